Context: an optimization exercise on an open-source flow, tuned for small area and a short achievable clock period. The choices shown serve that exercise and are no tape-out recipe.
In this exercise RTL edits were held to simulation tests only and were not proved equivalent to the original.
The runs stand in the order in which they began. Some may have run side by side, so a run need not build on the results above it, and the first need not be the original design.
The series may have gaps, and a smaller design here may also do less where the tests do not look.
The clock port is modelled as an ideal driver; clocking choices that lean on that would not hold on a real chip.
No activity file was given, so power comes from the tool's default toggle rates.

### design.v
module PC(clk,reset,AddrIn,AddrOut);
  input clk;
  input reset;  
  input[15:0] AddrIn;
  output[15:0] AddrOut;
  reg[15:0] R;
  assign AddrOut=R;
  always @(posedge clk)
    if (reset) R<=0;
    else R<=AddrIn;
endmodule
module IF_ID(Clk,Reset,Flush,InsIn,PCIn,InsOut,PCOut);
input Clk;
input Reset;
input Flush;
input[15:0]InsIn;
input[15:0]PCIn;
output[15:0]InsOut;
output[15:0]PCOut;
reg[31:0]R;
assign InsOut=R[31:16];
assign PCOut=R[15:0];
always@(posedge Clk)
if(Reset)R<=0;
else if(Flush)R<=0;
else begin R[31:16]<=InsIn;R[15:0]<=PCIn;end
endmodule
module DECODER(opcode,controls);
input[4:0] opcode;
output reg[7:0]controls;
parameter NOP=5'b00000,ADD=5'b00001,SUB=5'b00010,MOVI=5'b00011;
parameter LODR=5'b00100,STOR=5'b00101,JMP=5'b00110,JEQ=5'b00111;
always@(opcode)
case(opcode)
NOP:controls=8'b00000010;
ADD:controls=8'b00100011;
SUB:controls=8'b00100111;
MOVI:controls=8'b00100001;
LODR:controls=8'b10000011;
STOR:controls=8'b01000010;
JMP:controls=8'b00101010;
JEQ:controls=8'b00110110;
default:controls=8'b00000010;
endcase
endmodule
module RG(Clk, R1, R2, R3, D1, D2, D3, RegWrite);
input [2:0] R1,R2,R3;
input [15:0]D3;
input Clk;
input RegWrite;
output [15:0]D1,D2;
reg[15:0]RAM[7:0];
assign D1=RAM[R1];
assign D2=RAM[R2];
always@(posedge Clk)
if(RegWrite==1)RAM[R3]<=D3;
endmodule
module ADD5_16(in5,in16,out);
input[4:0]in5;
input[15:0]in16;
output[15:0]out;
wire[15:0]temp;
assign temp={{(11){in5[4]}},in5};
assign out=temp+in16;
endmodule
module ADD11_16(in11,in16,out);
input[10:0]in11;
input[15:0]in16;
output[15:0]out;
wire[15:0]temp;
assign temp={{(5){in11[10]}},in11};
assign out=temp+in16;
endmodule
module ID_EX(Clk,Reset,Flush,ControlsIn,Data1In,Data2In,JEQAddrIn,JMPAddrIn,Imm8In,Reg1In,Reg2In,ControlsOut,Data1Out,Data2Out,JEQAddrOut,JMPAddrOut,Imm8Out,Reg1Out,Reg2Out);
input Clk,Reset,Flush;
input[7:0]ControlsIn;
input[15:0]Data1In;
input[15:0]Data2In;
input[15:0]JEQAddrIn;
input[15:0]JMPAddrIn;
input[7:0]Imm8In;
input[2:0]Reg1In;
input[2:0]Reg2In;
output[7:0]ControlsOut;
output[15:0]Data1Out;
output[15:0]Data2Out;
output[15:0]JEQAddrOut;
output[15:0]JMPAddrOut;
output[7:0]Imm8Out;
output[2:0]Reg1Out;
output[2:0]Reg2Out;
reg[85:0]R;
assign ControlsOut=R[85:78];
assign Data1Out=R[77:62];
assign Data2Out=R[61:46];
assign JEQAddrOut=R[45:30];
assign JMPAddrOut=R[29:14];
assign Imm8Out=R[13:6];
assign Reg1Out=R[5:3];
assign Reg2Out=R[2:0];
always@(posedge Clk)
begin
if(Reset)R<=0;
else if(Flush)R<=0;
else 
begin 
R[85:78]<=ControlsIn;
R[77:62]<=Data1In;
R[61:46]<=Data2In;
R[45:30]<=JEQAddrIn;
R[29:14]<=JMPAddrIn;
R[13:6]<=Imm8In;
R[5:3]<=Reg1In;
R[2:0]<=Reg2In;
end
end
endmodule
module MUX2_1(a0,a1,s,y);
input [15:0] a0,a1;
input s;
output [15:0]y;
assign y=s? a1:a0;
endmodule
module ALU(
input[15:0] dataA,
input[15:0] dataB,
input op,
output reg[15:0] result,
output zero
);
assign zero=~|result;
always @(dataA,dataB,op)
case (op)
1'b0:result=dataA+dataB;
1'b1:result=dataA-dataB;
endcase
endmodule
module EXT8_16(
  input[7:0] in,
  output[15:0] out
);
  assign out={{(8){in[7]}},in};
endmodule
module EX_MEM(
input Clk,
input Reset,
input Flush,
input[4:0]ControlsIn,
input[15:0]ResultIn,
input ZeroIn,
input[15:0]DataIn,
input[15:0]MemAddrIn,
input[15:0]JEQAddrIn,
input[2:0]Reg1In,
output[4:0]ControlsOut,
output[15:0]ResultOut,
output ZeroOut,
output[15:0]DataOut,
output[15:0]MemAddrOut,
output[15:0]JEQAddrOut,
output[2:0]Reg1Out
);
reg[72:0]R;
assign ControlsOut=R[72:68];
assign ResultOut=R[67:52];
assign ZeroOut=R[51];
assign DataOut=R[50:35];
assign MemAddrOut=R[34:19];
assign JEQAddrOut=R[18:3];
assign Reg1Out=R[2:0];
always@(posedge Clk)
if(Reset)R<=0;
else if(Flush)R<=0;
else begin
R[72:68]<=ControlsIn;
R[67:52]<=ResultIn;
R[51]<=ZeroIn;
R[50:35]<=DataIn;
R[34:19]<=MemAddrIn;
R[18:3]<=JEQAddrIn;
R[2:0]<=Reg1In;
end
endmodule
module AND(
  input in1,
  input in2,
  output out
);
  assign out=in1&in2;
endmodule
module CONTROL_HAZARD(JEQControl,JMPControl,IF_IDFLUSH,ID_EXFLUSH,EX_MAFLUSH);
input JEQControl,JMPControl;
output IF_IDFLUSH,ID_EXFLUSH,EX_MAFLUSH;
assign IF_IDFLUSH=JMPControl|JEQControl;
assign ID_EXFLUSH=JMPControl|JEQControl;
assign EX_MAFLUSH=JEQControl;
endmodule
module DATA_HARZARD(
input EX_MEM_RW,
input[2:0]EX_MEM_Reg1,
input[2:0]ID_EX_Reg1,
input[2:0]ID_EX_Reg2,
output reg S_D1_Result,
output reg S_D2_Result
);
always@(EX_MEM_RW,EX_MEM_Reg1,ID_EX_Reg1,ID_EX_Reg2)
begin
if(EX_MEM_RW)
begin
if(EX_MEM_Reg1==ID_EX_Reg1)
S_D1_Result=1;
else S_D1_Result=0;
if(EX_MEM_Reg1==ID_EX_Reg2)
S_D2_Result=1;
else S_D2_Result=0;
end
else
begin
S_D1_Result=0;
S_D2_Result=0;
end
end
endmodule
module MEM_WB(
input clk,
input reset,
input controlsIn,
input[15:0] result2In,
input[2:0] Reg1In,
output controlsOut,
output[15:0] result2Out,
output[2:0] Reg1Out
);
reg[19:0] R;
assign controlsOut=R[19];
assign result2Out=R[18:3];
assign Reg1Out=R[2:0];
always@(posedge clk)
if (reset) R<=0;
else begin
R[19]<=controlsIn;
R[18:3]<=result2In;
R[2:0]<=Reg1In; 
end
endmodule
module PCPLUS(
  input[15:0] in,
  output[15:0] out
); 
  assign out=in+1;
endmodule
module CPU(
input clk,
input reset,
output[15:0]imem_addr,
input[15:0]imem_data,
output dmem_re,
output dmem_we,
output[15:0]dmem_addr,
output[15:0]dmem_wdata,
input[15:0]dmem_rdata,
output wb_en,
output[2:0]wb_reg,
output[15:0]wb_data
);
wire[15:0]AddrFromAddrMUX2;
wire[15:0]AddrToPC;
assign AddrToPC=AddrFromAddrMUX2;
wire[15:0]AddrFromPC;
PC pc(clk,reset,AddrToPC,AddrFromPC);
wire[15:0]AddrToIMEM;
assign AddrToIMEM=AddrFromPC;
wire[15:0]InsFromIMEM;
assign imem_addr=AddrToIMEM;
assign InsFromIMEM=imem_data;
wire[15:0]InsToIFID;
assign InsToIFID=InsFromIMEM;
wire[15:0]AddrToIFID;
assign AddrToIFID=AddrFromPC;
wire[15:0]InsFromIFID;
wire[15:0]AddrFromIFID;
wire FlushIFID;
IF_ID ifid(clk,reset,FlushIFID,InsToIFID,AddrToIFID,InsFromIFID,AddrFromIFID);
wire[4:0] OpcodeToDecoder;
assign OpcodeToDecoder=InsFromIFID[15:11];
wire[7:0]ControlsFromDecoder;
DECODER decoder(OpcodeToDecoder,ControlsFromDecoder);
wire RegWriteFromMEMWB;
wire RegWriteToRG;
assign RegWriteToRG=RegWriteFromMEMWB;
wire[2:0]Reg1ToRG;
assign Reg1ToRG=InsFromIFID[10:8];
wire[2:0]Reg2ToRG;
assign Reg2ToRG=InsFromIFID[7:5];
wire[2:0]Reg1FromMEMWB;
wire[2:0]Reg3ToRG;
assign Reg3ToRG=Reg1FromMEMWB;
wire[15:0]ResultFromMEMWB;
wire[15:0]Data3ToRG;
assign Data3ToRG=ResultFromMEMWB;
wire[15:0]Data1FromRG;
wire[15:0]Data2FromRG;
RG rg(clk,Reg1ToRG,Reg2ToRG,Reg3ToRG,Data1FromRG,Data2FromRG,Data3ToRG,RegWriteToRG);
wire[4:0]Offset5TOADDER5;
assign Offset5TOADDER5=InsFromIFID[4:0];
wire[15:0]AddrToADDER5;
assign AddrToADDER5=AddrFromIFID;
wire[15:0]JEQAddrFromADDER5;
ADD5_16 JEQADDR(Offset5TOADDER5,AddrToADDER5,JEQAddrFromADDER5);
wire[10:0]Offset11TOADDER11;
assign Offset11TOADDER11=InsFromIFID[10:0];
wire[15:0]AddrToADDER11;
assign AddrToADDER11=AddrFromIFID;
wire[15:0]JMPAddrFromADDER11;
ADD11_16 JMPaddr(Offset11TOADDER11,AddrToADDER11,JMPAddrFromADDER11);
wire[7:0]ControlsToIDEX;
assign ControlsToIDEX=ControlsFromDecoder;
wire[15:0]Data1ToIDEX;
assign Data1ToIDEX=Data1FromRG;
wire[15:0]Data2ToIDEX;
assign Data2ToIDEX=Data2FromRG;
wire[15:0]JEQAddrToIDEX;
assign JEQAddrToIDEX=JEQAddrFromADDER5;
wire[15:0]JMPAddrToIDEX;
assign JMPAddrToIDEX=JMPAddrFromADDER11;
wire[7:0]Imm8ToIDEX;
assign Imm8ToIDEX=InsFromIFID[7:0];
wire[2:0]Reg1ToIDEX;
wire[2:0]Reg2ToIDEX;
assign Reg1ToIDEX=InsFromIFID[10:8];
assign Reg2ToIDEX=InsFromIFID[7:5];
wire FlushIDEX; 
wire[7:0]ControlsFromIDEX;
wire[15:0]Data1FromIDEX;
wire[15:0]Data2FromIDEX;
wire[15:0]JEQAddrFromIDEX;
wire[15:0]JMPAddrFromIDEX;
wire[7:0]Imm8FromIDEX;
wire[2:0]Reg1FromIDEX;
wire[2:0]Reg2FromIDEX;
ID_EX idex(clk,reset,FlushIDEX,ControlsToIDEX,Data1ToIDEX,Data2ToIDEX,JEQAddrToIDEX,JMPAddrToIDEX,Imm8ToIDEX,Reg1ToIDEX,Reg2ToIDEX,ControlsFromIDEX,Data1FromIDEX,Data2FromIDEX,JEQAddrFromIDEX,JMPAddrFromIDEX,Imm8FromIDEX,Reg1FromIDEX,Reg2FromIDEX);
wire[15:0]Data1ToMux1;
wire[15:0]Data2ToMux2;
assign Data1ToMux1=Data1FromIDEX;
assign Data2ToMux2=Data2FromIDEX;
wire[15:0]ResultToMux1;   
wire[15:0]ResultToMux2;
wire SelectMux1;
wire SelectMux2;
wire[15:0]Mux1Data1ToALu;
wire[15:0]Mux2Data2ToALu;
MUX2_1 AluData1Mux(Data1ToMux1,ResultToMux1,SelectMux1,Mux1Data1ToALu);
MUX2_1 AluData2Mux(Data2ToMux2,ResultToMux2,SelectMux2,Mux2Data2ToALu);
wire AluopToAlu;
assign AluopToAlu=ControlsFromIDEX[2];
wire[15:0]ResultFromAlu;
wire ZeroFromAlu;
ALU alu(Mux1Data1ToALu,Mux2Data2ToALu,AluopToAlu,ResultFromAlu,ZeroFromAlu);
wire[7:0]Imm8ToSEXT8;
assign Imm8ToSEXT8=Imm8FromIDEX;
wire[15:0]Imm16FromSEXT8;
EXT8_16 imm8_16(Imm8ToSEXT8,Imm16FromSEXT8);
wire JMPFlag;
assign JMPFlag=ControlsFromIDEX[3];
wire opToMUXResultorImm;
assign opToMUXResultorImm=ControlsFromIDEX[1]; 
wire[15:0]Data1ToMUXResultorImm;
wire[15:0]Data0ToMUXResultorImm;
assign Data0ToMUXResultorImm=Imm16FromSEXT8;
assign Data1ToMUXResultorImm=ResultFromAlu;
wire[15:0]DataFromMUXResultorImm;
MUX2_1 MUXResultorImm(Data0ToMUXResultorImm,Data1ToMUXResultorImm,opToMUXResultorImm,DataFromMUXResultorImm);
wire[4:0]ControlsToEXMEM;
assign ControlsToEXMEM={ControlsFromIDEX[7],ControlsFromIDEX[6],ControlsFromIDEX[4],ControlsFromIDEX[5],ControlsFromIDEX[0]};
wire[15:0]ResultToEXMEM;
assign ResultToEXMEM=DataFromMUXResultorImm;
wire ZeroToEXMEM;
assign ZeroToEXMEM=ZeroFromAlu;
wire[15:0] MemAddrToEXMEM;
assign MemAddrToEXMEM=Data2FromIDEX;
wire[15:0]DataToEXMEM;
assign DataToEXMEM=Data1FromIDEX;
wire[15:0]JEQAddrToEXMEM;
assign JEQAddrToEXMEM=JEQAddrFromIDEX;
wire[2:0]Reg1ToEXMEM;
assign Reg1ToEXMEM=Reg1FromIDEX;
wire FlushEXMEM;
wire[4:0]ControlsFromEXMEM;
wire[15:0]ResultFromEXMEM;
wire ZeroFromEXMEM;
wire[15:0]MemAddrFromEXMEM;
wire[15:0]DataFromEXMEM;
wire[15:0]JEQAddrFromEXMEM;
wire[2:0]Reg1FromEXMEM;
EX_MEM exmem(clk,reset,FlushEXMEM,ControlsToEXMEM,ResultToEXMEM,ZeroToEXMEM,DataToEXMEM,MemAddrToEXMEM,JEQAddrToEXMEM,Reg1ToEXMEM,ControlsFromEXMEM,ResultFromEXMEM,ZeroFromEXMEM,DataFromEXMEM,MemAddrFromEXMEM,JEQAddrFromEXMEM,Reg1FromEXMEM);
assign ResultToMux1=ResultFromEXMEM;
assign ResultToMux2=ResultFromEXMEM;
wire ReadToDMEM;
assign ReadToDMEM=ControlsFromEXMEM[4];
wire WriteToDMEM;
assign WriteToDMEM=ControlsFromEXMEM[3];
wire[15:0]AddrToDMEM;
assign AddrToDMEM=MemAddrFromEXMEM;
wire[15:0]DataToDMEM;
assign DataToDMEM=DataFromEXMEM;
wire[15:0]DataFromDMEM;
assign dmem_re=ReadToDMEM;
assign dmem_we=WriteToDMEM;
assign dmem_addr=AddrToDMEM;
assign dmem_wdata=DataToDMEM;
assign DataFromDMEM=dmem_rdata;
wire JEQFlag;
wire JEQSignal;
assign JEQSignal=ControlsFromEXMEM[2];
AND JEQFLAG(ZeroFromEXMEM,JEQSignal,JEQFlag);
CONTROL_HAZARD controlhazard(JEQFlag,JMPFlag,FlushIFID,FlushIDEX,FlushEXMEM);
wire EXMEM_WB;
assign EXMEM_WB=ControlsFromEXMEM[0];
DATA_HARZARD datahazard(EXMEM_WB,Reg1FromEXMEM,Reg1FromIDEX,Reg2FromIDEX,SelectMux1,SelectMux2);
wire opToMUXResultorMem;
assign opToMUXResultorMem=ControlsFromEXMEM[1]; 
wire[15:0]Data0ToMUXResultorMem;
assign Data0ToMUXResultorMem=DataFromDMEM;
wire[15:0]Data1ToMUXResultorMem;
assign Data1ToMUXResultorMem=ResultFromEXMEM;
wire[15:0]DataFromMUXResultorMem;
MUX2_1 MUXResultorMem(Data0ToMUXResultorMem,Data1ToMUXResultorMem,opToMUXResultorMem,DataFromMUXResultorMem);
wire RegWriteToMEMWB;
assign RegWriteToMEMWB=ControlsFromEXMEM[0];
wire[15:0]ResultToMEMWB;
assign ResultToMEMWB=DataFromMUXResultorMem;
wire[2:0]Reg1ToMEMWB;
assign Reg1ToMEMWB=Reg1FromEXMEM;
MEM_WB memwb(clk,reset,RegWriteToMEMWB,ResultToMEMWB,Reg1ToMEMWB,RegWriteFromMEMWB,ResultFromMEMWB,Reg1FromMEMWB);
wire[15:0]AddrToPCPLUS;
assign AddrToPCPLUS=AddrFromPC;
wire[15:0]AddrFromPCPLUS;
PCPLUS pcplus(AddrToPCPLUS,AddrFromPCPLUS);
wire opToAddrMUX1;
assign opToAddrMUX1=JMPFlag; 
wire[15:0]Addr0ToAddrMUX1;
assign Addr0ToAddrMUX1=AddrFromPCPLUS;
wire[15:0]Addr1ToAddrMUX1;
assign Addr1ToAddrMUX1=JMPAddrFromIDEX;
wire[15:0]AddrFromAddrMUX1;
MUX2_1 AddrMUX1(Addr0ToAddrMUX1,Addr1ToAddrMUX1,opToAddrMUX1,AddrFromAddrMUX1);
wire opToAddrMUX2;
assign opToAddrMUX2=JEQFlag;
wire[15:0]Addr0ToAddrMUX2;
assign Addr0ToAddrMUX2=AddrFromAddrMUX1;
wire[15:0]Addr1ToAddrMUX2;
assign Addr1ToAddrMUX2=JEQAddrFromEXMEM;
MUX2_1 AddrMUX2(Addr0ToAddrMUX2,Addr1ToAddrMUX2,opToAddrMUX2,AddrFromAddrMUX2);
assign wb_en=RegWriteFromMEMWB;
assign wb_reg=Reg1FromMEMWB;
assign wb_data=ResultFromMEMWB;
endmodule
### run.sh
#!/bin/bash
# synth_recipe.tcl (not shown) runs the flow's synth.tcl, then flattens the netlist and writes it again
# the make line also repeats each setting of config.mk as NAME=value (left out here)
make -C /OpenROAD-flow-scripts/flow DESIGN_CONFIG=/design/flow/config.mk WORK_HOME=/design/flow/orfs CLKGATE_MAP_FILE= SYNTH_SCRIPT=/design/flow/synth_recipe.tcl finish
### config.mk
export PLATFORM = sky130hd
export DESIGN_NAME = CPU
export DESIGN_NICKNAME = CPU
export VERILOG_FILES = /design/flow/design.v
export SDC_FILE = /design/flow/constraint.sdc
export NUM_CORES = 4
export LEC_CHECK = 0
export CAP_MARGIN = 20
export CORE_MARGIN = 2
export CORE_UTILIZATION = 40
export SLEW_MARGIN = 20
### constraint.sdc
create_clock -name core_clock -period 5.0 [get_ports {clk}]
set_input_delay 1.0000 -clock core_clock [delete_from_list [all_inputs] [get_ports {clk}]]
set_output_delay 1.0000 -clock core_clock [all_outputs]
set_load 0.01 [all_outputs]
==> results.sh, run 1 <==
export IMPL_outcome="no timing/DRC/antenna violations"
export IMPL_setup_tns_ns=0
export IMPL_initial_core_util_pct=40.25
export IMPL_drc=0
export IMPL_layout_min_cycle_time_ns=4.595
export IMPL_netlist_instances=1248
export IMPL_synthTopCellsByCount="224 x dfxtp_1, 128 x edfxtp_1, 118 x nor2_1, 105 x and2_1, 76 x nand2_1"
export IMPL_wl_per_cell_um=19.54
export IMPL_area_growth_pct=18.08
export IMPL_grt_pass1_wl_um=56510
export IMPL_synth_xor_area_share_pct=3.757
export IMPL_ys_ff_latch=352
export IMPL_synth_fa_ha_area_share_pct=3.674
export IMPL_cpMaxStageDelayCell="or4_1"
export IMPL_fmax_mhz=217.6
export IMPL_grt_util_all_layers_pct=19.02
export IMPL_synth_edff_count=128
export IMPL_regToRegEndpoint="exmem.R[51]$_SDFF_PP0_"
export IMPL_criticalPathCategory="reg2reg"
export IMPL_yosysTopAreaCell="dfxtp_1"
export IMPL_first_iter_violations=799
export IMPL_whs_endpoint="exmem.R[71]$_SDFF_PP0_"
export IMPL_synth_flop_cell="dfxtp_1"
export IMPL_fin_skew_ns=0.01084
export IMPL_relSlewSlack_pct=28.60
export IMPL_crit_fanout=7
export IMPL_numCtsBuffers=37
export IMPL_final_period_utilization_pct=91.89
export IMPL_holdBufCountCts=0
export IMPL_end_kind="flip-flop"
export IMPL_fin_ws_ns=0.4053
export IMPL_synth_top_family_by_area="multiplexers"
export IMPL_powerDensity_mw_per_mm2=357.7
export IMPL_drt_total_wl_um=36730
export IMPL_diodes=0
export IMPL_num_rows=71
export IMPL_hpwlAfterDp_um=24450
export IMPL_syn_area_mm2=0.01505
export IMPL_htreeDepth=2
export IMPL_start_kind="flip-flop"
export IMPL_avgViaCountPerCell=5.187
export IMPL_first_pass_iters=5
export IMPL_root_buffer="clkbuf_16"
export IMPL_synthArstFlopShare_pct=0
export IMPL_r2r_start="exmem.R[2]$_SDFF_PP0_"
export IMPL_maxCapViolations=0
export IMPL_cp_required_ns=5.45
export IMPL_drive_above_1_share_pct=11.69
export IMPL_ys_types=58
export IMPL_dp_slack_ns=0.4632
export IMPL_synth_top_area_share_pct=29.79
export IMPL_muxShareOfSynthArea_pct=15.08
export IMPL_power_mw=6.359
export IMPL_r2r_setup_slack_ns=0.41
export IMPL_die_area_mm2=0.03920
export IMPL_syn_area_per_cell_um2=12.06
export IMPL_clkSlewWorstSetupHoldPaths_ns=0.06
export IMPL_setup_viol=0
export IMPL_hold_violations=0
export IMPL_io_pin_count=104
export IMPL_path_cells="xnor2_1, nand4_1, mux2_2, nand2b_1, xnor2_1, fa_1, a21oi_2, o21bai_1, xor2_1, or4_1, or4_1, or4_1, or4b_1, nor4b_2"
export IMPL_cp_slowest_stage_delay_ns=0.52
export IMPL_via_count=9751
export IMPL_critPathArrivalTime_ns=5.05
export IMPL_antenna_found_initial=1
export IMPL_finalWeightedCongestion=0.8451
export IMPL_fp_dieW_um=198
export IMPL_clock_sinks=352
export IMPL_maxSlewViolCount=0
export IMPL_ys_seq_area_share_pct=55.32
export IMPL_synthTopCellsByArea="dfxtp_1 30%, edfxtp_1 26%, mux4_2 9.6%"
export IMPL_drtAntennaViolNets=0
export IMPL_p_leak_nw=6.475
export IMPL_cts_resized=0
export IMPL_rr_worst_depth=14
export IMPL_grt_max_degree=57
export IMPL_hold_slack_ns=0.4217
export IMPL_portBuffers=103
export IMPL_synth_nets=1325
export IMPL_path_common_cell="or4_1"
export IMPL_min_from="idex.R[84]$_SDFF_PP0_"
export IMPL_yosys_warnings=9
export IMPL_grt_pass1_vias=9783
export IMPL_final_nets=1421
export IMPL_clockBufferDepth=3
export IMPL_synth_compound_area_share_pct=6.034
export IMPL_die_h_um=198
export IMPL_grt_remaining_overflow=0
export IMPL_insertion_delay_ns=0.54
export IMPL_tightest_slew_ns=1.070
export IMPL_post_cts_buffers=0
export IMPL_coreArea_mm2=0.03740
export IMPL_yosysMostFrequentCell="dfxtp_1"
export IMPL_hold_path_depth=1
export IMPL_ir_drop_uv=188.8
export IMPL_synth_simple_area_share_pct=14.33
export IMPL_grt_setup_unrepaired="false"
export IMPL_hp_class="reg2reg"
export IMPL_cts_tree="built"
## registers in the layout (all words and copies together), names as in the netlist, named ones only
| signal | flops |
|---|---|
| ifid.R | 29 |
| memwb.R | 20 |
| idex.R | 78 |
| pc.R | 16 |
| rg.RAM | 128 |
| exmem.R | 73 |
## kinds of logic (layout without fill, tap and decap cells)
family	Yosys count	after routing
AOI/OAI and AO/OA	149	149
xor gates and xnor gates	63	63
adders and majority gates	43	43
buffers and inverters	72	193
DFF	352	352
muxes	145	145
and+or+nand+nor	424	424
## metrics by stage
stage | utilization [%] | std cells | cell area, um^2
4_1_cts | 47.48 | 1880 | 17760
5_1_grt | 47.53 | 1880 | 17780
2_1_floorplan | - | 1248 | 15050
6_report | 47.53 | 1880 | 17780
3_3_place_gp | 44.55 | 1816 | 16660
3_5_place_dp | 44.55 | 1816 | 16660
## worst max-delay path by stage
stage	from	slack, ns	endpoint	depth (start not counted)
2_1_floorplan	exmem.R[1]$_SDFF_PP0_	0.44	exmem.R[51]$_SDFF_PP0_	15
3_3_place_gp	exmem.R[2]$_SDFF_PP0_	0.59	exmem.R[51]$_SDFF_PP0_	14
3_5_place_dp	exmem.R[2]$_SDFF_PP0_	0.46	exmem.R[51]$_SDFF_PP0_	14
4_1_cts	exmem.R[2]$_SDFF_PP0_	0.43	exmem.R[51]$_SDFF_PP0_	14
5_1_grt	exmem.R[1]$_SDFF_PP0_	0.19	exmem.R[51]$_SDFF_PP0_	15
6_report	exmem.R[2]$_SDFF_PP0_	0.41	exmem.R[51]$_SDFF_PP0_	14
## power breakdown
part / internal, mW / switching (mW)
clock: 1.42 / 1.11
combinational: 0.321 / 0.352
sequential: 3.06 / 0.103
total: 4.80 / 1.56
## cells in the final DEF (no fill, tap or decap), types with 5 or more instances in the layout
cell type	Yosys	final
ha_1	41	41
nand4_1	5	5
mux2_2	15	15
nor3_1	29	27
o21a_1	6	6
xnor2_1	39	39
inv_1	12	12
or3_1	9	8
clkbuf_16	0	37
mux4_2	64	64
o211ai_1	9	9
nor2_1	118	110
and3_1	9	9
nor2b_1	12	12
clkinv_1	0	5
or4_1	6	6
a21oi_1	54	54
and2_1	105	105
a211oi_1	13	13
dfxtp_1	224	221
nand2_1	76	76
clkdlybuf4s50_1	0	103
nand3_1	12	12
o21ai_0	36	36
nor4_1	5	5
edfxtp_1	128	128
nor2_4	0	6
xor2_1	23	23
buf_4	0	14
clkbuf_1	44	11
mux2i_1	66	66
nand2b_1	22	22
a31oi_1	5	5
## layout make-up
cell class,count,area (um^2)
clock inverters,13,87.58
fillers,3342,19620
flip-flops and latches,352,8332
inverters,12,45.04
multi-input cells,824,6529
well taps,511,639.4
repair buffers,117,1136
clock buffers,51,1008
## routing by layer
metal / share of wire (%) / GRT usage, %
met5: 0.035 / 0
met4: 1.7 / 4.762
met3: 5.6 / 3.355
met2: 45 / 29.51
met1: 48 / 27.62
## worst max-delay path: cells and delay by family (launching register included)
family,cells,cell delay (ns)
adder cells (fa/ha/maj),1,0.45
XOR/XNOR,3,0.41
multiplexers,1,0.43
flip-flops,1,0.38
AND/OR/NAND/NOR,7,2.54
AO/OA/AOI/OAI,2,0.31
==> run 2: changes to the inputs <==
==> design.v (replaced) <==
module CPU(
input clk,
input reset,
output[15:0]imem_addr,
input[15:0]imem_data,
output dmem_re,
output dmem_we,
output[15:0]dmem_addr,
output[15:0]dmem_wdata,
input[15:0]dmem_rdata,
output wb_en,
output[2:0]wb_reg,
output[15:0]wb_data
);
reg [15:0] pc;
assign imem_addr = pc;
reg [4:0]  if_op;      
reg [10:0] if_f;       
reg [15:0] rf [7:0];
reg        wb_en_r;
reg [2:0]  wb_reg_r;
reg [15:0] wb_data_r;
always @(posedge clk)
  if (wb_en_r) rf[wb_reg_r] <= wb_data_r;
wire [2:0] id_ra = if_f[10:8];
wire [2:0] id_rb = if_f[7:5];
wire id_add  = (if_op == 5'd1);
wire id_sub  = (if_op == 5'd2);
wire id_movi = (if_op == 5'd3);
wire id_lodr = (if_op == 5'd4);
wire id_stor = (if_op == 5'd5);
wire id_jmp  = (if_op == 5'd6);
wire id_jeq  = (if_op == 5'd7);
wire id_rw   = id_add | id_sub | id_movi | id_lodr;
wire [11:0] id_djmp = {if_f[10], if_f} - 12'd2;
wire [15:0] id_d1 = id_jmp  ? {4'b0, id_djmp} : rf[id_ra];
wire [15:0] id_d2 = id_movi ? {{8{if_f[7]}}, if_f[7:0]} : rf[id_rb];
reg ex_rw, ex_mr, ex_mw, ex_jeq, ex_jmp, ex_sub;
reg ex_s1, ex_e1, ex_s2, ex_e2;
reg [15:0] ex_d1, ex_d2;
reg [2:0]  ex_rd;
reg [4:0]  ex_off;
reg mem_rw, mem_mr, mem_mw, mem_tk;
reg [15:0] mem_x, mem_addr;
reg [2:0]  mem_rd;
wire fwd1 = ex_rw & (ex_rd == id_ra);
wire fwd2 = ex_rw & (ex_rd == id_rb);
wire id_use1 = id_add | id_sub | id_lodr | id_jeq;
wire id_s1 = fwd1 & id_use1;
wire id_s2 = fwd2 & id_use1;
wire id_e1 = ~id_s1 & ~id_movi;
wire id_e2 = ~id_s2 & ~id_stor;
wire flush = ex_jmp | mem_tk;
wire kill  = reset | flush;
wire [15:0] opa = ({16{ex_s1}} & mem_x) | ({16{ex_e1}} & ex_d1);
wire [15:0] opb = ({16{ex_s2}} & mem_x) | ({16{ex_e2}} & ex_d2);
wire [15:0] alu = ex_sub ? (opa - opb) : (opa + opb);
wire        eq  = (opa == opb);
wire [5:0]  djeq = {ex_off[4], ex_off} - 6'd3;
assign dmem_re    = mem_mr;
assign dmem_we    = mem_mw;
assign dmem_addr  = mem_addr;
assign dmem_wdata = mem_x;
wire [15:0] mem_res = mem_mr ? dmem_rdata : mem_x;
wire [15:0] delta = mem_tk ? {{10{mem_addr[5]}}, mem_addr[5:0]} :
                    ex_jmp ? {{4{ex_d1[11]}}, ex_d1[11:0]} : 16'd1;
always @(posedge clk) begin
  if (reset) pc <= 16'd0;
  else       pc <= pc + delta;
  if (kill) if_op <= 5'd0;
  else      if_op <= imem_data[15:11];
  if_f <= imem_data[10:0];
  if (kill) begin
    ex_rw <= 1'b0; ex_mr <= 1'b0; ex_mw <= 1'b0;
    ex_jeq <= 1'b0; ex_jmp <= 1'b0;
  end else begin
    ex_rw <= id_rw; ex_mr <= id_lodr; ex_mw <= id_stor;
    ex_jeq <= id_jeq; ex_jmp <= id_jmp;
  end
  ex_sub <= id_sub;
  ex_s1 <= id_s1; ex_e1 <= id_e1;
  ex_s2 <= id_s2; ex_e2 <= id_e2;
  ex_d1 <= id_d1;
  ex_d2 <= id_d2;
  ex_rd <= id_ra;
  ex_off <= if_f[4:0];
  if (reset | mem_tk) begin
    mem_rw <= 1'b0; mem_mr <= 1'b0; mem_mw <= 1'b0; mem_tk <= 1'b0;
  end else begin
    mem_rw <= ex_rw; mem_mr <= ex_mr; mem_mw <= ex_mw; mem_tk <= ex_jeq & eq;
  end
  mem_x <= alu;
  mem_addr <= ex_jeq ? {10'b0, djeq} : ex_d2;
  mem_rd <= ex_rd;
  if (reset) wb_en_r <= 1'b0;
  else       wb_en_r <= mem_rw;
  wb_reg_r  <= mem_rd;
  wb_data_r <= mem_res;
end
assign wb_en   = wb_en_r;
assign wb_reg  = wb_reg_r;
assign wb_data = wb_data_r;
endmodule
==> run 2 against run 1 <==
- highest routed layer is now met4
- cell count decreased by 21%
- final area decreased by 17%
- global-route usage decreased by 0.17 points
- combinational power increased by 44%
- clock power decreased by 17%
- hold slack got worse by 0.091 ns
- synthesized cell count decreased by 21%
==> results.sh, run 2 <==
export IMPL_yosysMostFrequentCell="dfxtp_1"
export IMPL_maxSlewViolCount=0
export IMPL_ys_seq_area_share_pct=53.40
export IMPL_holdBufCountCts=0
export IMPL_layout_common_cells="139 x dfxtp_1, 128 x edfxtp_1, 103 x clkdlybuf4s50_1, 64 x mux4_2, 55 x nand2_1"
export IMPL_path_depth=10
export IMPL_hpwlAfterDp_um=21720
export IMPL_criticalPathCategory="reg2reg"
export IMPL_hold_violations=0
export IMPL_drt_total_wl_um=30930
export IMPL_clockBufferDepth=3
export IMPL_yosys_warnings=1
export IMPL_final_area_mm2=0.01482
export IMPL_largest_reg_flops=128
export IMPL_post_cts_buffers=0
export IMPL_synthTopCellsByCount="141 x dfxtp_1, 128 x edfxtp_1, 64 x mux4_2, 55 x nand2_1, 55 x nor2_1"
export IMPL_grt_setup_unrepaired="false"
export IMPL_fp_dieW_um=180.7
export IMPL_finalWeightedCongestion=0.8545
export IMPL_portBuffers=103
export IMPL_syn_area_per_cell_um2=12.66
export IMPL_initial_core_util_pct=40.70
export IMPL_rr_worst_depth=10
export IMPL_htreeDepth=1
export IMPL_avgViaCountPerCell=5.428
export IMPL_synth_edff_count=128
export IMPL_grt_pass1_wl_um=47830
export IMPL_cts_resized=0
export IMPL_numCtsBuffers=28
export IMPL_r2r_setup_slack_ns=1.70
export IMPL_netlist_instances=986
export IMPL_r2r_start="mem_tk$_SDFF_PP0_"
export IMPL_drc=0
export IMPL_cts_tree="built"
export IMPL_die_area_mm2=0.03264
export IMPL_clock_sinks=269
export IMPL_grt_util_all_layers_pct=18.85
export IMPL_syn_area_mm2=0.01248
export IMPL_crit_start="mem_tk$_SDFF_PP0_"
export IMPL_place_area_mm2=0.01387
export IMPL_cp_required_ns=5.42
export IMPL_io_pin_count=104
export IMPL_first_iter_violations=829
export IMPL_antenna_found_initial=1
export IMPL_synthTopCellsByArea="edfxtp_1 31%, dfxtp_1 23%, mux4_2 12%"
export IMPL_grt_pass1_vias=8158
export IMPL_fmax_mhz=302.9
export IMPL_clkSlewWorstSetupHoldPaths_ns=0.06
export IMPL_insertion_delay_ns=0.54
export IMPL_cp_slowest_stage_delay_ns=0.57
export IMPL_grt_remaining_overflow=0
export IMPL_critPathArrivalTime_ns=3.72
export IMPL_cpMaxStageDelayCell="nor2b_1"
export IMPL_powerDensity_mw_per_mm2=402.3
export IMPL_critPathBufInv=0
export IMPL_num_rows=64
export IMPL_tightest_slew_ns=1.061
export IMPL_setup_tns_ns=0
export IMPL_p_leak_nw=5.565
export IMPL_layout_min_cycle_time_ns=3.302
export IMPL_synthArstFlopShare_pct=0
export IMPL_critPathCapture="pc[10]$_SDFF_PP0_"
export IMPL_drive_above_1_share_pct=15.08
export IMPL_synth_nets=1070
export IMPL_root_buffer="clkbuf_16"
export IMPL_relSlewSlack_pct=29.06
export IMPL_via_count=8087
export IMPL_final_nets=1156
export IMPL_diodes=0
export IMPL_area_growth_pct=18.71
export IMPL_regMostFlops="rf"
export IMPL_outcome="no timing/DRC/antenna violations"
export IMPL_ys_ff_latch=269
export IMPL_fin_skew_ns=0.01925
export IMPL_die_h_um=180.7
export IMPL_regToRegEndpoint="pc[10]$_SDFF_PP0_"
export IMPL_ys_types=67
export IMPL_final_period_utilization_pct=66.03
export IMPL_wl_per_cell_um=20.76
export IMPL_synth_flop_cell="dfxtp_1"
export IMPL_crit_fanout=12
export IMPL_setup_viol=0
export IMPL_drtAntennaViolNets=0
export IMPL_end_kind="flip-flop"
export IMPL_cp_top_family="compound AO/OA/AOI/OAI gates"
export IMPL_path_cells="nor2b_1, a21oi_1, ha_1, fa_1, a21oi_1, nor2b_1, a311oi_1, o2bb2ai_2, o21a_1, mux2_2"
export IMPL_yosysTopAreaCell="edfxtp_1"
export IMPL_coreArea_mm2=0.03067
export IMPL_ir_drop_uv=298.4
export IMPL_maxCapViolations=0
export IMPL_grt_max_degree=38
export IMPL_mostFrequentLayoutCell="dfxtp_1"
export IMPL_synth_top_area_share_pct=30.79
export IMPL_first_pass_iters=5
export IMPL_start_kind="flip-flop"
export IMPL_hp_class="reg2reg"
run 2: cell types whose count changed after synthesis, sizes merged, moves of 16 or more:
cell / delta
o21ai: +19
nand2: -21
a21oi: -19
and2: -96
mux2i: -48
a22o: +34
nor2: -63
buf: +16
inv: +27
dfxtp: -83
run 2: worst min path at each step:
| stage | from | endpoint | cells past startpoint |
|---|---|---|---|
| after floorplan | mem_rd[0]$_DFF_P_ | wb_reg_r[0]$_DFF_P_ | 0 |
| after global placement | mem_rd[1]$_DFF_P_ | wb_reg_r[1]$_DFF_P_ | 0 |
| after detailed placement | mem_rd[0]$_DFF_P_ | wb_reg_r[0]$_DFF_P_ | 0 |
| after CTS | mem_rd[0]$_DFF_P_ | wb_reg_r[0]$_DFF_P_ | 0 |
| after global routing | mem_rd[0]$_DFF_P_ | wb_reg_r[0]$_DFF_P_ | 0 |
| final | mem_rd[0]$_DFF_P_ | wb_reg_r[0]$_DFF_P_ | 0 |
run 2: power by group:
| group | internal, mW | switching (mW) | leakage (nW) | total [mW] |
|---|---|---|---|---|
| Combinational | 0.507 | 0.465 | 2.78 | 0.971 |
| Clock | 1.25 | 0.852 | 0.459 | 2.10 |
| Sequential | 2.60 | 0.290 | 2.33 | 2.89 |
run 2: layout make-up:
cell class                 count  area, um^2
fill                        2711       15850
sequential                   269        6669
multi-input combinational    615        5406
timing repair buffer         119        1151
clock buffer                  37       817.0
tap                          396       495.5
inverter                      39       146.4
clock inverter                15       133.9
run 2: layer usage:
| metal | up-vias | track usage, % | wire length [um] | share of wire, % |
|---|---|---|---|---|
| met3 | 41 | 3.314 | 1692 | 5.5 |
| met1 | 3978 | 25.52 | 13890 | 45 |
| met2 | 198 | 31.48 | 14710 | 48 |
| li1 | 3870 | - | - | - |
| met5 | - | 0 | 0 | 0 |
| met4 | 0 | 4.710 | 640 | 2.1 |
run 2: per-stage QoR:
step / power (mW) / util, % / worst slack [ns] / hold WS, ns / std cells
6_report: 5.962 / 48.32 / 1.698 / 0.3310 / 1490
5_1_grt: 6.223 / 48.32 / 1.402 / 0.3484 / 1490
4_1_cts: 6.021 / 48.32 / 1.713 / 0.3327 / 1490
3_5_place_dp: 3.897 / 45.22 / 1.726 / 0.3171 / 1438
3_3_place_gp: 3.902 / 45.22 / 1.828 / 0.3134 / 1438
2_1_floorplan: 3.350 / - / 2.040 / 0.3096 / 986
run 2: kinds of logic (layout without fill, tap and decap cells):
family | count (synthesis) | count (layout) | synth area share, %
compound gates | 211 | 211 | 12.02
xor+xnor | 41 | 41 | 2.877
fa+ha+maj | 50 | 50 | 5.192
buf+inv | 102 | 210 | 3.528
flops | 269 | 269 | 53.40
mux | 103 | 103 | 14.88
simple gates | 210 | 210 | 8.099
run 2: worst register-to-register path: cells and delay by family, from the launching register on:
kind / cells / cell delay, ns
AOI/OAI and AO/OA: 5 / 1.13
adders and majority gates: 2 / 0.72
DFF: 1 / 0.38
and+or+nand+nor: 2 / 0.66
muxes: 1 / 0.32
==> run 3: changes to the inputs <==
==> design.v (replaced) <==
module EQZ16(
  input  [15:0] p,
  output        eq
);
  assign eq = ~|p;
endmodule
module g_inv(input a, output y); assign y = ~a; endmodule
module g_nand2(input a, b, output y); assign y = ~(a & b); endmodule
module g_nor2(input a, b, output y); assign y = ~(a | b); endmodule
module g_and2(input a, b, output y); assign y = a & b; endmodule
module g_xor2(input a, b, output y); assign y = a ^ b; endmodule
module g_xnor2(input a, b, output y); assign y = ~(a ^ b); endmodule
module g_aoi21(input a, b, c, output y); assign y = ~((a & b) | c); endmodule
module g_oai21(input a, b, c, output y); assign y = ~((a | b) & c); endmodule
module g_aoi22(input a, b, c, d, output y); assign y = ~((a & b) | (c & d)); endmodule
module g_aoi222(input a, b, c, d, e, f, output y); assign y = ~((a & b) | (c & d) | (e & f)); endmodule
module g_nand4(input a, b, c, d, output y); assign y = ~(a & b & c & d); endmodule
module g_mux2(input a, b, s, output y); assign y = s ? b : a; endmodule
module pfx16_inv(input [15:0] p, input [15:0] g, input inv, output [15:0] s);
  wire w1;
  g_aoi21 u1(.a(p[1]), .b(g[0]), .c(g[1]), .y(w1));
  wire w2;
  g_aoi21 u2(.a(p[3]), .b(g[2]), .c(g[3]), .y(w2));
  wire w3;
  g_nand2 u3(.a(p[3]), .b(p[2]), .y(w3));
  wire w4;
  g_aoi21 u4(.a(p[5]), .b(g[4]), .c(g[5]), .y(w4));
  wire w5;
  g_nand2 u5(.a(p[5]), .b(p[4]), .y(w5));
  wire w6;
  g_aoi21 u6(.a(p[7]), .b(g[6]), .c(g[7]), .y(w6));
  wire w7;
  g_nand2 u7(.a(p[7]), .b(p[6]), .y(w7));
  wire w8;
  g_aoi21 u8(.a(p[9]), .b(g[8]), .c(g[9]), .y(w8));
  wire w9;
  g_nand2 u9(.a(p[9]), .b(p[8]), .y(w9));
  wire w10;
  g_aoi21 u10(.a(p[11]), .b(g[10]), .c(g[11]), .y(w10));
  wire w11;
  g_nand2 u11(.a(p[11]), .b(p[10]), .y(w11));
  wire w12;
  g_aoi21 u12(.a(p[13]), .b(g[12]), .c(g[13]), .y(w12));
  wire w13;
  g_nand2 u13(.a(p[13]), .b(p[12]), .y(w13));
  wire w14;
  g_aoi21 u14(.a(p[15]), .b(g[14]), .c(g[15]), .y(w14));
  wire w15;
  g_nand2 u15(.a(p[15]), .b(p[14]), .y(w15));
  wire w16;
  g_inv u16(.a(g[2]), .y(w16));
  wire w17;
  g_inv u17(.a(p[2]), .y(w17));
  wire w18;
  g_oai21 u18(.a(w17), .b(w1), .c(w16), .y(w18));
  wire w19;
  g_oai21 u19(.a(w3), .b(w1), .c(w2), .y(w19));
  wire w20;
  g_inv u20(.a(g[6]), .y(w20));
  wire w21;
  g_inv u21(.a(p[6]), .y(w21));
  wire w22;
  g_oai21 u22(.a(w21), .b(w4), .c(w20), .y(w22));
  wire w23;
  g_nor2 u23(.a(w21), .b(w5), .y(w23));
  wire w24;
  g_oai21 u24(.a(w7), .b(w4), .c(w6), .y(w24));
  wire w25;
  g_nor2 u25(.a(w7), .b(w5), .y(w25));
  wire w26;
  g_inv u26(.a(g[10]), .y(w26));
  wire w27;
  g_inv u27(.a(p[10]), .y(w27));
  wire w28;
  g_oai21 u28(.a(w27), .b(w8), .c(w26), .y(w28));
  wire w29;
  g_nor2 u29(.a(w27), .b(w9), .y(w29));
  wire w30;
  g_oai21 u30(.a(w11), .b(w8), .c(w10), .y(w30));
  wire w31;
  g_nor2 u31(.a(w11), .b(w9), .y(w31));
  wire w32;
  g_inv u32(.a(g[14]), .y(w32));
  wire w33;
  g_inv u33(.a(p[14]), .y(w33));
  wire w34;
  g_oai21 u34(.a(w33), .b(w12), .c(w32), .y(w34));
  wire w35;
  g_nor2 u35(.a(w33), .b(w13), .y(w35));
  wire w36;
  g_oai21 u36(.a(w15), .b(w12), .c(w14), .y(w36));
  wire w37;
  g_nor2 u37(.a(w15), .b(w13), .y(w37));
  wire w38;
  g_aoi21 u38(.a(p[4]), .b(w19), .c(g[4]), .y(w38));
  wire w39;
  g_inv u39(.a(w4), .y(w39));
  wire w40;
  g_inv u40(.a(w5), .y(w40));
  wire w41;
  g_aoi21 u41(.a(w40), .b(w19), .c(w39), .y(w41));
  wire w42;
  g_aoi21 u42(.a(w23), .b(w19), .c(w22), .y(w42));
  wire w43;
  g_aoi21 u43(.a(w25), .b(w19), .c(w24), .y(w43));
  wire w44;
  g_aoi21 u44(.a(p[12]), .b(w30), .c(g[12]), .y(w44));
  wire w45;
  g_nand2 u45(.a(p[12]), .b(w31), .y(w45));
  wire w46;
  g_inv u46(.a(w12), .y(w46));
  wire w47;
  g_inv u47(.a(w13), .y(w47));
  wire w48;
  g_aoi21 u48(.a(w47), .b(w30), .c(w46), .y(w48));
  wire w49;
  g_nand2 u49(.a(w47), .b(w31), .y(w49));
  wire w50;
  g_aoi21 u50(.a(w35), .b(w30), .c(w34), .y(w50));
  wire w51;
  g_nand2 u51(.a(w35), .b(w31), .y(w51));
  wire w52;
  g_aoi21 u52(.a(w37), .b(w30), .c(w36), .y(w52));
  wire w53;
  g_nand2 u53(.a(w37), .b(w31), .y(w53));
  wire w54;
  g_inv u54(.a(g[8]), .y(w54));
  wire w55;
  g_inv u55(.a(p[8]), .y(w55));
  wire w56;
  g_oai21 u56(.a(w55), .b(w43), .c(w54), .y(w56));
  wire w57;
  g_oai21 u57(.a(w9), .b(w43), .c(w8), .y(w57));
  wire w58;
  g_inv u58(.a(w28), .y(w58));
  wire w59;
  g_inv u59(.a(w29), .y(w59));
  wire w60;
  g_oai21 u60(.a(w59), .b(w43), .c(w58), .y(w60));
  wire w61;
  g_inv u61(.a(w30), .y(w61));
  wire w62;
  g_inv u62(.a(w31), .y(w62));
  wire w63;
  g_oai21 u63(.a(w62), .b(w43), .c(w61), .y(w63));
  wire w64;
  g_oai21 u64(.a(w45), .b(w43), .c(w44), .y(w64));
  wire w65;
  g_oai21 u65(.a(w49), .b(w43), .c(w48), .y(w65));
  wire w66;
  g_oai21 u66(.a(w51), .b(w43), .c(w50), .y(w66));
  wire w67;
  g_oai21 u67(.a(w53), .b(w43), .c(w52), .y(w67));
  wire w68;
  g_xor2 u68(.a(p[0]), .b(inv), .y(w68));
  wire w69;
  g_xor2 u69(.a(p[1]), .b(inv), .y(w69));
  wire w70;
  g_xor2 u70(.a(p[2]), .b(inv), .y(w70));
  wire w71;
  g_xor2 u71(.a(p[3]), .b(inv), .y(w71));
  wire w72;
  g_xor2 u72(.a(p[4]), .b(inv), .y(w72));
  wire w73;
  g_xor2 u73(.a(p[5]), .b(inv), .y(w73));
  wire w74;
  g_xor2 u74(.a(p[6]), .b(inv), .y(w74));
  wire w75;
  g_xor2 u75(.a(p[7]), .b(inv), .y(w75));
  wire w76;
  g_xor2 u76(.a(p[8]), .b(inv), .y(w76));
  wire w77;
  g_xor2 u77(.a(p[9]), .b(inv), .y(w77));
  wire w78;
  g_xor2 u78(.a(p[10]), .b(inv), .y(w78));
  wire w79;
  g_xor2 u79(.a(p[11]), .b(inv), .y(w79));
  wire w80;
  g_xor2 u80(.a(p[12]), .b(inv), .y(w80));
  wire w81;
  g_xor2 u81(.a(p[13]), .b(inv), .y(w81));
  wire w82;
  g_xor2 u82(.a(p[14]), .b(inv), .y(w82));
  wire w83;
  g_xor2 u83(.a(p[15]), .b(inv), .y(w83));
  wire w84;
  g_xor2 u84(.a(w69), .b(g[0]), .y(w84));
  wire w85;
  g_xnor2 u85(.a(w70), .b(w1), .y(w85));
  wire w86;
  g_xor2 u86(.a(w71), .b(w18), .y(w86));
  wire w87;
  g_xor2 u87(.a(w72), .b(w19), .y(w87));
  wire w88;
  g_xnor2 u88(.a(w73), .b(w38), .y(w88));
  wire w89;
  g_xnor2 u89(.a(w74), .b(w41), .y(w89));
  wire w90;
  g_xnor2 u90(.a(w75), .b(w42), .y(w90));
  wire w91;
  g_xnor2 u91(.a(w76), .b(w43), .y(w91));
  wire w92;
  g_xor2 u92(.a(w77), .b(w56), .y(w92));
  wire w93;
  g_xor2 u93(.a(w78), .b(w57), .y(w93));
  wire w94;
  g_xor2 u94(.a(w79), .b(w60), .y(w94));
  wire w95;
  g_xor2 u95(.a(w80), .b(w63), .y(w95));
  wire w96;
  g_xor2 u96(.a(w81), .b(w64), .y(w96));
  wire w97;
  g_xor2 u97(.a(w82), .b(w65), .y(w97));
  wire w98;
  g_xor2 u98(.a(w83), .b(w66), .y(w98));
  assign s[0] = w68;
  assign s[1] = w84;
  assign s[2] = w85;
  assign s[3] = w86;
  assign s[4] = w87;
  assign s[5] = w88;
  assign s[6] = w89;
  assign s[7] = w90;
  assign s[8] = w91;
  assign s[9] = w92;
  assign s[10] = w93;
  assign s[11] = w94;
  assign s[12] = w95;
  assign s[13] = w96;
  assign s[14] = w97;
  assign s[15] = w98;
endmodule
module pfx16(input [15:0] p, input [15:0] g, output [15:0] s);
  wire w1;
  g_aoi21 u1(.a(p[1]), .b(g[0]), .c(g[1]), .y(w1));
  wire w2;
  g_aoi21 u2(.a(p[3]), .b(g[2]), .c(g[3]), .y(w2));
  wire w3;
  g_nand2 u3(.a(p[3]), .b(p[2]), .y(w3));
  wire w4;
  g_aoi21 u4(.a(p[5]), .b(g[4]), .c(g[5]), .y(w4));
  wire w5;
  g_nand2 u5(.a(p[5]), .b(p[4]), .y(w5));
  wire w6;
  g_aoi21 u6(.a(p[7]), .b(g[6]), .c(g[7]), .y(w6));
  wire w7;
  g_nand2 u7(.a(p[7]), .b(p[6]), .y(w7));
  wire w8;
  g_aoi21 u8(.a(p[9]), .b(g[8]), .c(g[9]), .y(w8));
  wire w9;
  g_nand2 u9(.a(p[9]), .b(p[8]), .y(w9));
  wire w10;
  g_aoi21 u10(.a(p[11]), .b(g[10]), .c(g[11]), .y(w10));
  wire w11;
  g_nand2 u11(.a(p[11]), .b(p[10]), .y(w11));
  wire w12;
  g_aoi21 u12(.a(p[13]), .b(g[12]), .c(g[13]), .y(w12));
  wire w13;
  g_nand2 u13(.a(p[13]), .b(p[12]), .y(w13));
  wire w14;
  g_aoi21 u14(.a(p[15]), .b(g[14]), .c(g[15]), .y(w14));
  wire w15;
  g_nand2 u15(.a(p[15]), .b(p[14]), .y(w15));
  wire w16;
  g_inv u16(.a(g[2]), .y(w16));
  wire w17;
  g_inv u17(.a(p[2]), .y(w17));
  wire w18;
  g_oai21 u18(.a(w17), .b(w1), .c(w16), .y(w18));
  wire w19;
  g_oai21 u19(.a(w3), .b(w1), .c(w2), .y(w19));
  wire w20;
  g_inv u20(.a(g[6]), .y(w20));
  wire w21;
  g_inv u21(.a(p[6]), .y(w21));
  wire w22;
  g_oai21 u22(.a(w21), .b(w4), .c(w20), .y(w22));
  wire w23;
  g_nor2 u23(.a(w21), .b(w5), .y(w23));
  wire w24;
  g_oai21 u24(.a(w7), .b(w4), .c(w6), .y(w24));
  wire w25;
  g_nor2 u25(.a(w7), .b(w5), .y(w25));
  wire w26;
  g_inv u26(.a(g[10]), .y(w26));
  wire w27;
  g_inv u27(.a(p[10]), .y(w27));
  wire w28;
  g_oai21 u28(.a(w27), .b(w8), .c(w26), .y(w28));
  wire w29;
  g_nor2 u29(.a(w27), .b(w9), .y(w29));
  wire w30;
  g_oai21 u30(.a(w11), .b(w8), .c(w10), .y(w30));
  wire w31;
  g_nor2 u31(.a(w11), .b(w9), .y(w31));
  wire w32;
  g_inv u32(.a(g[14]), .y(w32));
  wire w33;
  g_inv u33(.a(p[14]), .y(w33));
  wire w34;
  g_oai21 u34(.a(w33), .b(w12), .c(w32), .y(w34));
  wire w35;
  g_nor2 u35(.a(w33), .b(w13), .y(w35));
  wire w36;
  g_oai21 u36(.a(w15), .b(w12), .c(w14), .y(w36));
  wire w37;
  g_nor2 u37(.a(w15), .b(w13), .y(w37));
  wire w38;
  g_aoi21 u38(.a(p[4]), .b(w19), .c(g[4]), .y(w38));
  wire w39;
  g_inv u39(.a(w4), .y(w39));
  wire w40;
  g_inv u40(.a(w5), .y(w40));
  wire w41;
  g_aoi21 u41(.a(w40), .b(w19), .c(w39), .y(w41));
  wire w42;
  g_aoi21 u42(.a(w23), .b(w19), .c(w22), .y(w42));
  wire w43;
  g_aoi21 u43(.a(w25), .b(w19), .c(w24), .y(w43));
  wire w44;
  g_aoi21 u44(.a(p[12]), .b(w30), .c(g[12]), .y(w44));
  wire w45;
  g_nand2 u45(.a(p[12]), .b(w31), .y(w45));
  wire w46;
  g_inv u46(.a(w12), .y(w46));
  wire w47;
  g_inv u47(.a(w13), .y(w47));
  wire w48;
  g_aoi21 u48(.a(w47), .b(w30), .c(w46), .y(w48));
  wire w49;
  g_nand2 u49(.a(w47), .b(w31), .y(w49));
  wire w50;
  g_aoi21 u50(.a(w35), .b(w30), .c(w34), .y(w50));
  wire w51;
  g_nand2 u51(.a(w35), .b(w31), .y(w51));
  wire w52;
  g_aoi21 u52(.a(w37), .b(w30), .c(w36), .y(w52));
  wire w53;
  g_nand2 u53(.a(w37), .b(w31), .y(w53));
  wire w54;
  g_inv u54(.a(g[8]), .y(w54));
  wire w55;
  g_inv u55(.a(p[8]), .y(w55));
  wire w56;
  g_oai21 u56(.a(w55), .b(w43), .c(w54), .y(w56));
  wire w57;
  g_oai21 u57(.a(w9), .b(w43), .c(w8), .y(w57));
  wire w58;
  g_inv u58(.a(w28), .y(w58));
  wire w59;
  g_inv u59(.a(w29), .y(w59));
  wire w60;
  g_oai21 u60(.a(w59), .b(w43), .c(w58), .y(w60));
  wire w61;
  g_inv u61(.a(w30), .y(w61));
  wire w62;
  g_inv u62(.a(w31), .y(w62));
  wire w63;
  g_oai21 u63(.a(w62), .b(w43), .c(w61), .y(w63));
  wire w64;
  g_oai21 u64(.a(w45), .b(w43), .c(w44), .y(w64));
  wire w65;
  g_oai21 u65(.a(w49), .b(w43), .c(w48), .y(w65));
  wire w66;
  g_oai21 u66(.a(w51), .b(w43), .c(w50), .y(w66));
  wire w67;
  g_oai21 u67(.a(w53), .b(w43), .c(w52), .y(w67));
  wire w68;
  g_xor2 u68(.a(p[1]), .b(g[0]), .y(w68));
  wire w69;
  g_xnor2 u69(.a(p[2]), .b(w1), .y(w69));
  wire w70;
  g_xor2 u70(.a(p[3]), .b(w18), .y(w70));
  wire w71;
  g_xor2 u71(.a(p[4]), .b(w19), .y(w71));
  wire w72;
  g_xnor2 u72(.a(p[5]), .b(w38), .y(w72));
  wire w73;
  g_xnor2 u73(.a(p[6]), .b(w41), .y(w73));
  wire w74;
  g_xnor2 u74(.a(p[7]), .b(w42), .y(w74));
  wire w75;
  g_xnor2 u75(.a(p[8]), .b(w43), .y(w75));
  wire w76;
  g_xor2 u76(.a(p[9]), .b(w56), .y(w76));
  wire w77;
  g_xor2 u77(.a(p[10]), .b(w57), .y(w77));
  wire w78;
  g_xor2 u78(.a(p[11]), .b(w60), .y(w78));
  wire w79;
  g_xor2 u79(.a(p[12]), .b(w63), .y(w79));
  wire w80;
  g_xor2 u80(.a(p[13]), .b(w64), .y(w80));
  wire w81;
  g_xor2 u81(.a(p[14]), .b(w65), .y(w81));
  wire w82;
  g_xor2 u82(.a(p[15]), .b(w66), .y(w82));
  assign s[0] = p[0];
  assign s[1] = w68;
  assign s[2] = w69;
  assign s[3] = w70;
  assign s[4] = w71;
  assign s[5] = w72;
  assign s[6] = w73;
  assign s[7] = w74;
  assign s[8] = w75;
  assign s[9] = w76;
  assign s[10] = w77;
  assign s[11] = w78;
  assign s[12] = w79;
  assign s[13] = w80;
  assign s[14] = w81;
  assign s[15] = w82;
endmodule
module CPU(
input clk,
input reset,
output[15:0]imem_addr,
input[15:0]imem_data,
output dmem_re,
output dmem_we,
output[15:0]dmem_addr,
output[15:0]dmem_wdata,
input[15:0]dmem_rdata,
output wb_en,
output[2:0]wb_reg,
output[15:0]wb_data
);
reg [15:0] pc;
assign imem_addr = pc;
reg [4:0]  if_op;      
reg [10:0] if_f;       
reg [15:0] rf [7:0];
reg        wb_en_r;
reg [2:0]  wb_reg_r;
reg [15:0] wb_data_r;
always @(posedge clk)
  if (wb_en_r) rf[wb_reg_r] <= wb_data_r;
wire [2:0] id_ra = if_f[10:8];
wire [2:0] id_rb = if_f[7:5];
wire id_add  = (if_op == 5'd1);
wire id_sub  = (if_op == 5'd2);
wire id_movi = (if_op == 5'd3);
wire id_lodr = (if_op == 5'd4);
wire id_stor = (if_op == 5'd5);
wire id_jmp  = (if_op == 5'd6);
wire id_jeq  = (if_op == 5'd7);
wire id_rw   = id_add | id_sub | id_movi | id_lodr;
wire [11:0] id_djmp = {if_f[10], if_f} - 12'd2;
wire [15:0] id_rd1 = rf[id_ra];
wire [15:0] id_d2 = id_movi ? {{8{if_f[7]}}, if_f[7:0]} : rf[id_rb];
reg ex_rw, ex_mr, ex_mw, ex_jeq, ex_jmp, ex_sub;
reg ex_s1p, ex_s1n, ex_e1, ex_s2, ex_e2;
reg [15:0] ex_d1s;     
reg [15:0] ex_d2;
reg [2:0]  ex_rd;
reg [4:0]  ex_off;
reg mem_rw, mem_mr, mem_mw, mem_tk, mem_ld;
reg [15:0] mem_x, mem_addr;
reg [2:0]  mem_rd;
wire fwd1 = ex_rw & (ex_rd == id_ra);
wire fwd2 = ex_rw & (ex_rd == id_rb);
wire id_use1 = id_add | id_sub | id_lodr | id_jeq;
wire id_s1 = fwd1 & id_use1;
wire id_s2 = fwd2 & id_use1;
wire id_e1 = ~id_s1 & ~id_movi;
wire id_e2 = ~id_s2 & ~id_stor;
wire flush = ex_jmp | mem_tk;
wire kill  = reset | flush;
wire [15:0] mem_xi, na, nb, alu_p, alu_g, alu;
genvar gi;
generate
  for (gi = 0; gi < 16; gi = gi + 1) begin : exb
    g_inv   ux(.a(mem_x[gi]), .y(mem_xi[gi]));
    g_aoi222 ua(.a(ex_s1p), .b(mem_x[gi]), .c(ex_s1n), .d(mem_xi[gi]), .e(ex_e1), .f(ex_d1s[gi]), .y(na[gi]));
    g_aoi22 ub(.a(ex_s2), .b(mem_x[gi]), .c(ex_e2), .d(ex_d2[gi]), .y(nb[gi]));
    g_xor2  up(.a(na[gi]), .b(nb[gi]), .y(alu_p[gi]));
    g_nor2  ug(.a(na[gi]), .b(nb[gi]), .y(alu_g[gi]));
  end
endgenerate
pfx16_inv alu_add(.p(alu_p), .g(alu_g), .inv(ex_sub), .s(alu));
wire [7:0] eq_a;
wire [1:0] eq_b;
wire       eq;
generate
  for (gi = 0; gi < 8; gi = gi + 1) begin : eqa
    g_nor2 u(.a(alu_p[2*gi]), .b(alu_p[2*gi+1]), .y(eq_a[gi]));
  end
  for (gi = 0; gi < 2; gi = gi + 1) begin : eqb
    g_nand4 u(.a(eq_a[4*gi]), .b(eq_a[4*gi+1]), .c(eq_a[4*gi+2]), .d(eq_a[4*gi+3]), .y(eq_b[gi]));
  end
endgenerate
g_nor2 ueq(.a(eq_b[0]), .b(eq_b[1]), .y(eq));
wire [5:0]  djeq = {ex_off[4], ex_off} - 6'd3;
assign dmem_re    = mem_mr;
assign dmem_we    = mem_mw;
assign dmem_addr  = mem_addr;
assign dmem_wdata = mem_x;
wire [15:0] mem_res = mem_ld ? dmem_rdata : mem_x;
reg  [11:0] delta;
wire tk_ok    = ~(reset | mem_tk) & ex_jeq;     
wire tk_next  = tk_ok & eq;
wire jmp_next = ~kill & id_jmp;
wire [11:0] delta_nj = jmp_next ? id_djmp : 12'd1;
wire [11:0] delta_tk = tk_ok ? {{6{djeq[5]}}, djeq} : delta_nj;
wire [11:0] delta_next;
generate
  for (gi = 0; gi < 12; gi = gi + 1) begin : dsel
    g_mux2 u(.a(delta_nj[gi]), .b(delta_tk[gi]), .s(eq), .y(delta_next[gi]));
  end
endgenerate
wire [15:0] pc_sum, pc_p, pc_g;
wire [15:0] dext = {{4{delta[11]}}, delta};
generate
  for (gi = 0; gi < 16; gi = gi + 1) begin : pcb
    g_xor2 up(.a(pc[gi]), .b(dext[gi]), .y(pc_p[gi]));
    g_and2 ug(.a(pc[gi]), .b(dext[gi]), .y(pc_g[gi]));
  end
endgenerate
pfx16 pc_add(.p(pc_p), .g(pc_g), .s(pc_sum));
always @(posedge clk) begin
  if (reset) pc <= 16'd0;
  else       pc <= pc_sum;
  delta <= delta_next;
  if (kill) if_op <= 5'd0;
  else      if_op <= imem_data[15:11];
  if_f <= imem_data[10:0];
  if (kill) begin
    ex_rw <= 1'b0; ex_mr <= 1'b0; ex_mw <= 1'b0;
    ex_jeq <= 1'b0; ex_jmp <= 1'b0;
  end else begin
    ex_rw <= id_rw; ex_mr <= id_lodr; ex_mw <= id_stor;
    ex_jeq <= id_jeq; ex_jmp <= id_jmp;
  end
  ex_sub <= id_sub;
  ex_s1p <= id_s1 & ~id_sub; ex_s1n <= id_s1 & id_sub; ex_e1 <= id_e1;
  ex_s2 <= id_s2; ex_e2 <= id_e2;
  ex_d1s <= id_rd1 ^ {16{id_sub}};
  ex_d2 <= id_d2;
  ex_rd <= id_ra;
  ex_off <= if_f[4:0];
  if (reset | mem_tk) begin
    mem_rw <= 1'b0; mem_mr <= 1'b0; mem_mw <= 1'b0;
  end else begin
    mem_rw <= ex_rw; mem_mr <= ex_mr; mem_mw <= ex_mw;
  end
  mem_tk <= tk_next;
  mem_ld <= ex_mr;         
  mem_x <= alu;
  mem_addr <= ex_d2;
  mem_rd <= ex_rd;
  if (reset) wb_en_r <= 1'b0;
  else       wb_en_r <= mem_rw;
  wb_reg_r  <= mem_rd;
  wb_data_r <= mem_res;
end
assign wb_en   = wb_en_r;
assign wb_reg  = wb_reg_r;
assign wb_data = wb_data_r;
endmodule
==> flow/run.sh (new file) <==
#!/bin/bash
# Own layout flow: the standard ORFS flow (standard.sh, standard synthesis) with two changes:
#  - port buffers are sky130 buf_2 cells
#  - CTS with larger sink clusters and no dummy loads
# Each step's full output goes to its own log here; ORFS keeps its per-step logs under orfs/logs.
set -euo pipefail
export BUFFER_PORTS_ARGS="-buffer_cell sky130_fd_sc_hd__buf_2"
export CTS_ARGS="-sink_clustering_enable -repair_clock_nets -sink_clustering_size 30 -sink_clustering_max_diameter 80 -dont_use_dummy_load"
bash standard.sh synth > synth.log 2>&1
bash standard.sh finish > layout.log 2>&1
==> standard.sh (new file) <==
#!/bin/bash
# synth_recipe.tcl (not shown) runs the flow's synth.tcl, then flattens the netlist and writes it again
# the make line also repeats each setting of config.mk as NAME=value (left out here)
make -C /OpenROAD-flow-scripts/flow DESIGN_CONFIG=/design/flow/config.mk WORK_HOME=/design/flow/orfs CLKGATE_MAP_FILE= SYNTH_SCRIPT=/design/flow/synth_recipe.tcl "${@:-finish}"
--- a/config.mk
+++ b/config.mk
@@ -8,4 +8,7 @@
 export CAP_MARGIN = 20
 export CORE_MARGIN = 2
 export CORE_UTILIZATION = 40
+export SETUP_SLACK_MARGIN = 2.8
 export SLEW_MARGIN = 20
+export SYNTH_HIERARCHICAL = 1
+export SYNTH_MINIMUM_KEEP_SIZE = 0
removed: run.sh
==> run 3 against run 2 <==
- still clean on timing, DRC and antenna
- critical path depth decreased by 3
- sequential share of layout area increased by 5.1 points
- fmax increased by 47%
- register-to-register slack improved by 1.1 ns
- final area decreased by 5.7%
- critical endpoint is now delta[8]$_DFF_P_
- largest cell class unchanged
- highest routed layer unchanged
==> results.sh, run 3 <==
export IMPL_holdBufCountCts=0
export IMPL_critPathArrivalTime_ns=2.61
export IMPL_htreeDepth=1
export IMPL_via_count=7360
export IMPL_clock_sinks=283
export IMPL_portBuffers=103
export IMPL_powerDensity_mw_per_mm2=370.6
export IMPL_syn_area_mm2=0.01256
export IMPL_grt_pass1_wl_um=42860
export IMPL_cp_required_ns=5.36
export IMPL_clkSlewWorstSetupHoldPaths_ns=0.09
export IMPL_fp_dieW_um=181.2
export IMPL_ir_drop_uv=168.3
export IMPL_final_area_mm2=0.01398
export IMPL_grt_remaining_overflow=0
export IMPL_grt_max_degree=36
export IMPL_area_growth_pct=11.27
export IMPL_grt_util_all_layers_pct=16.90
export IMPL_place_area_mm2=0.01325
export IMPL_numCtsBuffers=14
export IMPL_placed_cells=1387
export IMPL_die_h_um=181.2
export IMPL_relSlewSlack_pct=30.99
export IMPL_first_pass_iters=6
export IMPL_final_period_utilization_pct=44.96
export IMPL_maxSlewViolCount=0
export IMPL_drc=0
export IMPL_wl_per_cell_um=19.50
export IMPL_tightest_slew_ns=1.032
export IMPL_hp_class="reg2reg"
export IMPL_avgViaCountPerCell=5.136
export IMPL_setup_viol=0
export IMPL_antenna_found_initial=0
export IMPL_layout_min_cycle_time_ns=2.248
export IMPL_num_rows=64
export IMPL_wl_met2_um=13520
export IMPL_hold_violations=0
export IMPL_grt_setup_unrepaired="true"
export IMPL_drtAntennaViolNets=0
export IMPL_p_leak_nw=5.378
export IMPL_outcome="no timing/DRC/antenna violations"
export IMPL_wl_met1_um=12680
export IMPL_hpwlAfterDp_um=18530
export IMPL_synth_nets=977
export IMPL_coreArea_mm2=0.03075
export IMPL_drt_total_wl_um=27950
export IMPL_largest_reg_flops=128
export IMPL_yosys_warnings=7
export IMPL_layout_common_cells="128 x edfxtp_1, 122 x dfxtp_1, 103 x buf_2, 79 x xor2_1, 62 x nor2_1"
export IMPL_final_nets=1075
export IMPL_crit_fanout=16
export IMPL_maxCapViolations=0
export IMPL_netlist_instances=941
export IMPL_end_kind="flip-flop"
export IMPL_drive_above_1_share_pct=33.56
export IMPL_fin_cells=1433
export IMPL_io_pin_count=104
export IMPL_highest_layer="met4"
export IMPL_start_kind="flip-flop"
export IMPL_regMostFlops="rf"
export IMPL_insertion_delay_ns=0.50
export IMPL_syn_area_per_cell_um2=13.35
export IMPL_root_buffer="clkbuf_16"
export IMPL_grt_pass1_vias=7378
export IMPL_initial_core_util_pct=40.85
export IMPL_mostFrequentLayoutCell="edfxtp_1"
export IMPL_fmax_mhz=444.9
export IMPL_criticalPathCategory="reg2reg"
export IMPL_diodes=0
export IMPL_clockBufferDepth=3
export IMPL_die_area_mm2=0.03284
export IMPL_met3_length_um=1369
export IMPL_finalWeightedCongestion=0.7914
export IMPL_post_route_util_pct=45.46
export IMPL_first_iter_violations=675
export IMPL_setup_tns_ns=0
export IMPL_cts_tree="built"
export IMPL_fin_skew_ns=0.02927
run 3: power by group:
part	total [mW]	switching, mW	internal [mW]	leakage, nW
Sequential	3.11	0.332	2.78	2.45
Combinational	0.884	0.474	0.410	2.76
Clock	1.19	0.679	0.506	0.173
Total	5.18	1.49	3.69	5.38
run 3: layer usage:
layer  global-route usage (%)  up-vias
met3                    2.600       26
met5                        0        -
li1                         -     3524
met1                    23.19     3634
met4                    3.382        0
met2                    28.54      176
run 3: per-stage QoR:
step / setup WS, ns / power [mW] / hold WS [ns]
2_1_floorplan: 2.655 / 3.636 / 0.3096
3_3_place_gp: 2.390 / 3.952 / 0.3111
3_5_place_dp: 2.308 / 3.957 / 0.3157
4_1_cts: 2.802 / 5.189 / 0.3392
5_1_grt: 2.682 / 5.435 / 0.3472
6_report: 2.752 / 5.180 / 0.3369
run 3: what timing repair did:
item | in CTS | in global routing
pin swaps | 15 | 19
setup endpoints to repair | 55 | 41
gates resized for setup | 26 | 22
hold endpoints to repair | 0 | 0
buffers inserted | 16 | 15
run 3: critical path: stages (launching register included):
cell	delay [ns]
dfxtp_4	0.42
a222oi_1	0.49
xor2_1	0.23
nor2_1	0.17
nand4_1	0.20
nor2_4	0.15
buf_12	0.17
mux2_4	0.30
run 3: path summary, 6_finish.rpt:
path                                        start                  end  slack (ns)  depth (start not counted)
worst max-delay path               ex_s1p$_DFF_P_     delta[8]$_DFF_P_        2.75                          7
worst min-delay path            mem_rd[2]$_DFF_P_  wb_reg_r[2]$_DFF_P_        0.34                          0
worst max register to register     ex_s1p$_DFF_P_     delta[8]$_DFF_P_        2.75                          7
worst min register to register  mem_rd[2]$_DFF_P_  wb_reg_r[2]$_DFF_P_        0.34                          0
run 3: area by class of cell:
class	instances	area, um^2
inverter	56	210.2
clock buffer	14	350.3
sequential	283	7003
fill	2821	16770
multi-input combinational	537	5039
timing repair buffer	147	880.8
tap	396	495.5
==> run 4: changes to the inputs <==
--- a/design.v
+++ b/design.v
@@ -447,8 +447,31 @@
 wire id_jeq  = (if_op == 5'd7);
 wire id_rw   = id_add | id_sub | id_movi | id_lodr;
 wire [11:0] id_djmp = {if_f[10], if_f} - 12'd2;
-wire [15:0] id_rd1 = rf[id_ra];
-wire [15:0] id_d2 = id_movi ? {{8{if_f[7]}}, if_f[7:0]} : rf[id_rb];
+wire [7:0] sel1, sel2;
+genvar gi;
+generate
+  for (gi = 0; gi < 8; gi = gi + 1) begin : dec
+    assign sel1[gi] = (id_ra == gi);
+    assign sel2[gi] = (id_rb == gi) & ~id_movi;
+  end
+endgenerate
+wire [15:0] id_imm = {{8{if_f[7]}}, if_f[7:0]};
+wire [15:0] id_rd1, id_d2;
+wire [15:0] r1a, r1b, r1c, r1d, r2a, r2b, r2c, r2d;
+generate
+  for (gi = 0; gi < 16; gi = gi + 1) begin : rd
+    g_aoi22  u1a(.a(sel1[0]), .b(rf[0][gi]), .c(sel1[1]), .d(rf[1][gi]), .y(r1a[gi]));
+    g_aoi22  u1b(.a(sel1[2]), .b(rf[2][gi]), .c(sel1[3]), .d(rf[3][gi]), .y(r1b[gi]));
+    g_aoi22  u1c(.a(sel1[4]), .b(rf[4][gi]), .c(sel1[5]), .d(rf[5][gi]), .y(r1c[gi]));
+    g_aoi22  u1d(.a(sel1[6]), .b(rf[6][gi]), .c(sel1[7]), .d(rf[7][gi]), .y(r1d[gi]));
+    g_nand4  u1(.a(r1a[gi]), .b(r1b[gi]), .c(r1c[gi]), .d(r1d[gi]), .y(id_rd1[gi]));
+    g_aoi22  u2a(.a(sel2[0]), .b(rf[0][gi]), .c(sel2[1]), .d(rf[1][gi]), .y(r2a[gi]));
+    g_aoi22  u2b(.a(sel2[2]), .b(rf[2][gi]), .c(sel2[3]), .d(rf[3][gi]), .y(r2b[gi]));
+    g_aoi22  u2c(.a(sel2[4]), .b(rf[4][gi]), .c(sel2[5]), .d(rf[5][gi]), .y(r2c[gi]));
+    g_aoi222 u2d(.a(sel2[6]), .b(rf[6][gi]), .c(sel2[7]), .d(rf[7][gi]), .e(id_movi), .f(id_imm[gi]), .y(r2d[gi]));
+    g_nand4  u2(.a(r2a[gi]), .b(r2b[gi]), .c(r2c[gi]), .d(r2d[gi]), .y(id_d2[gi]));
+  end
+endgenerate
 reg ex_rw, ex_mr, ex_mw, ex_jeq, ex_jmp, ex_sub;
 reg ex_s1p, ex_s1n, ex_e1, ex_s2, ex_e2;
 reg [15:0] ex_d1s;     
@@ -468,7 +491,6 @@
 wire flush = ex_jmp | mem_tk;
 wire kill  = reset | flush;
 wire [15:0] mem_xi, na, nb, alu_p, alu_g, alu;
-genvar gi;
 generate
   for (gi = 0; gi < 16; gi = gi + 1) begin : exb
     g_inv   ux(.a(mem_x[gi]), .y(mem_xi[gi]));
@@ -497,18 +519,11 @@
 assign dmem_addr  = mem_addr;
 assign dmem_wdata = mem_x;
 wire [15:0] mem_res = mem_ld ? dmem_rdata : mem_x;
-reg  [11:0] delta;
-wire tk_ok    = ~(reset | mem_tk) & ex_jeq;     
-wire tk_next  = tk_ok & eq;
+reg  [11:0] dnj;        
+reg  [5:0]  mem_djeq;   
+wire tk_next  = ~(reset | mem_tk) & ex_jeq & eq;
 wire jmp_next = ~kill & id_jmp;
-wire [11:0] delta_nj = jmp_next ? id_djmp : 12'd1;
-wire [11:0] delta_tk = tk_ok ? {{6{djeq[5]}}, djeq} : delta_nj;
-wire [11:0] delta_next;
-generate
-  for (gi = 0; gi < 12; gi = gi + 1) begin : dsel
-    g_mux2 u(.a(delta_nj[gi]), .b(delta_tk[gi]), .s(eq), .y(delta_next[gi]));
-  end
-endgenerate
+wire [11:0] delta = mem_tk ? {{6{mem_djeq[5]}}, mem_djeq} : dnj;
 wire [15:0] pc_sum, pc_p, pc_g;
 wire [15:0] dext = {{4{delta[11]}}, delta};
 generate
@@ -521,7 +536,8 @@
 always @(posedge clk) begin
   if (reset) pc <= 16'd0;
   else       pc <= pc_sum;
-  delta <= delta_next;
+  dnj <= jmp_next ? id_djmp : 12'd1;
+  mem_djeq <= djeq;
   if (kill) if_op <= 5'd0;
   else      if_op <= imem_data[15:11];
   if_f <= imem_data[10:0];
==> flow/run.sh (replaced) <==
#!/bin/bash
# Own layout flow: the standard ORFS flow (standard.sh, standard synthesis) with these changes:
#  - port buffers are sky130 buf_2 cells
#  - CTS with larger sink clusters and no dummy loads
#  - area recovery (flow/area_recover.tcl): after CTS's timing repair,
#    cells are downsized where the worst setup slack stays at or above
#    SETUP_SLACK_MARGIN plus some headroom (post_cts.tcl)
# Each step's full output goes to its own log here; ORFS keeps its per-step logs under orfs/logs.
set -euo pipefail
here="$(cd "$(dirname "${BASH_SOURCE[0]}")" && pwd)"
export BUFFER_PORTS_ARGS="-buffer_cell sky130_fd_sc_hd__buf_2"
export CTS_ARGS="-sink_clustering_enable -repair_clock_nets -sink_clustering_size 30 -sink_clustering_max_diameter 80 -dont_use_dummy_load"
export POST_CTS_TCL="$here/post_cts.tcl"
bash standard.sh synth > synth.log 2>&1
bash standard.sh finish > layout.log 2>&1
==> flow/area_recover.tcl (new file) <==
# Area recovery: try each standard cell at a smaller drive strength of the same
# function (same cell name up to the _N suffix), keeping the change only if the
# worst setup slack stays at or above the flow's setup margin and no max
# slew/capacitance violation appears.
proc my_area_recover {margin} {
  set db [ord::get_db]
  set block [ord::get_db_block]
  set lib_masters {}
  foreach lib [$db getLibs] {
    foreach m [$lib getMasters] { dict set lib_masters [$m getName] $m }
  }
  set dont_use [expr {[info exists ::env(DONT_USE_CELLS)] ? $::env(DONT_USE_CELLS) : {}}]
  set base_slew [sta::max_slew_violation_count]
  set base_cap [sta::max_capacitance_violation_count]
  set ws0 [worst_slack -max]
  set floor [expr {min($margin, $ws0)}]
  set saved 0.0
  set changed 0
  # visit cells from the largest slack down: sort by worst slack on their output pins
  set cands {}
  foreach inst [$block getInsts] {
    set mname [[$inst getMaster] getName]
    if {![regexp {^(sky130_fd_sc_hd__[a-z0-9]+)_([0-9]+)$} $mname -> base drive]} continue
    if {[string match "*clkbuf*" $base] || [string match "*clkinv*" $base] || [string match "*tap*" $base] || [string match "*fill*" $base] || [string match "*decap*" $base]} continue
    if {[$inst isFixed]} continue
    lappend cands [list $inst $base $drive]
  }
  foreach c $cands {
    lassign $c inst base drive
    set cur [$inst getMaster]
    # smaller drives of the same base, smallest first
    set opts {}
    foreach d {0 1 2 4 6 8 12 16} {
      if {$d >= $drive} continue
      set n "${base}_$d"
      if {![dict exists $lib_masters $n]} continue
      if {[lsearch -exact $dont_use $n] >= 0} continue
      set m [dict get $lib_masters $n]
      if {[$m getWidth] >= [$cur getWidth]} continue
      lappend opts $m
    }
    foreach m $opts {
      set old [$inst getMaster]
      set ok [$inst swapMaster $m]
      if {!$ok} continue
      set ws [worst_slack -max]
      if {$ws >= $floor && [sta::max_slew_violation_count] <= $base_slew && [sta::max_capacitance_violation_count] <= $base_cap} {
        set saved [expr {$saved + ([$old getWidth] - [$m getWidth]) * [$m getHeight] / 1e6}]
        incr changed
        break
      } else {
        $inst swapMaster $old
      }
    }
  }
  puts "area recovery: $changed cells downsized, [format %.1f $saved] um2 saved, worst slack [worst_slack -max]"
}
==> flow/post_cts.tcl (new file) <==
# POST_CTS hook: recover area on paths with slack to spare after CTS's timing repair,
# leaving some headroom for the routing parasitics that come next.
source [file join [file dirname [info script]] area_recover.tcl]
my_area_recover [expr {$::env(SETUP_SLACK_MARGIN) + 0.15}]
==> run 4 against run 3 <==
- critical path type unchanged
- sequential power is 4% higher
- first-iteration DRC count is 21% higher
- combinational power is 2.9% lower
- via count is 11% higher
- wire length is 14% higher
- critical path depth is 4 higher
- clock power is 5% higher
- largest power group unchanged
- total power is 3.0% higher
- non-clock buffer count is 40 higher
- fmax is 2.3% higher
- still clean
- critical endpoint is now pc[9]$_SDFF_PP0_
- final area is 2.0% lower
- worst setup slack better by 0.050 ns
==> results.sh, run 4 <==
export IMPL_clkSlewWorstSetupHoldPaths_ns=0.11
export IMPL_multiInputGateArea_mm2=0.004527
export IMPL_first_iter_violations=816
export IMPL_grt_pass1_vias=7869
export IMPL_regMostFlops="rf"
export IMPL_grt_use_met1_pct=27.26
export IMPL_die_area_mm2=0.03247
export IMPL_die_h_um=180.2
export IMPL_grt_pass1_wl_um=47260
export IMPL_cts_tree="built"
export IMPL_use_met2_pct=29.79
export IMPL_regToRegEndpoint="pc[9]$_SDFF_PP0_"
export IMPL_first_pass_iters=6
export IMPL_drive_above_1_share_pct=18.56
export IMPL_fin_skew_ns=0.06239
export IMPL_fmax_mhz=455.1
export IMPL_criticalPathCategory="reg2reg"
export IMPL_fin_cells=1538
export IMPL_coreArea_mm2=0.03059
export IMPL_whs_endpoint="wb_reg_r[1]$_DFF_P_"
export IMPL_power_frac_clock_pct=23.5
export IMPL_grt_max_degree=31
export IMPL_layout_common_cells="134 x dfxtp_1, 129 x a22oi_1, 128 x edfxtp_1, 123 x buf_1, 68 x inv_1"
export IMPL_avgViaCountPerCell=5.328
export IMPL_fp_dieW_um=180.2
export IMPL_finalWeightedCongestion=0.7982
export IMPL_hold_violations=0
export IMPL_n_fill_cell=2923
export IMPL_drt_total_wl_um=31840
export IMPL_final_period_utilization_pct=43.95
export IMPL_yosys_warnings=7
export IMPL_hp_class="reg2reg"
export IMPL_swShare_pct=29.51
export IMPL_grt_setup_unrepaired="true"
export IMPL_relSlewSlack_pct=30.74
export IMPL_syn_area_mm2=0.01242
export IMPL_switchingPower_mw=1.575
export IMPL_via_count=8194
export IMPL_drtAntennaViolNets=0
export IMPL_placed_cells=1461
export IMPL_ir_drop_uv=248.6
export IMPL_synth_nets=1023
export IMPL_setup_tns_ns=0
export IMPL_mostFrequentLayoutCell="dfxtp_1"
export IMPL_place_area_mm2=0.01339
export IMPL_diodes=0
export IMPL_rr_worst_depth=11
export IMPL_outcome="no timing/DRC/antenna violations"
export IMPL_start_kind="flip-flop"
export IMPL_hpwlAfterDp_um=21530
export IMPL_num_rows=64
export IMPL_cp_slowest_stage_delay_ns=0.43
export IMPL_final_area_mm2=0.01370
export IMPL_grt_busiest_layer="met2"
export IMPL_min_from="mem_rd[1]$_DFF_P_"
export IMPL_combPwrFrac_pct=16.1
export IMPL_initial_core_util_pct=40.60
export IMPL_drc=0
export IMPL_area_growth_pct=10.30
export IMPL_antenna_found_initial=0
export IMPL_crit_fanout=8
export IMPL_r2r_setup_slack_ns=2.80
export IMPL_p_leak_nw=4.940
export IMPL_maxCapViolations=0
export IMPL_portBuffers=103
export IMPL_grt_util_all_layers_pct=18.68
export IMPL_seq_power_share_pct=60.4
export IMPL_insertion_delay_ns=0.52
export IMPL_internal_power_mw=3.762
export IMPL_met3_usage_pct=2.203
export IMPL_r2r_start="mem_tk$_DFF_P_"
export IMPL_largest_reg_flops=128
export IMPL_powerDensity_mw_per_mm2=389.6
export IMPL_path_cells="buf_6, buf_8, o21ai_4, xor2_2, a21oi_2, o21ai_1, a21oi_2, buf_6, o21ai_2, xor2_1, nor2b_2"
export IMPL_tightest_slew_ns=1.039
export IMPL_syn_area_per_cell_um2=12.58
export IMPL_critPathArrivalTime_ns=2.55
export IMPL_layout_min_cycle_time_ns=2.197
export IMPL_grt_remaining_overflow=0
export IMPL_seq_area_mm2=0.007131
export IMPL_cp_required_ns=5.35
export IMPL_setup_viol=0
export IMPL_hold_path_depth=0
export IMPL_end_kind="flip-flop"
export IMPL_io_pin_count=104
export IMPL_final_nets=1180
export IMPL_wl_per_cell_um=20.70
export IMPL_netlist_instances=987
export IMPL_cpMaxStageDelayCell="dfxtp_4"
export IMPL_clock_sinks=289
export IMPL_maxSlewViolCount=0
run 4: final cells by class:
| class | count | share of cell area [%] |
|---|---|---|
| Clock buffer | 15 | 2.740 |
| Tap cell | 396 | 3.617 |
| Sequential cell | 289 | 52.06 |
| Inverter | 68 | 1.863 |
| Multi-Input combinational cell | 583 | 33.05 |
| Timing Repair Buffer | 187 | 6.677 |
run 4: routing by layer:
metal / wire, um / part of all wire (%)
met3: 1796 / 5.6
met1: 14920 / 47
met5: 0 / 0
met2: 14520 / 46
met4: 605 / 1.9
run 4: power groups by stage:
stage	Clock [mW]	Combinational (mW)	Sequential, mW
floorplan	0	0.579	3.15
global placement	0	0.824	3.24
global route	1.37	0.939	3.27
finish	1.25	0.858	3.22
detailed placement	0	0.823	3.25
run 4: critical path, delay by kind of cell (launching register included):
kind | cells | cell delay [ns]
flip-flops | 1 | 0.43
buffers and inverters | 3 | 0.48
XOR/XNOR | 2 | 0.36
AND/OR/NAND/NOR | 1 | 0.15
AO/OA/AOI/OAI | 5 | 0.60
run 4: per-stage QoR:
step | setup WS (ns) | util (%) | hold slack, ns | power [mW]
final | 2.803 | 44.78 | 0.3384 | 5.337
after global routing | 2.709 | 44.78 | 0.3424 | 5.578
after floorplan | 2.791 | - | 0.3096 | 3.730
after global placement | 2.494 | 43.75 | 0.3103 | 4.064
after detailed placement | 2.485 | 43.77 | 0.3121 | 4.077
run 4: worst max path at each step:
| stage | endpoint | start | depth (start not counted) |
|---|---|---|---|
| 2_1_floorplan | pc[12]$_SDFF_PP0_ | mem_tk$_DFF_P_ | 11 |
| 3_3_place_gp | dnj[0]$_SDFF_PN1_ | reset | 5 |
| 3_5_place_dp | dnj[0]$_SDFF_PN1_ | reset | 5 |
| 5_1_grt | mem_x[13]$_DFF_P_ | ex_e1$_DFF_P_ | 9 |
| 6_report | pc[9]$_SDFF_PP0_ | mem_tk$_DFF_P_ | 11 |
==> run 5: changes to the inputs <==
--- a/config.mk
+++ b/config.mk
@@ -8,7 +8,7 @@
 export CAP_MARGIN = 20
 export CORE_MARGIN = 2
 export CORE_UTILIZATION = 40
-export SETUP_SLACK_MARGIN = 2.8
+export SETUP_SLACK_MARGIN = 2.9
 export SLEW_MARGIN = 20
 export SYNTH_HIERARCHICAL = 1
 export SYNTH_MINIMUM_KEEP_SIZE = 0
==> run 5 against run 4 <==
- clock-buffer cell count stayed put
- register-to-register slack better by 0.05 ns
- utilization is 0.47 points lower
- highest routed layer unchanged
- first-iteration DRC count is 8.0% higher
- largest power group unchanged
- hold slack worse by 0.0067 ns
- via count is 0.56% lower
- sequential share of layout area is 0.77 points higher
==> results.sh, run 5 <==
export IMPL_regMostFlops="rf"
export IMPL_maxCapViolations=0
export IMPL_use_met2_pct=30.78
export IMPL_drive_above_1_share_pct=18.62
export IMPL_regToRegEndpoint="pc[11]$_SDFF_PP0_"
export IMPL_cts_tree="built"
export IMPL_netlist_instances=987
export IMPL_drc=0
export IMPL_crit_start="mem_tk$_DFF_P_"
export IMPL_die_area_mm2=0.03247
export IMPL_fp_dieW_um=180.2
export IMPL_power_mw=5.308
export IMPL_largest_reg_flops=128
export IMPL_syn_area_per_cell_um2=12.58
export IMPL_cp_required_ns=5.37
export IMPL_syn_area_mm2=0.01242
export IMPL_grt_remaining_overflow=0
export IMPL_hp_class="reg2reg"
export IMPL_grt_max_degree=31
export IMPL_first_iter_violations=881
export IMPL_critPathCapture="pc[11]$_SDFF_PP0_"
export IMPL_hold_violations=0
export IMPL_antenna_found_initial=0
export IMPL_num_rows=64
export IMPL_initial_core_util_pct=40.60
export IMPL_grt_pass1_wl_um=48290
export IMPL_met3_usage_pct=3.739
export IMPL_yosys_warnings=7
export IMPL_grt_busiest_layer="met2"
export IMPL_setup_tns_ns=0
export IMPL_p_leak_nw=4.864
export IMPL_powerDensity_mw_per_mm2=391.6
export IMPL_coreArea_mm2=0.03059
export IMPL_maxSlewViolCount=0
export IMPL_drtAntennaViolNets=0
export IMPL_wl_per_cell_um=21.20
export IMPL_avgViaCountPerCell=5.346
export IMPL_fin_skew_ns=0.03886
export IMPL_relSlewSlack_pct=38.36
export IMPL_crit_fanout=8
export IMPL_rr_worst_depth=10
export IMPL_setup_viol=0
export IMPL_tightest_slew_ns=0.9234
export IMPL_synth_nets=1023
export IMPL_area_growth_pct=9.148
export IMPL_clkSlewWorstSetupHoldPaths_ns=0.10
export IMPL_fmax_mhz=465.4
export IMPL_criticalPathCategory="reg2reg"
export IMPL_hpwlAfterDp_um=21460
export IMPL_finalWeightedCongestion=0.7831
export IMPL_r2r_start="mem_tk$_DFF_P_"
export IMPL_layout_common_cells="128 x a22oi_1, 128 x edfxtp_1, 118 x dfxtp_1, 118 x buf_1, 68 x inv_1"
export IMPL_final_nets=1166
export IMPL_final_period_utilization_pct=42.97
export IMPL_diodes=0
export IMPL_clock_sinks=289
export IMPL_drt_total_wl_um=32310
export IMPL_first_pass_iters=6
export IMPL_critPathArrivalTime_ns=2.51
export IMPL_grt_util_all_layers_pct=19.30
export IMPL_grt_pass1_vias=7915
export IMPL_ir_drop_uv=179.9
export IMPL_layout_min_cycle_time_ns=2.149
export IMPL_r2r_setup_slack_ns=2.85
export IMPL_die_h_um=180.2
export IMPL_via_count=8148
export IMPL_grt_use_met1_pct=27.00
export IMPL_outcome="no timing/DRC/antenna violations"
export IMPL_end_kind="flip-flop"
export IMPL_start_kind="flip-flop"
export IMPL_grt_setup_unrepaired="true"
export IMPL_portBuffers=103
export IMPL_io_pin_count=104
export IMPL_insertion_delay_ns=0.51
==> run 5: layout make-up <==
class	instances	area [um^2]
Tap cell	396	495.5
Clock buffer	15	375.4
Sequential cell	289	7161
Multi-Input combinational cell	583	4482
Inverter	68	255.2
Fill cell	2885	17030
Timing Repair Buffer	173	787.0
==> run 5: report_power, final <==
| part | switching, mW | internal (mW) |
|---|---|---|
| clock | 0.699 | 0.541 |
| sequential | 0.311 | 2.87 |
| combinational | 0.532 | 0.359 |
==> run 5: worst max-delay path, cell delays in order (launching register included) <==
cell	delay, ns
dfxtp_4	0.44
buf_6	0.15
mux2_4	0.33
xor2_4	0.16
a21oi_2	0.14
o21ai_2	0.10
a21oi_2	0.16
buf_6	0.18
o21ai_4	0.06
xor2_1	0.15
nor2b_2	0.15
==> run 5: per-stage QoR <==
step           cell area [um^2]  hold slack [ns]  instances  utilization (%)  setup WS, ns
3_5_place_dp              13390           0.3136       1461            43.79         2.477
5_1_grt                   13560           0.3362       1524            44.31         2.740
3_3_place_gp              13390           0.3130       1461            43.79         2.500
2_1_floorplan             12530           0.3096        987                -         2.789
6_report                  13560           0.3317       1524            44.31         2.851
==> run 5: worst min path at each step <==
stage | start | end | depth (start not counted)
3_5_place_dp | mem_rd[0]$_DFF_P_ | wb_reg_r[0]$_DFF_P_ | 0
3_3_place_gp | mem_rd[2]$_DFF_P_ | wb_reg_r[2]$_DFF_P_ | 0
5_1_grt | mem_rd[1]$_DFF_P_ | wb_reg_r[1]$_DFF_P_ | 0
6_report | mem_rd[0]$_DFF_P_ | wb_reg_r[0]$_DFF_P_ | 0
2_1_floorplan | mem_rd[0]$_DFF_P_ | wb_reg_r[0]$_DFF_P_ | 0
==> run 5: layer usage <==
metal	vias to the layer above	routed length (um)
met4	0	680
met2	293	14550
li1	3857	-
met1	3949	14540
met5	-	0
met3	49	2538
==> run 6: changes to the inputs <==
==> flow/run.sh (replaced) <==
#!/bin/bash
# Own layout flow: the standard ORFS flow (standard.sh, standard synthesis) with these changes:
#  - port buffers are sky130 buf_2 cells
#  - CTS with larger sink clusters and no dummy loads
#  - area recovery (flow/area_recover.tcl) after CTS's timing repair (post_cts.tcl, optimistic) and after
#    the global-route step's timing repair (post_grt.tcl): cells are downsized where the
#    worst setup slack stays at or above SETUP_SLACK_MARGIN
# Each step's full output goes to its own log here; ORFS keeps its per-step logs under orfs/logs.
set -euo pipefail
here="$(cd "$(dirname "${BASH_SOURCE[0]}")" && pwd)"
export BUFFER_PORTS_ARGS="-buffer_cell sky130_fd_sc_hd__buf_2"
export CTS_ARGS="-sink_clustering_enable -repair_clock_nets -sink_clustering_size 30 -sink_clustering_max_diameter 80 -dont_use_dummy_load"
export POST_CTS_TCL="$here/post_cts.tcl"
export POST_GLOBAL_ROUTE_TCL="$here/post_grt.tcl"
bash standard.sh synth > synth.log 2>&1
bash standard.sh finish > layout.log 2>&1
--- a/flow/area_recover.tcl
+++ b/flow/area_recover.tcl
@@ -1,8 +1,11 @@
 # Area recovery: try each standard cell at a smaller drive strength of the same
 # function (same cell name up to the _N suffix), keeping the change only if the
-# worst setup slack stays at or above the flow's setup margin and no max
-# slew/capacitance violation appears.
-proc my_area_recover {margin} {
+# worst setup slack stays at or above the flow's setup margin (or the slack before
+# recovery, if that is lower) and no max slew/capacitance violation appears.
+# With est placement or global_routing, parasitics are re-estimated after every change;
+# with est none they are not, so the nets of changed cells keep no wire load and the
+# pass is optimistic (a later timing repair puts back what is needed).
+proc my_area_recover {margin {est placement}} {
   set db [ord::get_db]
   set block [ord::get_db_block]
   set lib_masters {}
@@ -16,7 +19,7 @@
   set floor [expr {min($margin, $ws0)}]
   set saved 0.0
   set changed 0
-  # visit cells from the largest slack down: sort by worst slack on their output pins
+  # candidate cells: sized standard cells, not clock buffers or physical cells
   set cands {}
   foreach inst [$block getInsts] {
     set mname [[$inst getMaster] getName]
@@ -43,13 +46,15 @@
       set old [$inst getMaster]
       set ok [$inst swapMaster $m]
       if {!$ok} continue
+      if {$est ne "none"} { estimate_parasitics -$est }
       set ws [worst_slack -max]
-      if {$ws >= $floor && [sta::max_slew_violation_count] <= $base_slew && [sta::max_capacitance_violation_count] <= $base_cap} {
+      if {$ws >= $floor - 0.001 && [sta::max_slew_violation_count] <= $base_slew && [sta::max_capacitance_violation_count] <= $base_cap} {
         set saved [expr {$saved + ([$old getWidth] - [$m getWidth]) * [$m getHeight] / 1e6}]
         incr changed
         break
       } else {
         $inst swapMaster $old
+        if {$est ne "none"} { estimate_parasitics -$est }
       }
     }
   }
==> flow/post_cts.tcl (replaced) <==
# POST_CTS hook: optimistic area recovery after CTS's timing repair (no re-estimation of
# the changed nets); the global-route step's timing repair then restores what timing needs.
source [file join [file dirname [info script]] area_recover.tcl]
my_area_recover [expr {$::env(SETUP_SLACK_MARGIN) + 0.15}] none
==> flow/post_grt.tcl (new file) <==
# POST_GLOBAL_ROUTE hook: recover area again with global-route parasitics after the
# global-route step's timing repair; the nets of changed cells are rerouted incrementally.
source [file join [file dirname [info script]] area_recover.tcl]
global_route -start_incremental
my_area_recover $::env(SETUP_SLACK_MARGIN) global_routing
global_route -end_incremental
estimate_parasitics -global_routing
puts "after area recovery: worst setup slack [worst_slack -max]"
==> run 6 against run 5 <==
- still clean on timing, DRC and antenna
- sequential cell count unchanged
- cell count did not move
- critical path depth fell by 9
- area after synthesis stayed put
- combinational power fell by 2.9%
- register-to-register slack lost 0.06 ns
- worst setup slack worse by 0.095 ns
- total power down 1.1%
- fmax shrank 4.2%
- first-iteration DRC count is 0.34% lower
- clock-buffer cell count did not move
- sequential power is 1% lower
- highest routed layer unchanged
==> results.sh, run 6 <==
export IMPL_powerDensity_mw_per_mm2=396.0
export IMPL_grt_pass1_vias=7915
export IMPL_relSlewSlack_pct=36.67
export IMPL_hold_path_depth=0
export IMPL_final_period_utilization_pct=44.88
export IMPL_drt_total_wl_um=32320
export IMPL_hpwlAfterDp_um=21460
export IMPL_first_pass_iters=8
export IMPL_die_area_mm2=0.03247
export IMPL_die_h_um=180.2
export IMPL_cp_required_ns=4.00
export IMPL_setup_tns_ns=0
export IMPL_initial_core_util_pct=40.60
export IMPL_setup_viol=0
export IMPL_layout_min_cycle_time_ns=2.244
export IMPL_criticalPathCategory="reg2out"
export IMPL_avgViaCountPerCell=5.308
export IMPL_critPathArrivalTime_ns=1.24
export IMPL_syn_area_mm2=0.01242
export IMPL_coreArea_mm2=0.03059
export IMPL_area_growth_pct=6.740
export IMPL_crit_fanout=4
export IMPL_placed_cells=1461
export IMPL_regMostFlops="rf"
export IMPL_antenna_found_initial=0
export IMPL_n_fill_cell=2952
export IMPL_diodes=0
export IMPL_grt_remaining_overflow=0
export IMPL_io_pin_count=104
export IMPL_fmax_mhz=445.7
export IMPL_cpMaxStageDelayCell="dfxtp_1"
export IMPL_layout_common_cells="144 x dfxtp_1, 129 x buf_1, 128 x a22oi_1, 128 x edfxtp_1, 68 x inv_1"
export IMPL_first_iter_violations=878
export IMPL_yosys_warnings=7
export IMPL_clock_sinks=289
export IMPL_grt_pass1_wl_um=48290
export IMPL_outcome="no timing/DRC/antenna violations"
export IMPL_cp_slowest_stage_delay_ns=0.57
export IMPL_drc=0
export IMPL_portBuffers=103
export IMPL_cp_top_family="flip-flops"
export IMPL_p_leak_nw=4.769
export IMPL_maxSlewViolCount=0
export IMPL_netlist_instances=987
export IMPL_end_kind="primary output"
export IMPL_drive_above_1_share_pct=13.92
export IMPL_mostFrequentLayoutCell="dfxtp_1"
export IMPL_rr_worst_depth=5
export IMPL_ir_drop_uv=182.3
export IMPL_path_cells="buf_1"
export IMPL_wl_per_cell_um=21.20
export IMPL_hp_class="reg2reg"
export IMPL_insertion_delay_ns=0.51
export IMPL_hold_violations=0
export IMPL_syn_area_per_cell_um2=12.58
export IMPL_grt_max_degree=31
export IMPL_power_mw=5.250
export IMPL_cts_tree="built"
export IMPL_maxCapViolations=0
export IMPL_tightest_slew_ns=0.9490
export IMPL_largest_reg_flops=128
export IMPL_synth_nets=1023
export IMPL_num_rows=64
export IMPL_fin_cells=1524
export IMPL_start_kind="flip-flop"
export IMPL_path_depth=1
export IMPL_clkSlewWorstSetupHoldPaths_ns=0.09
export IMPL_critPathBufInv=1
export IMPL_r2r_setup_slack_ns=2.79
export IMPL_final_nets=1166
export IMPL_grt_util_all_layers_pct=19.30
export IMPL_drtAntennaViolNets=0
export IMPL_fp_dieW_um=180.2
export IMPL_fin_skew_ns=0.03732
export IMPL_via_count=8090
export IMPL_finalWeightedCongestion=0.7831
run 6: changes by cell type in the layout (fill, tap and decap cells not counted), moves of 4 or more:
| cell | previous run | this run |
|---|---|---|
| nor2_4 | 7 | 3 |
| buf_4 | 14 | 1 |
| dfxtp_4 | 16 | 3 |
| xor2_4 | 5 | 1 |
| buf_1 | 118 | 129 |
| dfxtp_2 | 27 | 14 |
| dfxtp_1 | 118 | 144 |
run 6: through the flow:
step | setup WS [ns] | util, % | area (um^2) | hold slack [ns]
2_1_floorplan | 2.789 | - | 12530 | 0.3096
3_3_place_gp | 2.500 | 43.79 | 13390 | 0.3130
3_5_place_dp | 2.477 | 43.79 | 13390 | 0.3136
6_report | 2.756 | 43.34 | 13260 | 0.3351
run 6: cell type report:
cell class	count	area [um^2]	area share [%]
clock buffers	15	375.4	2.832
flip-flops and latches	289	7096	53.53
repair buffers	173	725.7	5.474
well taps	396	495.5	3.738
inverters	68	255.2	1.925
multi-input cells	583	4309	32.51
run 6: final timing paths:
| check | startpoint | endpoint |
|---|---|---|
| max | wb_data_r[9]$_DFF_P_ | wb_data[9] |
| min | mem_rd[0]$_DFF_P_ | wb_reg_r[0]$_DFF_P_ |
| max reg2reg | if_f[9]$_DFF_P_ | ex_d1s[8]$_DFF_P_ |
| min reg2reg | mem_rd[0]$_DFF_P_ | wb_reg_r[0]$_DFF_P_ |
run 6: routing by layer:
metal / track usage [%] / vias to the layer above / routed length (um)
met5: 0 / - / 0
met4: 4.968 / 0 / 734
met3: 3.739 / 53 / 2351
met2: 30.78 / 265 / 14530
met1: 27.00 / 3913 / 14700
li1: - / 3859 / -
run 6: worst register-to-register path: cells and delay by family (launching register included):
family / cells / cell delay [ns]
compound gates: 1 / 0.13
buf+inv: 1 / 0.52
flops: 1 / 0.46
simple gates: 2 / 0.85
xor+xnor: 1 / 0.11
run 6: power breakdown:
part	internal, mW	total (mW)	leakage, nW	switching, mW
sequential	2.83	3.14	2.50	0.311
combinational	0.338	0.865	2.09	0.527
clock	0.541	1.24	0.185	0.703
total	3.71	5.25	4.77	1.54
==> run 7: changes to the inputs <==
--- a/flow/run.sh
+++ b/flow/run.sh
@@ -2,7 +2,7 @@
 # Own layout flow: the standard ORFS flow (standard.sh, standard synthesis) with these changes:
 #  - port buffers are sky130 buf_2 cells
 #  - CTS with larger sink clusters and no dummy loads
-#  - area recovery (flow/area_recover.tcl) after CTS's timing repair (post_cts.tcl, optimistic) and after
+#  - area recovery (flow/area_recover.tcl) after CTS's timing repair (post_cts.tcl) and after
 #    the global-route step's timing repair (post_grt.tcl): cells are downsized where the
 #    worst setup slack stays at or above SETUP_SLACK_MARGIN
 # Each step's full output goes to its own log here; ORFS keeps its per-step logs under orfs/logs.
--- a/flow/area_recover.tcl
+++ b/flow/area_recover.tcl
@@ -2,9 +2,7 @@
 # function (same cell name up to the _N suffix), keeping the change only if the
 # worst setup slack stays at or above the flow's setup margin (or the slack before
 # recovery, if that is lower) and no max slew/capacitance violation appears.
-# With est placement or global_routing, parasitics are re-estimated after every change;
-# with est none they are not, so the nets of changed cells keep no wire load and the
-# pass is optimistic (a later timing repair puts back what is needed).
+# Parasitics are re-estimated (placement or global_routing) after every change.
 proc my_area_recover {margin {est placement}} {
   set db [ord::get_db]
   set block [ord::get_db_block]
@@ -19,7 +17,7 @@
   set floor [expr {min($margin, $ws0)}]
   set saved 0.0
   set changed 0
-  # candidate cells: sized standard cells, not clock buffers or physical cells
+  # visit cells from the largest slack down: sort by worst slack on their output pins
   set cands {}
   foreach inst [$block getInsts] {
     set mname [[$inst getMaster] getName]
@@ -46,7 +44,7 @@
       set old [$inst getMaster]
       set ok [$inst swapMaster $m]
       if {!$ok} continue
-      if {$est ne "none"} { estimate_parasitics -$est }
+      estimate_parasitics -$est
       set ws [worst_slack -max]
       if {$ws >= $floor - 0.001 && [sta::max_slew_violation_count] <= $base_slew && [sta::max_capacitance_violation_count] <= $base_cap} {
         set saved [expr {$saved + ([$old getWidth] - [$m getWidth]) * [$m getHeight] / 1e6}]
@@ -54,7 +52,7 @@
         break
       } else {
         $inst swapMaster $old
-        if {$est ne "none"} { estimate_parasitics -$est }
+        estimate_parasitics -$est
       }
     }
   }
==> flow/post_cts.tcl (replaced) <==
# POST_CTS hook: recover area on paths with slack to spare after CTS's timing repair.
source [file join [file dirname [info script]] area_recover.tcl]
my_area_recover $::env(SETUP_SLACK_MARGIN) placement
==> run 7 against run 6 <==
- fmax shrank 0.65%
- utilization fell by 0.070 points
- sequential power about the same
- first-iteration DRC count is 8.4% lower
- cell count rose by 0.85%
- global-route usage down 0.080 points
- wire length grew 0.63%
- via count grew 1.1%
- area after synthesis did not move
- clock skew rose by 0.0015 ns
- critical path type is now reg2reg
- highest routed layer unchanged
==> results.sh, run 7 <==
export IMPL_syn_area_per_cell_um2=12.58
export IMPL_hp_class="reg2reg"
export IMPL_finalWeightedCongestion=0.7831
export IMPL_die_area_mm2=0.03247
export IMPL_fmax_mhz=442.8
export IMPL_via_count=8183
export IMPL_start_kind="flip-flop"
export IMPL_p_leak_nw=4.721
export IMPL_power_mw=5.242
export IMPL_coreArea_mm2=0.03059
export IMPL_insertion_delay_ns=0.51
export IMPL_first_pass_iters=5
export IMPL_die_h_um=180.2
export IMPL_ir_drop_uv=182.5
export IMPL_crit_fanout=11
export IMPL_grt_pass1_wl_um=48030
export IMPL_netlist_instances=987
export IMPL_synth_nets=1023
export IMPL_drive_above_1_share_pct=10.60
export IMPL_maxSlewViolCount=0
export IMPL_first_iter_violations=804
export IMPL_n_fill_cell=2976
export IMPL_outcome="no timing/DRC/antenna violations"
export IMPL_avgViaCountPerCell=5.324
export IMPL_final_period_utilization_pct=45.17
export IMPL_wl_per_cell_um=21.16
export IMPL_hold_violations=0
export IMPL_cp_slowest_stage_delay_ns=0.40
export IMPL_area_growth_pct=6.569
export IMPL_portBuffers=103
export IMPL_cts_tree="built"
export IMPL_cpMaxStageDelayCell="dfxtp_4"
export IMPL_hpwlAfterDp_um=21460
export IMPL_path_common_cell="buf_1"
export IMPL_layout_min_cycle_time_ns=2.258
export IMPL_cp_required_ns=5.36
export IMPL_critPathBufInv=3
export IMPL_seq_area_mm2=0.007086
export IMPL_clkSlewWorstSetupHoldPaths_ns=0.11
export IMPL_clock_sinks=289
export IMPL_antenna_found_initial=0
export IMPL_maxCapViolations=0
export IMPL_path_cells="buf_1, a222oi_1, buf_1, xor2_1, buf_1, a21oi_1, o21ai_2, a21oi_1, o21ai_2, xor2_1"
export IMPL_fp_dieW_um=180.2
export IMPL_grt_util_all_layers_pct=19.22
export IMPL_relSlewSlack_pct=5.576
export IMPL_critPathArrivalTime_ns=2.62
export IMPL_setup_tns_ns=0
export IMPL_drc=0
export IMPL_yosys_warnings=7
export IMPL_grt_max_degree=31
export IMPL_grt_remaining_overflow=0
export IMPL_final_nets=1179
export IMPL_tightest_slew_ns=1.416
export IMPL_syn_area_mm2=0.01242
export IMPL_mostFrequentLayoutCell="buf_1"
export IMPL_criticalPathCategory="reg2reg"
export IMPL_powerDensity_mw_per_mm2=396.1
export IMPL_setup_viol=0
export IMPL_largest_reg_flops=128
export IMPL_cp_top_family="compound AO/OA/AOI/OAI gates"
export IMPL_io_pin_count=104
export IMPL_drtAntennaViolNets=0
export IMPL_diodes=0
export IMPL_multiInputGateArea_mm2=0.004265
export IMPL_layout_common_cells="162 x buf_1, 152 x dfxtp_1, 129 x a22oi_1, 128 x edfxtp_1, 68 x inv_1"
export IMPL_num_rows=64
export IMPL_end_kind="flip-flop"
export IMPL_regMostFlops="rf"
export IMPL_hold_slack_ns=0.3351
export IMPL_fin_skew_ns=0.03881
export IMPL_grt_pass1_vias=7889
export IMPL_initial_core_util_pct=40.60
export IMPL_drt_total_wl_um=32520
==> run 7: cell types whose count changed in the layout (fill, tap and decap cells not counted), moves of 4 or more <==
cell      delta
xor2_2       -4
dfxtp_1      +8
buf_1       +33
dfxtp_2      -8
buf_2        +8
clkbuf_2    -30
==> run 7: per-stage QoR <==
stage	utilization, %	cell area [um^2]	setup slack (ns)	instances
final	43.27	13240	2.742	1537
after global placement	43.79	13390	2.500	1461
after floorplan	-	12530	2.789	987
after detailed placement	43.79	13390	2.477	1461
==> run 7: area by class of cell <==
type                            instances  area share (%)
Sequential cell                       289           53.54
Multi-Input combinational cell        583           32.23
Timing Repair Buffer                  186           5.729
Tap cell                              396           3.744
Clock buffer                           15           2.836
Inverter                               68           1.929
==> run 7: path summary, 6_finish.rpt <==
check	slack [ns]	depth (start not counted)	start	end
hold reg to reg	0.34	0	mem_rd[0]$_DFF_P_	wb_reg_r[0]$_DFF_P_
setup reg to reg	2.74	10	ex_e1$_DFF_P_	mem_x[15]$_DFF_P_
hold / removal	0.34	0	mem_rd[0]$_DFF_P_	wb_reg_r[0]$_DFF_P_
setup / recovery	2.74	10	ex_e1$_DFF_P_	mem_x[15]$_DFF_P_
==> run 7: metal layers <==
layer	vias to the layer above	track usage, %	part of all wire (%)
li1	3884	-	-
met5	-	0	0
met3	53	3.153	7.2
met2	295	30.50	45
met4	0	4.871	2.4
met1	3951	27.42	46
==> run 7: power breakdown <==
group | total [mW] | leakage (nW) | internal [mW] | switching (mW)
combinational | 0.859 | 2.04 | 0.334 | 0.525
clock | 1.25 | 0.185 | 0.541 | 0.706
sequential | 3.14 | 2.49 | 2.83 | 0.311
==> run 8: changes to the inputs <==
--- a/design.v
+++ b/design.v
@@ -16,6 +16,8 @@
 module g_aoi222(input a, b, c, d, e, f, output y); assign y = ~((a & b) | (c & d) | (e & f)); endmodule
 module g_nand4(input a, b, c, d, output y); assign y = ~(a & b & c & d); endmodule
 module g_mux2(input a, b, s, output y); assign y = s ? b : a; endmodule
+module g_aoi221(input a, b, c, d, e, output y); assign y = ~((a & b) | (c & d) | e); endmodule
+module g_nor2b(input a, bn, output y); assign y = ~(a | ~bn); endmodule
 module pfx16_inv(input [15:0] p, input [15:0] g, input inv, output [15:0] s);
   wire w1;
   g_aoi21 u1(.a(p[1]), .b(g[0]), .c(g[1]), .y(w1));
@@ -428,7 +430,7 @@
 );
 reg [15:0] pc;
 assign imem_addr = pc;
-reg [4:0]  if_op;      
+reg if_add, if_sub, if_movi, if_lodr, if_stor, if_jmp, if_jeq;
 reg [10:0] if_f;       
 reg [15:0] rf [7:0];
 reg        wb_en_r;
@@ -438,15 +440,31 @@
   if (wb_en_r) rf[wb_reg_r] <= wb_data_r;
 wire [2:0] id_ra = if_f[10:8];
 wire [2:0] id_rb = if_f[7:5];
-wire id_add  = (if_op == 5'd1);
-wire id_sub  = (if_op == 5'd2);
-wire id_movi = (if_op == 5'd3);
-wire id_lodr = (if_op == 5'd4);
-wire id_stor = (if_op == 5'd5);
-wire id_jmp  = (if_op == 5'd6);
-wire id_jeq  = (if_op == 5'd7);
+wire id_add  = if_add;
+wire id_sub  = if_sub;
+wire id_movi = if_movi;
+wire id_lodr = if_lodr;
+wire id_stor = if_stor;
+wire id_jmp  = if_jmp;
+wire id_jeq  = if_jeq;
 wire id_rw   = id_add | id_sub | id_movi | id_lodr;
 wire [11:0] id_djmp = {if_f[10], if_f} - 12'd2;
+reg ex_rw, ex_mr, ex_mw, ex_jeq, ex_jmp, ex_sub;
+reg ex_s1p, ex_s1n, ex_s2, ex_e2;
+reg [15:0] ex_d1s;     
+reg [15:0] ex_d2;
+reg [2:0]  ex_rd;
+reg [4:0]  ex_off;
+reg mem_rw, mem_mr, mem_mw, mem_tk, mem_ld;
+reg [15:0] mem_x, mem_addr;
+reg [2:0]  mem_rd;
+wire fwd1 = ex_rw & (ex_rd == id_ra);
+wire fwd2 = ex_rw & (ex_rd == id_rb);
+wire id_use1 = id_add | id_sub | id_lodr | id_jeq;
+wire id_s1 = fwd1 & id_use1;
+wire id_s2 = fwd2 & id_use1;
+wire id_e1 = ~id_s1 & ~id_movi;
+wire id_e2 = ~id_s2 & ~id_stor;
 wire [7:0] sel1, sel2;
 genvar gi;
 generate
@@ -472,29 +490,13 @@
     g_nand4  u2(.a(r2a[gi]), .b(r2b[gi]), .c(r2c[gi]), .d(r2d[gi]), .y(id_d2[gi]));
   end
 endgenerate
-reg ex_rw, ex_mr, ex_mw, ex_jeq, ex_jmp, ex_sub;
-reg ex_s1p, ex_s1n, ex_e1, ex_s2, ex_e2;
-reg [15:0] ex_d1s;     
-reg [15:0] ex_d2;
-reg [2:0]  ex_rd;
-reg [4:0]  ex_off;
-reg mem_rw, mem_mr, mem_mw, mem_tk, mem_ld;
-reg [15:0] mem_x, mem_addr;
-reg [2:0]  mem_rd;
-wire fwd1 = ex_rw & (ex_rd == id_ra);
-wire fwd2 = ex_rw & (ex_rd == id_rb);
-wire id_use1 = id_add | id_sub | id_lodr | id_jeq;
-wire id_s1 = fwd1 & id_use1;
-wire id_s2 = fwd2 & id_use1;
-wire id_e1 = ~id_s1 & ~id_movi;
-wire id_e2 = ~id_s2 & ~id_stor;
 wire flush = ex_jmp | mem_tk;
 wire kill  = reset | flush;
 wire [15:0] mem_xi, na, nb, alu_p, alu_g, alu;
 generate
   for (gi = 0; gi < 16; gi = gi + 1) begin : exb
     g_inv   ux(.a(mem_x[gi]), .y(mem_xi[gi]));
-    g_aoi222 ua(.a(ex_s1p), .b(mem_x[gi]), .c(ex_s1n), .d(mem_xi[gi]), .e(ex_e1), .f(ex_d1s[gi]), .y(na[gi]));
+    g_aoi221 ua(.a(ex_s1p), .b(mem_x[gi]), .c(ex_s1n), .d(mem_xi[gi]), .e(ex_d1s[gi]), .y(na[gi]));
     g_aoi22 ub(.a(ex_s2), .b(mem_x[gi]), .c(ex_e2), .d(ex_d2[gi]), .y(nb[gi]));
     g_xor2  up(.a(na[gi]), .b(nb[gi]), .y(alu_p[gi]));
     g_nor2  ug(.a(na[gi]), .b(nb[gi]), .y(alu_g[gi]));
@@ -523,13 +525,21 @@
 reg  [5:0]  mem_djeq;   
 wire tk_next  = ~(reset | mem_tk) & ex_jeq & eq;
 wire jmp_next = ~kill & id_jmp;
-wire [11:0] delta = mem_tk ? {{6{mem_djeq[5]}}, mem_djeq} : dnj;
+wire        ntk;
+wire [11:0] djeq_ext = {{6{mem_djeq[5]}}, mem_djeq};
+wire [11:0] ndelta;     
+g_inv utk(.a(mem_tk), .y(ntk));
+generate
+  for (gi = 0; gi < 12; gi = gi + 1) begin : dsel
+    g_aoi22 u(.a(mem_tk), .b(djeq_ext[gi]), .c(ntk), .d(dnj[gi]), .y(ndelta[gi]));
+  end
+endgenerate
 wire [15:0] pc_sum, pc_p, pc_g;
-wire [15:0] dext = {{4{delta[11]}}, delta};
+wire [15:0] ndext = {{4{ndelta[11]}}, ndelta};
 generate
   for (gi = 0; gi < 16; gi = gi + 1) begin : pcb
-    g_xor2 up(.a(pc[gi]), .b(dext[gi]), .y(pc_p[gi]));
-    g_and2 ug(.a(pc[gi]), .b(dext[gi]), .y(pc_g[gi]));
+    g_xnor2 up(.a(pc[gi]), .b(ndext[gi]), .y(pc_p[gi]));
+    g_nor2b ug(.a(ndext[gi]), .bn(pc[gi]), .y(pc_g[gi]));
   end
 endgenerate
 pfx16 pc_add(.p(pc_p), .g(pc_g), .s(pc_sum));
@@ -538,8 +548,18 @@
   else       pc <= pc_sum;
   dnj <= jmp_next ? id_djmp : 12'd1;
   mem_djeq <= djeq;
-  if (kill) if_op <= 5'd0;
-  else      if_op <= imem_data[15:11];
+  if (kill) begin
+    if_add <= 1'b0; if_sub <= 1'b0; if_movi <= 1'b0; if_lodr <= 1'b0;
+    if_stor <= 1'b0; if_jmp <= 1'b0; if_jeq <= 1'b0;
+  end else begin
+    if_add  <= (imem_data[15:11] == 5'd1);
+    if_sub  <= (imem_data[15:11] == 5'd2);
+    if_movi <= (imem_data[15:11] == 5'd3);
+    if_lodr <= (imem_data[15:11] == 5'd4);
+    if_stor <= (imem_data[15:11] == 5'd5);
+    if_jmp  <= (imem_data[15:11] == 5'd6);
+    if_jeq  <= (imem_data[15:11] == 5'd7);
+  end
   if_f <= imem_data[10:0];
   if (kill) begin
     ex_rw <= 1'b0; ex_mr <= 1'b0; ex_mw <= 1'b0;
@@ -549,9 +569,9 @@
     ex_jeq <= id_jeq; ex_jmp <= id_jmp;
   end
   ex_sub <= id_sub;
-  ex_s1p <= id_s1 & ~id_sub; ex_s1n <= id_s1 & id_sub; ex_e1 <= id_e1;
+  ex_s1p <= id_s1 & ~id_sub; ex_s1n <= id_s1 & id_sub;
   ex_s2 <= id_s2; ex_e2 <= id_e2;
-  ex_d1s <= id_rd1 ^ {16{id_sub}};
+  ex_d1s <= (id_rd1 ^ {16{id_sub}}) & {16{id_e1}};
   ex_d2 <= id_d2;
   ex_rd <= id_ra;
   ex_off <= if_f[4:0];
==> flow/run.sh (replaced) <==
#!/bin/bash
# Own layout flow: the standard ORFS flow (standard.sh, standard synthesis) with these changes:
#  - port buffers are sky130 buf_2 cells
#  - CTS with larger sink clusters and no dummy loads
#  - area recovery (flow/area_recover.tcl): after CTS's timing repair,
#    cells are downsized where the worst setup slack stays at or above
#    SETUP_SLACK_MARGIN plus some headroom (post_cts.tcl)
# Each step's full output goes to its own log here; ORFS keeps its per-step logs under orfs/logs.
set -euo pipefail
here="$(cd "$(dirname "${BASH_SOURCE[0]}")" && pwd)"
export BUFFER_PORTS_ARGS="-buffer_cell sky130_fd_sc_hd__buf_2"
export CTS_ARGS="-sink_clustering_enable -repair_clock_nets -sink_clustering_size 30 -sink_clustering_max_diameter 80 -dont_use_dummy_load"
export POST_CTS_TCL="$here/post_cts.tcl"
bash standard.sh synth > synth.log 2>&1
bash standard.sh finish > layout.log 2>&1
--- a/flow/area_recover.tcl
+++ b/flow/area_recover.tcl
@@ -1,9 +1,8 @@
 # Area recovery: try each standard cell at a smaller drive strength of the same
 # function (same cell name up to the _N suffix), keeping the change only if the
-# worst setup slack stays at or above the flow's setup margin (or the slack before
-# recovery, if that is lower) and no max slew/capacitance violation appears.
-# Parasitics are re-estimated (placement or global_routing) after every change.
-proc my_area_recover {margin {est placement}} {
+# worst setup slack stays at or above the flow's setup margin and no max
+# slew/capacitance violation appears.
+proc my_area_recover {margin} {
   set db [ord::get_db]
   set block [ord::get_db_block]
   set lib_masters {}
@@ -44,15 +43,13 @@
       set old [$inst getMaster]
       set ok [$inst swapMaster $m]
       if {!$ok} continue
-      estimate_parasitics -$est
       set ws [worst_slack -max]
-      if {$ws >= $floor - 0.001 && [sta::max_slew_violation_count] <= $base_slew && [sta::max_capacitance_violation_count] <= $base_cap} {
+      if {$ws >= $floor && [sta::max_slew_violation_count] <= $base_slew && [sta::max_capacitance_violation_count] <= $base_cap} {
         set saved [expr {$saved + ([$old getWidth] - [$m getWidth]) * [$m getHeight] / 1e6}]
         incr changed
         break
       } else {
         $inst swapMaster $old
-        estimate_parasitics -$est
       }
     }
   }
==> flow/post_cts.tcl (replaced) <==
# POST_CTS hook: recover area on paths with slack to spare after CTS's timing repair,
# leaving some headroom for the routing parasitics that come next.
source [file join [file dirname [info script]] area_recover.tcl]
my_area_recover [expr {$::env(SETUP_SLACK_MARGIN) + 0.15}]
--- a/config.mk
+++ b/config.mk
@@ -7,7 +7,7 @@
 export LEC_CHECK = 0
 export CAP_MARGIN = 20
 export CORE_MARGIN = 2
-export CORE_UTILIZATION = 40
+export CORE_UTILIZATION = 35
 export SETUP_SLACK_MARGIN = 2.9
 export SLEW_MARGIN = 20
 export SYNTH_HIERARCHICAL = 1
removed: flow/post_grt.tcl
==> run 8 against run 7 <==
- still clean
- first-iteration DRC count shrank 1.1%
- clock power grew 3%
- global-route usage fell by 2.0 points
- critical path type unchanged
- critical endpoint is now pc[10]$_SDFF_PP0_
- largest cell class unchanged
- highest routed layer unchanged
==> results.sh, run 8 <==
export IMPL_criticalPathCategory="reg2reg"
export IMPL_met3_usage_pct=2.887
export IMPL_end_kind="flip-flop"
export IMPL_fin_skew_ns=0.04331
export IMPL_first_pass_iters=6
export IMPL_drt_total_wl_um=33200
export IMPL_final_nets=1167
export IMPL_portBuffers=103
export IMPL_grt_util_all_layers_pct=17.22
export IMPL_powerDensity_mw_per_mm2=376.5
export IMPL_fp_dieW_um=194.1
export IMPL_critPathArrivalTime_ns=2.52
export IMPL_drive_above_1_share_pct=21.35
export IMPL_initial_core_util_pct=35.54
export IMPL_maxCapViolations=0
export IMPL_grt_busiest_layer="met2"
export IMPL_grt_use_met1_pct=22.70
export IMPL_clock_sinks=290
export IMPL_crit_fanout=8
export IMPL_tightest_slew_ns=0.9293
export IMPL_regMostFlops="rf"
export IMPL_cp_slowest_stage_delay_ns=0.39
export IMPL_antenna_found_initial=0
export IMPL_syn_area_per_cell_um2=12.90
export IMPL_layout_min_cycle_time_ns=2.130
export IMPL_n_fill_cell=3511
export IMPL_fin_ws_ns=2.870
export IMPL_grt_setup_unrepaired="true"
export IMPL_hp_class="reg2reg"
export IMPL_coreArea_mm2=0.03557
export IMPL_largest_reg_flops=128
export IMPL_rr_worst_depth=11
export IMPL_synth_nets=1016
export IMPL_drc=0
export IMPL_insertion_delay_ns=0.51
export IMPL_maxSlewViolCount=0
export IMPL_layout_common_cells="128 x a22oi_1, 128 x edfxtp_1, 111 x dfxtp_1, 106 x buf_1, 71 x nor2_1"
export IMPL_clkSlewWorstSetupHoldPaths_ns=0.09
export IMPL_final_period_utilization_pct=42.59
export IMPL_power_mw=5.196
export IMPL_setup_viol=0
export IMPL_netlist_instances=980
export IMPL_drtAntennaViolNets=0
export IMPL_syn_area_mm2=0.01264
export IMPL_die_area_mm2=0.03766
export IMPL_setup_tns_ns=0
export IMPL_io_pin_count=104
export IMPL_hold_violations=0
export IMPL_grt_pass1_vias=8442
export IMPL_avgViaCountPerCell=5.212
export IMPL_yosys_warnings=7
export IMPL_area_growth_pct=9.155
export IMPL_ir_drop_uv=383.4
export IMPL_path_cells="clkinvlp_4, buf_12, a22oi_2, xnor2_2, a21oi_2, o21ai_1, a21oi_4, buf_12, o21ai_2, xor2_1, nor2b_1"
export IMPL_grt_remaining_overflow=0
export IMPL_hpwlAfterDp_um=21850
export IMPL_wl_per_cell_um=20.88
export IMPL_cts_tree="built"
export IMPL_hold_path_depth=0
export IMPL_grt_max_degree=30
export IMPL_cpMaxStageDelayCell="dfxtp_4"
export IMPL_start_kind="flip-flop"
export IMPL_cp_required_ns=5.39
export IMPL_fmax_mhz=469.5
export IMPL_relSlewSlack_pct=37.96
export IMPL_num_rows=69
export IMPL_dp_slack_ns=2.168
export IMPL_via_count=8287
export IMPL_first_iter_violations=795
export IMPL_grt_pass1_wl_um=50380
export IMPL_finalWeightedCongestion=0.7837
export IMPL_use_met2_pct=28.79
export IMPL_diodes=0
export IMPL_p_leak_nw=4.854
export IMPL_path_common_cell="buf_12"
export IMPL_outcome="no timing/DRC/antenna violations"
export IMPL_die_h_um=194.1
run 8: through the flow:
stage	cell area [um^2]	hold slack (ns)	utilization, %	instances
after detailed placement	13830	0.3146	38.87	1521
after global routing	13800	0.3343	38.80	1590
after floorplan	12850	0.3096	-	980
final	13800	0.3279	38.80	1590
after global placement	13830	0.3099	38.87	1521
run 8: cell type report:
type / instances / area (um^2) / area share (%)
sequential: 290 / 7218 / 52.31
multi-input combinational: 584 / 4504 / 32.64
timing repair buffer: 179 / 870.8 / 6.311
tap: 461 / 576.8 / 4.180
clock buffer: 16 / 400.4 / 2.901
inverter: 60 / 229.0 / 1.659
run 8: worst max-delay path: cells and delay by family, from the launching register on:
family	cells	cell delay, ns
flip-flops	1	0.39
XOR/XNOR	2	0.32
AO/OA/AOI/OAI	5	0.75
buffers and inverters	3	0.42
AND/OR/NAND/NOR	1	0.14
run 8: final timing paths:
| kind | from | end | slack, ns |
|---|---|---|---|
| worst max-delay path | mem_tk$_DFF_P_ | pc[10]$_SDFF_PP0_ | 2.87 |
| worst min-delay path | mem_rd[0]$_DFF_P_ | wb_reg_r[0]$_DFF_P_ | 0.33 |
| worst max register to register | mem_tk$_DFF_P_ | pc[10]$_SDFF_PP0_ | 2.87 |
| worst min register to register | mem_rd[0]$_DFF_P_ | wb_reg_r[0]$_DFF_P_ | 0.33 |
run 8: where the power goes:
group | total [mW] | switching, mW | internal [mW]
sequential | 3.07 | 0.250 | 2.82
combinational | 0.829 | 0.504 | 0.325
clock | 1.29 | 0.719 | 0.575
run 8: layer usage:
metal  up-vias  part of all wire (%)
met4         0                   2.4
met2       250                    48
met5         -                     0
met1      4086                    43
met3        59                   6.7
li1       3892                     -

## port drivers added, routing unchanged
Ports are ideal in the flow. The routed layouts listed here were re-timed in OpenROAD.
Step 1: set_driving_cell puts a clkbuf_16 on clk and a buf_2 on each other input, an assumption about the parent block.
Step 2 also shifts input and output timing later by t, the mid clock arrival at the registers, as if the neighbouring blocks saw the same clock.
Three values: ideal ports, drivers, drivers and shift; two values: the first two.
run	t, ns	setup WS [ns]	worst hold slack (ns)	pins driven straight from the clock port
run 1	0.583	0.405 / 0.405 / 0.405	0.422 / 0.422 / 0.422	1
run 2	0.579	1.698 / 1.698 / 1.698	0.331 / 0.331 / 0.331	1
run 3	0.539	2.752 / 2.752 / 2.342	0.337 / 0.337 / 0.337	1
run 4	0.540	2.803 / 2.793 / 2.431	0.338 / 0.338 / 0.338	1
run 5	0.538	2.851 / 2.830 / 2.523	0.332 / 0.332 / 0.332	1
run 6	0.537	2.756 / 2.707 / 2.467	0.335 / 0.335 / 0.335	1
run 7	0.536	2.742 / 2.737 / 2.415	0.335 / 0.335 / 0.335	1
run 8	0.540	2.870 / 2.838 / 2.490	0.328 / 0.328 / 0.328	1
After both steps every run listed still meets setup and hold. For run 3, which loses most, drivers alone change the setup slack by 0.000 ns; drivers and shift together by -0.410 ns.
